Source: an optimization exercise on an open RTL-to-GDS flow (aim: small area, a short achievable clock period and few clock cycles per item). Production flows keep margins and buffers that such runs may drop.
At most, simulation tests tie the RTL to the original design; equivalence was not proved.
The runs stand in the order in which they began. Some may have run side by side, so a run need not build on the results above it, and the first need not be the original design.
Some runs may be left out. An edit can pass the tests and still lose a function that they never use.
The RTL of runs 2, 4, 6, 7 and 9 was laid out without a check of its function.

`flow/config.mk`:
```
export PLATFORM = sky130hd
export DESIGN_NAME = mod_exp
export DESIGN_NICKNAME = mod_exp
export VERILOG_FILES = /design/flow/design.v
export SDC_FILE = /design/flow/constraint.sdc
export NUM_CORES = 4
export LEC_CHECK = 0
export CAP_MARGIN = 20
export CORE_MARGIN = 2
export CORE_UTILIZATION = 40
export SLEW_MARGIN = 20
```
`flow/constraint.sdc`:
```
create_clock -name core_clock -period 95.0 [get_ports {clk}]
set_input_delay 19.0000 -clock core_clock [delete_from_list [all_inputs] [get_ports {clk}]]
set_output_delay 19.0000 -clock core_clock [all_outputs]
set_load 0.01 [all_outputs]
```
`flow/design.v`:
```
module mod_exp(
    input clk,
    input rst,
    input start,
    input [31:0] base,
    input [31:0] exponent,
    input [31:0] modulus,
    output reg [31:0] result,
    output reg done
);
    reg [31:0] temp;
    reg [31:0] exp;
    reg [31:0] base_reg;  
    reg [4:0] bit_idx;
    reg [1:0] state;
    always @(posedge clk or posedge rst) begin
        if (rst) begin
            done <= 0;
            state <= 0;
            result <= 0;
        end else begin
            case (state)
                0: begin
                    if (start) begin
                        temp <= 1;
                        exp <= exponent;
                        base_reg <= base;  
                        bit_idx <= 0;
                        done <= 0;
                        state <= 1;
                    end
                end
                1: begin
                    if (exp[bit_idx]) begin
                        temp <= (temp * base_reg) % modulus;
                    end
                    base_reg <= (base_reg * base_reg) % modulus;  
                    if (bit_idx == 31) begin
                        result <= exp[bit_idx] ? (temp * base_reg) % modulus : temp;
                        done <= 1;
                        state <= 0;
                    end else begin
                        bit_idx <= bit_idx + 1;
                    end
                end
                default: state <= 0;
            endcase
        end
    end
endmodule
```
`flow/run.sh`:
```
#!/bin/bash
# synth_recipe.tcl (not shown) runs the flow's synth.tcl, then flattens the netlist and writes it again
# the make line also repeats each setting of config.mk as NAME=value (left out here)
make -C /OpenROAD-flow-scripts/flow DESIGN_CONFIG=/design/flow/config.mk WORK_HOME=/design/flow/orfs CLKGATE_MAP_FILE= SYNTH_SCRIPT=/design/flow/synth_recipe.tcl finish
```
==> summary.txt, run 1 <==
The largest registers in the layout are exp x32, result x32, temp x32. The transition at the pin with the smallest max-transition slack came out at 1.19 ns. The final layout contains 16684 nets.

In the post-synthesis netlist, the biggest area contributors are ha_1 (17%), fa_1 (16%), nand2_1 (5.8%), inv_1 (5.3%), xnor2_1 (5.1%). The most common cell after layout, fill and taps aside is buf_4. In this run the remaining antenna-violating nets after routing total 0. The die covers 0.242 mm^2. The synthesis-to-finish area growth came out at 21.2%. For this run, the number of Yosys warnings is 1. Dividing the synthesized area by the synthesized cell count gives 7.45 um^2. In the routed layout, each cell is associated on average with a via count of 5.66. Leaving out fill and tap cells, the most frequent cells in the layout are buf_4 (1975), nand2_1 (1462), inv_1 (1323).

The critical path class is in -> reg. The number of antenna violations at the first check in global routing came out at 12. Measured along the y axis, the die boundary spans 492 um. The maximum clock skew at final layout is 0.00996 ns. Entering global routing, the biggest net connects 65 pins. The synthesized design contains 101 enable-type register cells. The run finished with no timing, DRC or antenna violations.

The type of destination of the critical path is a register. The last weighted congestion value of the routability-driven placer is 1.03. The final number of hold-violating endpoints is 0. The flip-flop and latch count after synthesis is 135. Counting I/O delays and the setup requirement, the final critical path takes 91.19 ns.

The maximum operating frequency came out at 0.0110 GHz. Across every metal layer, demand over resource in global routing totals 29.9%. The arrival time of the worst setup path is 91.51 ns. In the synthesized netlist the dominant register cell turns out to be edfxtp_1. The mapped netlist covers 0.0952 mm^2. The top-level port count is 132. The total of max-cap violations is 0. The total via count after detailed routing came out at 100094. The remaining design rule violation count is 0. The clock passes through at most 2 buffers.

The CTS tree is built. The CTS clock-pin slew for the worst setup and hold paths is 0.06 ns. The CTS buffer count came out at 17. The port buffer count came out at 131.

After the first detailed-routing iteration, the DRC count stood at 8243. The max-slew violation count is 0. Among the stages of the critical path, the cell type that occurs most often is ha_1. The worst relative slew slack is 20.0%.

The average detailed-routed wire length per instance is 21.1 um. The first-pass GRT wire length came out at 570000 um. Of all cell types, the one taking the most synthesized area is ha_1. From left edge to right edge, the die measures 492 um. The area share of the largest cell type after synthesis is 17.3%. Synthesis produced 12775 cells. The share of cells above drive strength 1 is 17.4%.

Once detailed placement completed, the half-perimeter wirelength came to 304000 um. The number of global-route vias before repair is 97043. In the finished design, the share of the clock period the worst path needs comes to 96.0%. The setup slack at placement is -0.913 ns. The worst setup path is launched from an input pin.

The H-tree level count came out at 4. Sequential cells were found to cover 4.08% of the synthesized design area. The count of hold buffers inserted by post-cts repair is 0. The largest driver fanout on the critical path is 35. The detailed-router iteration count before antenna repair is 6. The cell at the root of the clock tree is clkbuf_16. Among cell families on the critical path, the largest total delay comes from compound AO/OA/AOI/OAI gates. The largest individual stage delay along the critical path comes from the cell or4_4. The sum of overflow across all layers after global routing came out at 0. The internal reg-to-reg setup slack came out at 15.74 ns. The count of unique library cells instantiated by Yosys is 118. The core area is 0.237 mm^2.

The worst-case setup margin in the final layout came out at 3.81 ns. Wires add up to 374000 um. The number of standard-cell rows in the floorplan is 179. For this configuration, the core starts out at a cell density of 40.1%. CTS saw 135 sinks. The required time of the worst setup path came out at 95.32 ns. The clock insertion delay at the later pin of the skew report is 0.43 ns. The class of the tightest hold or removal check is reg -> reg.

Counting flops with an async set or reset pin after synthesis yields a share of 25.2%. The buffer and inverter count on the worst path is 39. The number of endpoints failing setup at the final stage came out at 0.

The largest stage delay on the critical path is 0.66 ns.
==> cell families after synthesis <==
kind of cell             Yosys count  synth area share (%)
AND/OR/NAND/NOR                 4435                  22.1
AO/OA/AOI/OAI                   3317                  22.9
adder cells (fa/ha/maj)         2090                  33.6
buffers and inverters           1770                  7.28
XOR/XNOR                         842                  7.76
multiplexers                     186                  2.23
flip-flops                       135                  4.08
==> final timing paths <==
path	start	end	depth (start not counted)
worst max-delay path	modulus[6]	result[18]	316
worst min-delay path	result[21]	result[21]	2
worst max register to register	base_reg[12]	base_reg[22]	354
worst min register to register	result[21]	result[21]	2
max in group asynchronous	rst	state[0]	3
min in group asynchronous	rst	result[31]	3
==> cell type report <==
cell class,instances,area (um^2)
inverters,1344,5060
flip-flops and latches,135,3880
clock buffers,17,425
well taps,3167,3960
diodes,2,5.00
repair buffers,2127,16500
clock inverters,15,191
fillers,23840,122000
multi-input cells,10870,85200
==> synth_stat cells (84+ instances only) <==
master and instances:
mux2_2 106, o21a_1 286, a21oi_1 876, a211oi_1 98
o21bai_1 91, a21o_1 361, nor2_1 1079, nand2_1 1465
and2_1 517, clkbuf_1 355, inv_1 1344, nand2b_1 117
o211ai_1 110, nor3_1 323, o21ai_0 614, ha_1 1312
nor2b_1 124, nand3_1 231, a31oi_1 161, nand4_1 93
o31ai_1 101, edfxtp_1 101, xnor2_1 558, or3_1 139
fa_1 778, and3_1 84, xor2_1 283
==> per-stage QoR <==
stage          cells  area, um^2  TNS [ns]  hold WS [ns]  utilization, %
4_1_cts        17656      114000         0         0.503            48.2
5_1_grt        17675      115000     -6.76         0.552            48.6
3_5_place_dp   17624      114000    -38.70         0.490            48.0
3_3_place_gp   17624      114000         0         0.481            48.0
6_report       17677      115000         0         0.505            48.6
2_1_floorplan  12775       95200         0         0.510               -
==> layer usage <==
layer / global-route usage [%] / share of wire [%]
met2: 50.1 / 46
met1: 40.2 / 43
met3: 3.50 / 7.1
met4: 9.05 / 3.6
met5: 0 / 0.0032
==> tightest hold or removal path: cells and delay by family (launching register included) <==
family | cells | cell delay [ns]
AOI/OAI and AO/OA | 1 | 0.06
DFF | 1 | 0.35
and+or+nand+nor | 1 | 0.05
==> what timing repair did <==
| action | 4_1_cts | 5_1_grt |
|---|---|---|
| setup buffers | 0 | 18 |
| endpoints found under the setup margin | 64 | 97 |
| pin swaps | 0 | 16 |
| gates resized for setup | 5 | 174 |
Testbench counts, summed over its fixed seeds: cycles 10,560, ops 320.
Power of run 1 is left out: the tool's default activity adds up to more than one toggle a clock period on the data nets, which glitch-free logic cannot reach.
==> inputs of run 2 (changes only) <==
==> flow/design.v (replaced) <==
module mod_exp(
    input clk,
    input rst,
    input start,
    input [31:0] base,
    input [31:0] exponent,
    input [31:0] modulus,
    output [31:0] result,
    output reg done
);
    localparam integer J1 = 2;               
    localparam integer J2 = 5;               
    localparam integer DW = 32 + J2 - J1;    
    reg        busy;
    reg        ph;        
    reg        indiv;     
    reg        tone;      
    reg [31:0] s, t, e, M;
    reg [DW-1:0] D;       
    reg [5:0]  L0;        
    reg [5:0]  lim;       
    assign result = t;
    wire tcp = ph && tone && !indiv;    
    wire [31:0] A = (ph && !tcp) ? t : s;
    wire [31:0] P = A * s;
    wire [31:0] x [0:J2];
    assign x[0] = A;
    genvar k;
    generate
        for (k = 1; k <= J2; k = k + 1) begin : g_step
            wire [31:0] xin = (k == J2 - J1 + 1) ? ((indiv || tcp) ? x[k-1] : P) : x[k-1];
            wire [DW-1:0] dk = D >> (k - 1);
            wire [DW:0] diff = {1'b0, {(DW-32){1'b0}}, xin} - {1'b0, dk};
            wire act = (lim >= k) && !diff[DW];
            assign x[k] = act ? diff[31:0] : xin;
        end
    endgenerate
    wire norm = !M[31];
    wire nz4 = (M[31:28] == 4'd0);
    wire [31:0] Mn = !busy ? modulus : norm ? (nz4 ? {M[27:0], 4'd0} : {M[30:0], 1'b0}) : M;
    wire fin = (lim <= J2);
    wire ehz = (e[31:1] == 31'd0);
    wire fin_all = (!ph && ehz) || (!norm && fin && ph && ehz);
    always @(posedge clk) begin
        M <= Mn;
        if (!busy || norm || fin)
            D <= {Mn, {(J2-J1){1'b0}}};
        else
            D <= D >> J2;
        if (!busy) begin
            s <= base;
            e <= exponent;
            ph <= exponent[0];
            indiv <= 1'b0;
            tone <= 1'b1;
            L0 <= 6'd1 + J2 - J1;
            lim <= 6'd1 + J2 - J1;
        end else if (!ph && ehz) begin
            t <= 32'd1;            
        end else if (norm) begin
            L0 <= L0 + (nz4 ? 6'd4 : 6'd1);
            lim <= L0 + (nz4 ? 6'd4 : 6'd1);
        end else begin
            if (ph) t <= x[J2]; else s <= x[J2];
            if (fin) begin
                lim <= L0;
                indiv <= 1'b0;
                if (!ph) begin
                    e <= e >> 1;
                    ph <= e[1];
                end else begin
                    ph <= 1'b0;
                    tone <= 1'b0;
                end
            end else begin
                lim <= lim - J2;
                indiv <= 1'b1;
            end
        end
    end
    always @(posedge clk or posedge rst) begin
        if (rst) begin
            busy <= 1'b0;
            done <= 1'b0;
        end else if (start) begin
            busy <= 1'b1;
            done <= 1'b0;
        end else if (busy && fin_all) begin
            busy <= 1'b0;
            done <= 1'b1;
        end
    end
endmodule
==> summary.txt, run 2 <==
The total of max-cap violations came out at 0 (unchanged). The count of routing violations after the opening detailed-route iteration was 2309 (-72%). The port buffer count came out at 131 (unchanged). The area share of the largest cell type after synthesis came out at 24.4% (+7.1 points). The flip-flop and latch count after synthesis was 179 (+33%). The estimated wirelength of the detail-placed design came out at 89500 um (-71%). The library cells used most frequently in the layout, excluding fill and tap cells, are inv_1 (598), nand2_1 (588), fa_1 (413). The first-pass GRT wire length is 172000 um (-70%). The count of mapped cells out of synthesis was 4035 (-68%).

The net total in the final layout is 4874 (-71%). The met3 global-route usage is 3.71% (+0.21 points). The largest stage delay on the critical path is 0.61 ns (-0.05 ns). The slowest stage of the critical path is the clkdlybuf4s50_1 cell.

The number of global-route vias before repair came out at 28103 (-71%). The share of the clock period used by the worst path came out at 21.6% (-74 points). The worst setup path is captured at a primary output. The transition at the pin with the smallest max-transition slack came out at 1.13 ns (-0.0647 ns).

The effective utilization at floorplan came to 40.5% (+0.38 points). The CTS clock-pin slew for the worst setup and hold paths is 0.11 ns (+0.05 ns). The register area came out at 0.00456 mm^2 (+17%). The most frequent cell after synthesis is inv_1. The most common cell after layout, fill and taps aside is inv_1. The remaining design rule violation count came out at 0 (unchanged). The final number of hold-violating endpoints was 0 (unchanged). The area of the mapped netlist was 0.0340 mm^2 (-64%).

The post-CTS setup repair buffer count came out at 0 (unchanged). In this run the clock root is driven by a clkbuf_16. Setup repair after global routing left no endpoint under its margin. The top-level port count is 132 (unchanged).

The area of the multi-input gates came to 0.0265 mm^2 (-69%). The maximum clock skew at final layout is 0.0456 ns (+0.0356 ns). By count the netlist is led by inv_1 (598), nand2_1 (588), fa_1 (413). The average vias per placed instance is 5.48 (-3.2%). In the synthesized netlist the dominant register cell turns out to be edfxtp_1. The CTS tree is built. The sum of overflow across all layers after global routing is 0 (unchanged).

The run finished, with violations left. The CTS buffer count is 17 (unchanged). The count of cells resized by post-cts repair is 0 (-5).

The chip width came out at 295 um (-40%). The post-route setup TNS came out at 0 ns (unchanged). The count of hold buffers inserted by post-cts repair is 0 (unchanged). The detailed-router iteration count before antenna repair came out at 6 (unchanged). The largest net degree at the start of global routing is 81 (+25%). The number of synthesized flops with an enable pin was 96 (-5.0%).

The count of unique library cells instantiated by Yosys is 88 (-25%). The met1 routing resource usage after global routing came out at 36.2% (-4.0 points). The met2 layer usage reported by global route is 42.2% (-7.9 points).

The number of antenna violations at the first check in global routing is 3 (-9). The number of clock sinks came out at 179 (+33%). The buffer and inverter count on the worst path came out at 1 (-97%).

The minimum clock period came to 20.55 ns (-70.64 ns). The part of the Yosys area used for sequential elements came out at 13.4% (+9.3 points). The H-tree level count came out at 4 (unchanged). The number of endpoints failing setup at the final stage is 0 (unchanged).

Yosys attributes the largest share of cell area to fa_1 (24%), ha_1 (11%), edfxtp_1 (8.5%), inv_1 (6.6%), nand2_1 (6.5%). The largest driver fanout on the critical path came to 4 (-89%). The total length of routed wires is 112000 um (-70%). STA classifies the critical path startpoint as a register.

The maximum count of clock buffers along a single path is 2 (unchanged). The total via count after detailed routing came out at 28658 (-71%). The violated checks flagged are antenna violations. The total of fill cells in the finished design was 8455 (-65%). The cell class contributing the biggest share of worst-path delay is buffers and inverters. The arrival time of the worst setup path came to 1.55 ns (-89.96 ns). The share of flip-flops with an asynchronous set or reset came to 1.12% (-24 points). The warning count from the yosys run is 1 (unchanged).

The maximum operating frequency is 0.0487 GHz (+340%). The height of the die came out at 295 um (-40%). The layer with the highest usage after global routing is met2.

The register with the most flip-flops in the final layout is D. The total global routing track utilization is 26.1% (-3.8 points). The worst setup path is of the reg -> out kind. The area enclosed by the die boundary is 0.0872 mm^2 (-64%). The register with the most flip-flops in the layout has 35 of them.

The mean post-synth cell area came out at 8.41 um^2 (+13%). The clock insertion delay at the later pin of the skew report came to 0.53 ns (+0.10 ns). The max-slew violation count came out at 0 (unchanged).

The worst relative slew slack came out at 24.5% (+4.6 points). From synthesis to final layout, the design area changed by 9.45%. fa_1 takes more of the synthesized area than any other cell. The share of cells above drive strength 1 is 7.15% (-10 points). The average detailed-routed wire length per instance came to 21.4 um (+1.1%).

The path class of the tightest hold or removal check is reg -> reg. The critical path goes through clkdlybuf4s50_1. The number of standard-cell rows in the floorplan came out at 106 (-41%). The required time of the worst setup path is 76.00 ns (-19.32 ns).

The post-detailed-route count of antenna-violating nets is 1 (+1). The last weighted congestion value of the routability-driven placer came out at 0.973 (-5.2%). The core area came out at 0.0838 mm^2 (-65%).
[run 2: logic make-up after synthesis]
logic type / Yosys count / share of synthesized area, %
simple gates: 1185 / 15.7
buf+inv: 778 / 8.84
compound gates: 781 / 14.6
flops: 179 / 13.4
fa+ha+maj: 702 / 35.0
mux: 208 / 6.90
xor+xnor: 202 / 5.46
[run 2: area by class of cell]
cell class | instances | share of cell area [%]
Clock inverter | 12 | 0.330
Multi-Input combinational cell | 3078 | 71.3
Sequential cell | 179 | 12.3
Clock buffer | 20 | 1.32
Timing Repair Buffer | 198 | 4.90
Inverter | 599 | 6.05
Tap cell | 1134 | 3.82
Antenna cell | 6 | 0.0404
[run 2: final timing paths]
kind                            startpoint  cells past startpoint   endpoint  slack, ns
worst max-delay path                  t[0]                      1  result[0]      74.45
worst min-delay path                 L0[0]                      2      L0[0]       0.49
worst max register to register        tone                     63      t[20]      75.14
worst min register to register       L0[0]                      2      L0[0]       0.49
max in group asynchronous              rst                      2       busy      76.24
min in group asynchronous              rst                      2       busy      18.64
[run 2: layer usage]
layer  wire length, um  vias to the layer above  share of wire [%]
met5                13                        -              0.012
met1             49600                    14136                 44
met3              7440                      180                6.7
met2             51100                      999                 46
met4              3530                        2                3.2
li1                  -                    13341                  -
[run 2: metrics by stage]
stage	cell area (um^2)	util (%)	std cells	hold slack, ns	worst slack, ns
4_1_cts	37100	44.3	5219	0.496	74.41
6_report	37200	44.3	5226	0.492	74.45
3_3_place_gp	36500	43.6	5187	0.470	74.99
3_5_place_dp	36500	43.6	5187	0.484	74.98
2_1_floorplan	34000	-	4035	0.454	75.43
5_1_grt	37100	44.3	5220	0.514	74.05
Power of run 2 is left out for the same reason.
==> inputs of run 3 (changes only) <==
--- a/flow/design.v
+++ b/flow/design.v
@@ -23,5 +23,6 @@
     wire tcp = ph && tone && !indiv;    
     wire [31:0] A = (ph && !tcp) ? t : s;
-    wire [31:0] P = A * s;
+    wire [31:0] P;
+    booth32 u_mul(.a(A), .b(s), .p(P));
     wire [31:0] x [0:J2];
     assign x[0] = A;
@@ -92,2 +93,21 @@
     end
 endmodule
+module booth32(input [31:0] a, input [31:0] b, output [31:0] p);
+  wire [32:0] bb = {b, 1'b0};
+  wire [31:0] rows [0:15];
+  wire [31:0] negv;
+  genvar i;
+  generate for (i = 0; i < 16; i = i + 1) begin : g
+    wire b0 = bb[2*i], b1 = bb[2*i+1], b2 = bb[2*i+2];
+    wire neg = b2 & ~(b1 & b0);
+    wire one = b1 ^ b0;
+    wire two = (b2 & ~b1 & ~b0) | (~b2 & b1 & b0);
+    wire [32:0] a2 = {a, 1'b0};
+    wire [31:0] mag = ({32{one}} & a) | ({32{two}} & a2[31:0]);
+    wire [31:0] r = (mag ^ {32{neg}});
+    assign rows[i] = r << (2*i);
+    assign negv[2*i] = neg;
+    assign negv[2*i+1] = 1'b0;
+  end endgenerate
+  assign p = rows[0] + rows[1] + rows[2] + rows[3] + rows[4] + rows[5] + rows[6] + rows[7] + rows[8] + rows[9] + rows[10] + rows[11] + rows[12] + rows[13] + rows[14] + rows[15] + negv;
+endmodule
==> summary.txt, run 3 <==
The min-delay analysis places its worst path in the category reg -> reg. The CTS clock-pin slew for the worst setup and hold paths is 0.09 ns (-0.02 ns). The part of the Yosys area used for sequential elements is 14.7% (+1.3 points). The most used flip-flop cell after synthesis is edfxtp_1.

The warning count from the yosys run is 2 (+1). The last weighted congestion value of the routability-driven placer is 0.986 (+1.4%). The flip-flop count of the largest register, all copies and words added came to 35 (unchanged). The total of fill cells in the finished design is 7786 (-7.9%). The area of the mapped netlist came out at 0.0310 mm^2 (-8.6%).

The internal reg-to-reg setup slack was 75.55 ns (+0.41 ns). The flow ran to the end and the layout has no timing, DRC or antenna violations. TritonCTS built the clock tree. The average detailed-routed wire length per instance came out at 23.8 um (+11%). The required time of the worst setup path is 76.00 ns (about the same). The area share of the largest cell type after synthesis came out at 12.4% (-12 points). The number of endpoints failing setup at the final stage is 0 (unchanged).

The post-route setup TNS is 0 ns (unchanged). The worst setup path is captured at a primary output. The total via count after detailed routing is 28518 (-0.49%).

The synthesis-to-finish area growth came out at 9.57%. The max-slew violation count came out at 0 (unchanged). The largest stage delay on the critical path is 0.62 ns (about the same).

The maximum count of clock buffers along a single path is 2 (unchanged). The chip width came to 283 um (-4.3%). The count of mapped cells out of synthesis came to 3678 (-8.8%). The share of the clock period used by the worst path came out at 21.5% (-0.097 points).

The count of unique library cells instantiated by Yosys was 96 (+9.1%). The most common cell in the synthesized netlist is ha_1. The number of antenna repair diodes came out at 0 (-6). The average vias per placed instance was 6.03 (+10%).

The share of cells above drive strength 1 came out at 7.41% (+0.26 points). The clock insertion delay at the later pin of the skew report came out at 0.48 ns (-0.05 ns). The number of global-route vias before repair is 27455 (-2.3%).

The remaining design rule violation count came out at 0 (unchanged). The count of hold buffers inserted by post-cts repair is 0 (unchanged). The number of standard-cell rows in the floorplan came out at 102 (-3.8%). The height of the die is 283 um (-4.3%).

The total global routing track utilization is 27.9% (+1.7 points). The mean post-synth cell area is 8.44 um^2 (+0.26%). The top-level port count is 132 (unchanged). The largest driver fanout on the critical path came out at 2 (-2). The count of routing violations after the opening detailed-route iteration is 2698 (+17%). The share of flip-flops with an asynchronous set or reset came out at 1.12% (unchanged). The cell class contributing the biggest share of worst-path delay is buffers and inverters.

The net total in the final layout is 4245 (-13%). The maximum clock skew at final layout was 0.0220 ns (-0.0236 ns). The first-pass GRT wire length is 169000 um (-1.9%).

The total of max-cap violations is 0 (unchanged). The worst setup path is of the reg -> out kind. The H-tree level count came to 4 (unchanged).

The most common cell after layout, fill and taps aside is ha_1. The post-detailed-route count of antenna-violating nets is 0 (-1). The post-CTS setup repair buffer count was 0 (unchanged). The commonest cells after synthesis are ha_1 (281), xnor2_1 (271), inv_1 (246). The CTS buffer count came out at 17 (unchanged). The maximum operating frequency came out at 0.0489 GHz (+0.45%).

The flip-flop and latch count after synthesis is 179 (unchanged). The transition at the pin with the smallest max-transition slack came out at 1.06 ns (-0.0607 ns). In the post-synthesis netlist, the biggest area contributors are fa_1 (12%), ha_1 (11%), edfxtp_1 (9.3%), xnor2_1 (7.6%), a22oi_1 (5.9%). In the layout the commonest cells are ha_1 (281), xnor2_1 (271), inv_1 (246). The estimated wirelength of the detail-placed design is 85100 um (-4.9%). The register area came out at 0.00456 mm^2 (unchanged). The detailed-router iteration count before antenna repair is 6 (unchanged).

The buffer and inverter count on the worst path was 1 (unchanged). Ranked by flip-flop count, first place goes to D. The area enclosed by the die boundary was 0.0798 mm^2 (-8.5%). The largest net degree at the start of global routing is 64 (-21%). The minimum clock period is 20.45 ns (-0.0925 ns).

Setup repair after global routing left no endpoint under its margin. The worst setup path is launched from a register. The total length of routed wires came out at 112000 um (+0.65%).

The number of antenna violations at the first check in global routing came out at 0 (-3). The sum of overflow across all layers after global routing was 0 (unchanged). The port buffer count is 131 (unchanged). The final number of hold-violating endpoints is 0 (unchanged). The largest individual stage delay along the critical path comes from the cell clkdlybuf4s50_1. The arrival time of the worst setup path was 1.45 ns (-0.10 ns). The biggest area contributor in the post-synthesis netlist is fa_1. The number of clock sinks is 179 (unchanged). The worst relative slew slack came out at 27.0% (+2.5 points). The effective utilization at floorplan was 40.3% (-0.25 points). Walking the worst path, the cells encountered are clkdlybuf4s50_1. The core area is 0.0771 mm^2 (-8.0%).

The area of the multi-input gates is 0.0248 mm^2 (-6.4%). The number of synthesized flops with an enable pin was 96 (unchanged). The count of cells resized by post-cts repair is 0 (unchanged). The cell at the root of the clock tree is clkbuf_16.
## run 3: layout make-up
cell class,count,area share (%)
repair buffers,198,5.34
flip-flops and latches,179,13.4
multi-input cells,3028,72.9
clock inverters,14,0.534
inverters,249,2.75
well taps,1040,3.83
clock buffers,18,1.26
## run 3: kinds of logic after synthesis
| family | Yosys count | synth area share, % |
|---|---|---|
| AOI/OAI and AO/OA | 1144 | 24.8 |
| and+or+nand+nor | 800 | 12.1 |
| adders and majority gates | 473 | 23.7 |
| buffers and inverters | 471 | 5.91 |
| xor gates and xnor gates | 413 | 11.8 |
| muxes | 198 | 6.94 |
| DFF | 179 | 14.7 |
## run 3: tightest hold or removal path, stage by stage, from the launching register on
cell and delay, ns:
dfxtp_1 0.33, nand2_1 0.05, a21boi_0 0.06
## run 3: per-layer routing
layer,vias up,GRT usage (%),wire length [um],part of all wire [%]
li1,13232,-,-,-
met1,13833,36.1,46500,41
met2,1191,46.5,52800,47
met3,262,3.58,7730,6.9
met4,0,12.3,5410,4.8
met5,-,0,0,0
## run 3: worst paths after layout
kind                            startpoint  cells past startpoint         to
worst max-delay path                  t[6]                      1  result[6]
worst min-delay path                 L0[0]                      2      L0[0]
worst max register to register          ph                     57       s[1]
worst min register to register       L0[0]                      2      L0[0]
max in group asynchronous              rst                      2       busy
min in group asynchronous              rst                      2       done
## run 3: through the flow
step,area [um^2],util [%],setup WS [ns],hold slack [ns],instances
6_report,34000,44.1,74.55,0.496,4726
2_1_floorplan,31000,-,75.46,0.457,3678
3_3_place_gp,33400,43.3,75.00,0.478,4694
3_5_place_dp,33400,43.3,75.00,0.485,4694
4_1_cts,34000,44.1,74.53,0.500,4726
5_1_grt,34000,44.1,74.52,0.515,4726
Testbench counts for the RTL of run 3, summed over its fixed seeds: cycles 32,174, ops 320.
Power of run 3 is left out for the same reason.
==> inputs of run 4 (changes only) <==
--- a/flow/design.v
+++ b/flow/design.v
@@ -9,6 +9,6 @@
     output reg done
 );
-    localparam integer J1 = 2;               
-    localparam integer J2 = 5;               
+    localparam integer J1 = 3;               
+    localparam integer J2 = 6;               
     localparam integer DW = 32 + J2 - J1;    
     reg        busy;
==> flow/flow/run.sh (new file) <==
#!/bin/bash
# The standard layout, with timing repair aimed at a 20.2 ns cycle
# (the design's 95 ns clock less a 74.8 ns setup margin) instead of 95 ns.
set -euo pipefail
bash standard.sh SETUP_SLACK_MARGIN=74.8 finish > standard_flow.log 2>&1
==> flow/standard.sh (new file) <==
#!/bin/bash
# synth_recipe.tcl (not shown) runs the flow's synth.tcl, then flattens the netlist and writes it again
# the make line also repeats each setting of config.mk as NAME=value (left out here)
make -C /OpenROAD-flow-scripts/flow DESIGN_CONFIG=/design/flow/config.mk WORK_HOME=/design/flow/orfs CLKGATE_MAP_FILE= SYNTH_SCRIPT=/design/flow/synth_recipe.tcl "${@:-finish}"
removed: flow/run.sh
==> summary.txt, run 4 <==
The final number of hold-violating endpoints is 0 (unchanged). The most common flop cell mapped by yosys is edfxtp_1. The worst-case setup margin in the final layout was 74.82 ns (+0.273 ns). The buffer and inverter count on the worst path is 1 (unchanged). The sum of overflow across all layers after global routing was 0 (unchanged). The CTS clock-pin slew for the worst setup and hold paths is 0.08 ns (about the same).

The flip-flop count of the largest register, all copies and words added is 35 (unchanged). The depth of the critical timing path with buffers and inverters included came out at 1 (unchanged). The height of the die is 288 um (+1.9%). The flip-flop and latch count after synthesis came to 179 (unchanged). The total global routing track utilization came out at 28.3% (+0.42 points). Traced cell by cell, the critical path runs through clkdlybuf4s15_1. The area of the mapped netlist is 0.0323 mm^2 (+4.0%). The number of antenna violations at the first check in global routing came out at 3 (+3).

The total of max-cap violations came to 0 (unchanged). The largest driver fanout on the critical path came to 2 (unchanged). STA classifies the critical path endpoint as a primary output. The required time of the worst setup path came out at 76.00 ns (about the same). The library cell used most frequently in the layout, excluding fill and tap cells, is xnor2_1. The largest stage delay on the critical path came out at 0.46 ns (-0.16 ns). The internal reg-to-reg setup slack is 75.91 ns (+0.36 ns). The core area came out at 0.0802 mm^2 (+4.0%). The detailed-router iteration count before antenna repair is 6 (unchanged). The CTS buffer count came out at 17 (unchanged). The area enclosed by the die boundary came out at 0.0829 mm^2 (+3.9%).

The count of mapped cells out of synthesis is 3845 (+4.5%). The warning count from the yosys run is 2 (unchanged). The minimum clock period came out at 20.18 ns (-0.273 ns). The most critical setup path has its endpoint at result[8]. The startpoint type of the worst setup path is a register. The arrival time of the worst setup path is 1.18 ns (-0.27 ns). The total via count after detailed routing is 29926 (+4.9%). The share of cells above drive strength 1 came out at 10.2% (+2.8 points).

The source of the critical timing path is t[8]. The chip width came out at 288 um (+1.9%). The post-detailed-route count of antenna-violating nets is 0 (unchanged). The total placed cells including tap cells is 4882 (+4.0%). The startpoint identified for the worst register-to-register timing path is tone. The post-route setup TNS came out at 0 ns (unchanged). The last weighted congestion value of the routability-driven placer is 0.998 (+1.2%). The H-tree level count is 4 (unchanged).

By startpoint and endpoint, the worst setup path is classified as reg -> out. Grouping stages by cell kind, the critical path spends the most delay in flip-flops. TritonCTS built the clock tree.

The setup slack at placement came to 73.75 ns (-1.25 ns). The worst reg2reg path depth is 75 (+32%). The share of flip-flops with an asynchronous set or reset came out at 1.12% (unchanged).

The net total in the final layout is 4483 (+5.6%). The area share of the largest cell type after synthesis came out at 12.0% (-0.40 points). The number of global-route vias before repair is 28568 (+4.1%).

The count of hold buffers inserted by post-cts repair came out at 0 (unchanged). Clock tree synthesis selected as its root buffer the cell clkbuf_16. The count of routing violations after the opening detailed-route iteration is 2752 (+2.0%). The commonest cells after synthesis are xnor2_1 (313), ha_1 (309), a21oi_1 (275).

The most frequent cell after synthesis is xnor2_1. The total length of routed wires is 120000 um (+6.6%). The maximum clock skew at final layout is 0.0233 ns (+0.00124 ns).

The non-filler instance count after layout is 4957 (+4.9%). The endpoint identified for the worst register-to-register timing path is t[0]. The number of standard-cell rows in the floorplan was 104 (+2.0%). The average vias per placed instance came out at 6.04 (about the same). The estimated wirelength of the detail-placed design is 91400 um (+7.4%). The number of endpoints failing setup at the final stage came to 0 (unchanged). The mean post-synth cell area came out at 8.39 um^2 (-0.54%). The highest-delay cell along the critical path is edfxtp_1. The effective utilization at floorplan is 40.3% (about the same).

The transition at the pin with the smallest max-transition slack came out at 1.12 ns (+0.0540 ns). The library cells used most frequently in the layout, excluding fill and tap cells, are xnor2_1 (313), ha_1 (309), a21oi_1 (271). The class of the tightest hold or removal check is reg -> reg. The top-level port count came out at 132 (unchanged).

The remaining design rule violation count is 0 (unchanged). In the post-synthesis netlist, the biggest area contributors are ha_1 (12%), fa_1 (12%), edfxtp_1 (8.9%), xnor2_1 (8.5%), a22oi_1 (5.6%). The number of clock sinks is 179 (unchanged). The part of the Yosys area used for sequential elements came out at 14.1% (-0.56 points). Summed over all instances, the cell type with the most area after synthesis is ha_1. The flow ran to the end and the layout has no timing, DRC or antenna violations. The count of unique library cells instantiated by Yosys was 87 (-9.4%). The max-slew violation count came out at 0 (unchanged).

The first-pass GRT wire length came out at 178000 um (+5.3%). The maximum operating frequency is 0.0496 GHz (+1.4%). The synthesis-to-finish area growth came out at 10.6%. The port buffer count was 131 (unchanged). The number of synthesized flops with an enable pin is 96 (unchanged). The worst relative slew slack is 25.4% (-1.6 points). The clock insertion delay at the later pin of the skew report came out at 0.47 ns (about the same). The share of the clock period used by the worst path was 21.2% (-0.29 points). Setup repair after global routing left no endpoint under its margin. The maximum count of clock buffers along a single path came out at 2 (unchanged).

The largest net degree at the start of global routing came to 85 (+33%). The average detailed-routed wire length per instance is 24.2 um (+1.6%). Ranked by flip-flop count, first place goes to D.
==> run 4: repair_timing <==
item	CTS	global route
buffers inserted	24	14
endpoints found under the hold margin	0	0
gates resized for setup	99	34
pin swaps	3	5
gates cloned	1	2
endpoints found under the setup margin	97	77
==> run 4: per-stage QoR <==
stage | instance area [um^2] | utilization [%] | hold slack [ns]
floorplan | 32300 | - | 0.458
global placement | 34700 | 43.2 | 0.464
detailed placement | 34700 | 43.2 | 0.473
CTS | 35500 | 44.3 | 0.490
global route | 35700 | 44.5 | 0.506
finish | 35700 | 44.5 | 0.486
==> run 4: logic make-up (layout without fill, tap and decap cells) <==
family	Yosys count	count (layout)	share of synthesized area (%)
buffers and inverters	488	535	5.87
muxes	242	242	8.26
adders and majority gates	502	502	24.0
AOI/OAI and AO/OA	1178	1179	24.0
DFF	179	179	14.1
xor gates and xnor gates	448	448	12.3
other	0	2	0
and+or+nand+nor	808	810	11.5
==> run 4: how the worst min path moves through the flow <==
stage	from	endpoint	slack (ns)	depth (start not counted)
floorplan	D[29]	D[23]	0.46	1
global placement	D[16]	D[10]	0.46	1
detailed placement	D[14]	D[8]	0.47	1
CTS	D[14]	D[8]	0.49	1
global route	D[18]	D[12]	0.51	1
finish	D[14]	D[8]	0.49	1
==> run 4: cell type report <==
cell class,instances,area (um^2)
diodes,2,5.00
inverters,262,983
repair buffers,241,2080
multi-input cells,3181,26100
clock inverters,15,199
flip-flops and latches,179,4560
fillers,8179,44500
well taps,1060,1330
clock buffers,17,425
==> run 4: worst reg2reg max path: cells and delay by family (launching register included) <==
kind                     cells  cell delay (ns)
multiplexers                 3             1.47
flip-flops                   1             0.39
adder cells (fa/ha/maj)      6             2.15
buffers and inverters        8             1.71
AND/OR/NAND/NOR              9             2.13
AO/OA/AOI/OAI               49            10.96
==> run 4: layer usage <==
metal,share of wire (%),up-vias,GRT usage (%)
met5,0,-,0
met4,5.3,0,13.3
met3,8.1,269,4.82
met2,46,1280,45.8
met1,41,14489,36.7
li1,-,13888,-
Power of run 4 is left out for the same reason.
==> inputs of run 5 (changes only) <==
--- a/flow/design.v
+++ b/flow/design.v
@@ -10,5 +10,5 @@
 );
     localparam integer J1 = 3;               
-    localparam integer J2 = 6;               
+    localparam integer J2 = 5;               
     localparam integer DW = 32 + J2 - J1;    
     reg        busy;
==> flow/run.sh (new file) <==
#!/bin/bash
# synth_recipe.tcl (not shown) runs the flow's synth.tcl, then flattens the netlist and writes it again
# the make line also repeats each setting of config.mk as NAME=value (left out here)
make -C /OpenROAD-flow-scripts/flow DESIGN_CONFIG=/design/flow/config.mk WORK_HOME=/design/flow/orfs CLKGATE_MAP_FILE= SYNTH_SCRIPT=/design/flow/synth_recipe.tcl finish
--- a/flow/config.mk
+++ b/flow/config.mk
@@ -6,4 +6,5 @@
 export NUM_CORES = 4
 export LEC_CHECK = 0
+export ABC_AREA = 1
 export CAP_MARGIN = 20
 export CORE_MARGIN = 2
removed: flow/flow/run.sh
removed: flow/standard.sh
==> summary.txt, run 5 <==
The buffer and inverter count on the worst path is 1 (unchanged). The sum of overflow across all layers after global routing is 0 (unchanged). The largest stage delay on the critical path came out at 0.59 ns (+0.13 ns).

The post-CTS setup repair buffer count is 0 (-100%). The worst setup path is captured at a primary output. The transition at the pin with the smallest max-transition slack came to 1.16 ns (+0.0436 ns). The maximum count of clock buffers along a single path came out at 2 (unchanged). The minimum clock period is 20.43 ns (+0.249 ns).

The number of clock sinks came out at 178 (-0.56%). The mean post-synth cell area is 7.03 um^2 (-16%). The largest net degree at the start of global routing is 78 (-8.2%). In this design, the largest share of critical-path delay is due to buffers and inverters. The count of hold buffers inserted by post-cts repair came to 0 (unchanged). The largest register by flop count is D.

The cell at the root of the clock tree is clkbuf_16. The worst hold slack came out at 0.478 ns (-0.00776 ns). The max-slew violation count is 0 (unchanged). The area of the multi-input gates came out at 0.0228 mm^2 (-13%). The count of unique library cells instantiated by Yosys is 59 (-32%). The count of mapped cells out of synthesis was 4325 (+12%). The total of fill cells in the finished design was 8063 (-1.4%). The chip width is 280 um (-2.9%).

The remaining design rule violation count was 0 (unchanged). The warning count from the yosys run is 2 (unchanged). The effective utilization at floorplan is 40.2% (about the same). The largest driver fanout on the critical path came to 2 (unchanged). The number of antenna repair diodes is 0 (-2). The area of the mapped netlist came to 0.0304 mm^2 (-5.7%). The number of synthesized flops with an enable pin was 96 (unchanged). The top-level port count came out at 132 (unchanged). After synthesis, the most frequently instantiated cells are nand2_1 (986), inv_1 (597), xor2_1 (325). By area the synthesized netlist is led by fa_1 (13%), nand2_1 (12%), ha_1 (11%), edfxtp_1 (9.5%), xor2_1 (9.4%).

The total length of routed wires came to 116000 um (-3.0%). The total of max-cap violations came out at 0 (unchanged). The library cell used most frequently in the layout, excluding fill and tap cells, is nand2_1. The share of the clock period used by the worst path is 21.5% (+0.26 points). The number of endpoints failing setup at the final stage came to 0 (unchanged).

The area share of the largest cell type after synthesis was 12.6% (+0.66 points). The height of the die came to 280 um (-2.9%). The worst setup path is of the reg -> out kind. The CTS buffer count came out at 17 (unchanged). The part of the Yosys area used for sequential elements came out at 14.9% (+0.79 points). The total via count after detailed routing was 30219 (+0.98%). The port buffer count is 131 (unchanged). The final number of hold-violating endpoints is 0 (unchanged). The most used flip-flop cell after synthesis is edfxtp_1. The area enclosed by the die boundary is 0.0782 mm^2 (-5.7%).

The maximum operating frequency is 0.0489 GHz (-1.2%). The first-pass GRT wire length is 175000 um (-1.4%). The count of cells resized by post-cts repair came out at 0 (-100%). The share of cells above drive strength 1 was 3.79% (-6.4 points). The share of flip-flops with an asynchronous set or reset came out at 1.12% (+0.0063 points).

The post-route setup TNS is 0 ns (unchanged). The flip-flop and latch count after synthesis came to 178 (-0.56%). The run finished with no timing, DRC or antenna violations.

The detailed-router iteration count before antenna repair is 6 (unchanged). The synthesis-to-finish area growth is 9.84%. The post-detailed-route count of antenna-violating nets is 0 (unchanged).

Among all cell types in the netlist, the one instantiated most often is nand2_1. The worst relative slew slack is 21.7% (-3.7 points). The core area is 0.0756 mm^2 (-5.7%). The clock insertion delay at the later pin of the skew report came out at 0.46 ns (about the same). The total global routing track utilization came out at 29.4% (+1.1 points). The signal on the critical path passes through clkdlybuf4s50_1. The last weighted congestion value of the routability-driven placer is 0.995 (-0.29%). The H-tree level count is 4 (unchanged). The flip-flop count of the largest register, all copies and words added is 34 (-2.9%). The required time of the worst setup path was 76.00 ns (about the same).

The cell type with the largest total area after synthesis is fa_1. The net total in the final layout is 4932 (+10%). The register area came to 0.00454 mm^2 (-0.52%).

The slowest stage of the critical path belongs to the cell clkdlybuf4s50_1. Setup repair after global routing left no endpoint under its margin. The worst setup path is launched from a register.

The number of antenna violations at the first check in global routing is 1 (-2). The maximum clock skew at final layout is 0.0184 ns (-0.00483 ns). The path class of the tightest hold or removal check is reg -> reg. The CTS clock-pin slew for the worst setup and hold paths is 0.09 ns (about the same). The number of standard-cell rows in the floorplan is 101 (-2.9%).

The average vias per placed instance is 5.65 (-6.5%). The count of routing violations after the opening detailed-route iteration came out at 2784 (+1.2%). The number of global-route vias before repair is 28743 (+0.61%).

The estimated wirelength of the detail-placed design came out at 90200 um (-1.4%). The top cell types in the final layout, fill and taps aside, are nand2_1 (986), inv_1 (596), xor2_1 (325). The average detailed-routed wire length per instance came out at 21.7 um (-10%).

The arrival time of the worst setup path was 1.43 ns (+0.25 ns). TritonCTS built the clock tree.
==> run 5: cell count changes after synthesis, moves of 125 or more <==
cell     change
nand3_1    +125
o22ai_1    +224
mux2_2     -154
inv_1      +336
xnor2_1    -222
nand2_1    +734
xor2_1     +194
a22oi_1    -237
==> run 5: layout make-up <==
cell class	instances	area share [%]
multi-input cells	3342	68.3
flip-flops and latches	178	13.6
inverters	624	7.02
repair buffers	199	5.51
well taps	978	3.66
clock buffers	17	1.27
clock inverters	15	0.603
==> run 5: through the flow <==
step                      cells  utilization [%]  area (um^2)  setup slack [ns]
after CTS                  5352             44.2        33400             74.54
final                      5353             44.2        33400             74.57
after global placement     5320             43.3        32700             74.95
after floorplan            4325                -        30400             75.43
after global routing       5353             44.2        33400             73.66
after detailed placement   5320             43.3        32700             74.96
==> run 5: kinds of logic (layout without fill, tap and decap cells) <==
| kind of cell | count (synthesis) | count (layout) | share of synthesized area (%) |
|---|---|---|---|
| and+or+nand+nor | 1495 | 1495 | 20.3 |
| AOI/OAI and AO/OA | 954 | 954 | 18.2 |
| buffers and inverters | 805 | 855 | 10.2 |
| adders and majority gates | 471 | 471 | 24.1 |
| xor gates and xnor gates | 417 | 417 | 12.1 |
| DFF | 178 | 178 | 14.9 |
| muxes | 5 | 5 | 0.169 |
==> run 5: routing by layer <==
metal	up-vias	part of all wire (%)	GRT usage, %
li1	14399	-	-
met1	14385	43	39.3
met2	1209	45	47.7
met3	224	7.0	3.43
met4	2	5.1	13.2
met5	-	0.0077	0
==> run 5: path summary, 6_finish.rpt <==
kind	startpoint	to	slack (ns)	cells after the start
min reg2reg	L0[5]	L0[5]	0.48	2
min	L0[5]	L0[5]	0.48	2
min in group asynchronous	rst	done	18.69	2
max in group asynchronous	rst	busy	76.19	2
max	t[20]	result[20]	74.57	1
max reg2reg	ph	t[31]	75.02	81
Testbench counts for the RTL of run 5, summed over its fixed seeds: cycles 30,693, ops 320.
Power of run 5 is left out for the same reason.
==> inputs of run 6 (changes only) <==
--- a/flow/design.v
+++ b/flow/design.v
@@ -9,6 +9,6 @@
     output reg done
 );
-    localparam integer J1 = 3;               
-    localparam integer J2 = 5;               
+    localparam integer J1 = 4;               
+    localparam integer J2 = 7;               
     localparam integer DW = 32 + J2 - J1;    
     reg        busy;
==> flow/flow/run.sh (new file) <==
#!/bin/bash
# The standard layout, with timing repair aimed at a 20.2 ns cycle
# (the design's 95 ns clock less a 74.8 ns setup margin) instead of 95 ns.
set -euo pipefail
bash standard.sh SETUP_SLACK_MARGIN=74.8 finish > standard_flow.log 2>&1
==> flow/standard.sh (new file) <==
#!/bin/bash
# synth_recipe.tcl (not shown) runs the flow's synth.tcl, then flattens the netlist and writes it again
# the make line also repeats each setting of config.mk as NAME=value (left out here)
make -C /OpenROAD-flow-scripts/flow DESIGN_CONFIG=/design/flow/config.mk WORK_HOME=/design/flow/orfs CLKGATE_MAP_FILE= SYNTH_SCRIPT=/design/flow/synth_recipe.tcl "${@:-finish}"
removed: flow/run.sh
==> summary.txt, run 6 <==
The worst-case setup margin in the final layout was 74.82 ns (+0.250 ns). The count of hold buffers inserted by post-cts repair is 0 (unchanged). In the post-synthesis netlist, the biggest area contributors are nand2_1 (13%), ha_1 (13%), fa_1 (12%), xor2_1 (9.5%), edfxtp_1 (8.6%). The path class of the tightest hold or removal check is reg -> reg. The number of endpoints failing setup at the final stage is 0 (unchanged). The largest stage delay on the critical path was 0.45 ns (-0.14 ns).

The maximum clock skew at final layout is 0.0232 ns (+0.00481 ns). The final number of hold-violating endpoints came to 0 (unchanged). The clock insertion delay at the later pin of the skew report came out at 0.47 ns (about the same). The share of the clock period used by the worst path is 21.2% (-0.26 points). The largest driver fanout on the critical path is 2 (unchanged).

The CTS clock-pin slew for the worst setup and hold paths came out at 0.07 ns (-0.02 ns). The required time of the worst setup path is 76.00 ns (about the same). The arrival time of the worst setup path is 1.18 ns (-0.25 ns).

The share of flip-flops with an asynchronous set or reset came out at 1.12% (-0.0063 points). The effective utilization at floorplan is 40.2% (about the same). The total of fill cells in the finished design is 8571 (+6.3%). The most common cell after layout, fill and taps aside is nand2_1. Setup repair after global routing could not meet its margin everywhere. The chip width came out at 293 um (+4.9%). The total via count after detailed routing came to 34651 (+15%). The largest total area in the synthesized netlist belongs to nand2_1. The cell at the root of the clock tree is clkbuf_16. The cell class contributing the biggest share of worst-path delay is flip-flops. In the post-synthesis netlist, the cell with the most instances is nand2_1. The average detailed-routed wire length per instance came out at 21.7 um (+0.13%). The area of the mapped netlist came out at 0.0335 mm^2 (+10%).

Among all flip-flop cells after synthesis, the most frequent one is edfxtp_1. The height of the die came to 293 um (+4.9%). The post-detailed-route count of antenna-violating nets was 0 (unchanged). The share of cells above drive strength 1 is 8.16% (+4.4 points). The largest net degree at the start of global routing came out at 73 (-6.4%). The number of synthesized flops with an enable pin is 96 (unchanged). The total global routing track utilization is 29.6% (+0.14 points). The number of standard-cell rows in the floorplan is 106 (+5.0%). The critical path is of the reg -> out type. The port buffer count came to 131 (unchanged). The number of global-route vias before repair came out at 32929 (+15%).

The net total in the final layout came out at 5608 (+14%). The count of unique library cells instantiated by Yosys came to 58 (-1.7%). The flip-flop count of the largest register, all copies and words added came out at 35 (+2.9%). The area enclosed by the die boundary is 0.0861 mm^2 (+10%).

The number of antenna violations at the first check in global routing was 1 (unchanged). The count of mapped cells out of synthesis is 4841 (+12%). The area share of the largest cell type after synthesis is 12.8% (+0.18 points).

The H-tree level count is 4 (unchanged). The worst setup path is launched from a register. The top-level port count came out at 132 (unchanged). The maximum operating frequency came out at 0.0496 GHz (+1.2%).

The largest register by flop count is D. The sum of overflow across all layers after global routing is 0 (unchanged). The type of destination of the critical path is a primary output. The remaining design rule violation count is 0 (unchanged). The flip-flop and latch count after synthesis is 179 (+0.56%). The core area is 0.0833 mm^2 (+10%).

After synthesis, the most frequently instantiated cells are nand2_1 (1144), inv_1 (606), o21ai_0 (369). The average vias per placed instance is 5.71 (+1.1%). The transition at the pin with the smallest max-transition slack came out at 1.02 ns (-0.142 ns). The max-slew violation count came out at 0 (unchanged). The last weighted congestion value of the routability-driven placer was 0.969 (-2.6%). The critical path goes through clkdlybuf4s15_2. Relative to the synthesized area, the layout overhead comes to 14.7%.

The buffer and inverter count on the worst path was 1 (unchanged). The number of clock sinks is 179 (+0.56%). The worst relative slew slack is 31.9% (+10 points). The total of max-cap violations is 0 (unchanged). TritonCTS built the clock tree. The CTS buffer count came out at 17 (unchanged). The detailed-router iteration count before antenna repair was 6 (unchanged).

The post-route setup TNS is 0 ns (unchanged). The estimated wirelength of the detail-placed design came out at 100000 um (+11%). The total length of routed wires came out at 132000 um (+14%).

The flow ran to the end and the layout has no timing, DRC or antenna violations. The warning count from the yosys run came out at 2 (unchanged). The minimum clock period came out at 20.18 ns (-0.250 ns). The count of routing violations after the opening detailed-route iteration came out at 3447 (+24%).

The part of the Yosys area used for sequential elements is 13.6% (-1.3 points). The first-pass GRT wire length came to 195000 um (+11%). The top cell types in the final layout, fill and taps aside, are nand2_1 (1121), inv_1 (602), xor2_1 (364). On the critical path, the stage with the largest delay is an instance of edfxtp_1. The mean post-synth cell area is 6.92 um^2 (-1.6%).

The maximum count of clock buffers along a single path came out at 2 (unchanged). The setup slack at placement came out at 69.81 ns (-5.14 ns).
-- run 6: cell count changes in the layout (fill, tap and decap cells not counted), sizes merged, moves of 19 or more --
cell,previous run,this run
a21oi,256,325
ha,279,340
clkdlybuf4s15,0,19
xnor2,91,118
o21ai,297,388
nand2,1003,1163
xor2,325,364
buf,68,164
clkdlybuf4s50,131,98
-- run 6: per-stage QoR --
stage | util, % | cell area (um^2) | cells | hold slack, ns
global placement | 43.3 | 36000 | 5943 | 0.464
floorplan | - | 33500 | 4841 | 0.449
detailed placement | 43.3 | 36000 | 5943 | 0.476
CTS | 44.7 | 37200 | 6011 | 0.486
finish | 46.1 | 38400 | 6071 | 0.485
global route | 46.1 | 38400 | 6068 | 0.503
-- run 6: repair_timing --
action                                  4_1_cts  5_1_grt
endpoints found under the setup margin       97       65
setup buffers                                26       48
pin swaps                                    12       46
gates cloned                                 10        8
gates resized for setup                     205      186
-- run 6: layout make-up --
class / count / area, um^2 / area share (%)
clock buffer: 18 / 429 / 1.12
clock inverter: 14 / 151 / 0.394
antenna: 3 / 7.51 / 0.0195
multi-input combinational: 3853 / 26700 / 69.6
timing repair inverter: 1 / 6.26 / 0.0163
sequential: 179 / 4560 / 11.9
timing repair buffer: 290 / 2790 / 7.26
inverter: 633 / 2400 / 6.24
tap: 1080 / 1350 / 3.52
-- run 6: logic make-up after synthesis --
family | after synthesis | share of synthesized area, %
AOI/OAI and AO/OA | 1120 | 19.0
xor gates and xnor gates | 482 | 12.6
DFF | 179 | 13.6
adders and majority gates | 534 | 24.3
buffers and inverters | 819 | 9.35
muxes | 9 | 0.276
and+or+nand+nor | 1698 | 20.8
-- run 6: per-layer routing --
layer / up-vias / routed length [um] / share of wire [%] / GRT usage, %
met4: 2 / 6000 / 4.5 / 12.8
met3: 297 / 10800 / 8.2 / 4.33
met2: 1529 / 61300 / 46 / 49.1
met1: 16375 / 54000 / 41 / 38.1
met5: - / 15 / 0.011 / 0
li1: 16448 / - / - / -
-- run 6: final timing paths --
kind	start	to	slack, ns	cells past startpoint
min in group asynchronous	rst	done	18.68	2
hold / removal	L0[2]	L0[2]	0.48	2
hold reg to reg	L0[2]	L0[2]	0.48	2
setup / recovery	t[11]	result[11]	74.82	1
max in group asynchronous	rst	busy	76.20	2
setup reg to reg	ph	s[31]	75.95	120
Power of run 6 is left out for the same reason.
==> inputs of run 7 (changes only) <==
--- a/flow/design.v
+++ b/flow/design.v
@@ -9,6 +9,6 @@
     output reg done
 );
-    localparam integer J1 = 4;               
-    localparam integer J2 = 7;               
+    localparam integer J1 = 5;               
+    localparam integer J2 = 8;               
     localparam integer DW = 32 + J2 - J1;    
     reg        busy;
@@ -31,8 +31,5 @@
         for (k = 1; k <= J2; k = k + 1) begin : g_step
             wire [31:0] xin = (k == J2 - J1 + 1) ? ((indiv || tcp) ? x[k-1] : P) : x[k-1];
-            wire [DW-1:0] dk = D >> (k - 1);
-            wire [DW:0] diff = {1'b0, {(DW-32){1'b0}}, xin} - {1'b0, dk};
-            wire act = (lim >= k) && !diff[DW];
-            assign x[k] = act ? diff[31:0] : xin;
+            csub #(.DW(DW)) u_cs(.x(xin), .d(D >> (k - 1)), .en(lim >= k), .y(x[k]));
         end
     endgenerate
@@ -112,2 +109,32 @@
   assign p = rows[0] + rows[1] + rows[2] + rows[3] + rows[4] + rows[5] + rows[6] + rows[7] + rows[8] + rows[9] + rows[10] + rows[11] + rows[12] + rows[13] + rows[14] + rows[15] + negv;
 endmodule
+module csub #(parameter DW = 35) (input [31:0] x, input [DW-1:0] d, input en, output [31:0] y);
+  reg [31:0] g, p, G, P, c;
+  integer l, i, j;
+  always @* begin
+    for (i = 0; i < 32; i = i + 1) begin
+      g[i] = x[i] & ~d[i];
+      p[i] = x[i] ^ ~d[i];
+    end
+    G = g; P = p;
+    G[0] = g[0] | p[0];    
+    for (l = 0; l < 5; l = l + 1)
+      for (i = 0; i < 32; i = i + 1)
+        if (((i + 1) % (2 << l)) == 0) begin
+          j = i - (1 << l);
+          G[i] = G[i] | (P[i] & G[j]);
+          P[i] = P[i] & P[j];
+        end
+    for (l = 3; l >= 0; l = l - 1)
+      for (i = 0; i < 32; i = i + 1)
+        if (((i + 1) % (2 << l)) == (1 << l) && i >= (2 << l)) begin
+          j = i - (1 << l);
+          G[i] = G[i] | (P[i] & G[j]);
+          P[i] = P[i] & P[j];
+        end
+    c[0] = 1'b1;
+    for (i = 1; i < 32; i = i + 1) c[i] = G[i-1];
+  end
+  wire ge = G[31] & ~(|d[DW-1:32]) & en;
+  assign y = ge ? (p ^ c) : x;
+endmodule
==> summary.txt, run 7 <==
The flow ran to the end and the layout has no timing, DRC or antenna violations. The clock insertion delay at the later pin of the skew report came out at 0.47 ns (about the same). The top-level port count came out at 132 (unchanged). The largest driver fanout on the critical path is 8 (+6). The total length of routed wires is 144000 um (+9.1%).

The number of clock sinks is 179 (unchanged). By count the netlist is led by nand2_1 (986), inv_1 (631), ha_1 (361). The number of standard-cell rows in the floorplan came out at 106 (unchanged). The required time of the worst setup path came out at 95.23 ns (+19.23 ns). The buffer and inverter count on the worst path was 44 (+43). The count of unique library cells instantiated by Yosys came to 67 (+16%). The share of cells above drive strength 1 is 19.6% (+11 points). The detailed-router iteration count before antenna repair is 7 (+1).

The total of max-cap violations came out at 0 (unchanged). The largest stage delay on the critical path came to 0.45 ns (about the same). The area of the multi-input gates is 0.0288 mm^2 (+7.7%). The estimated wirelength of the detail-placed design is 99200 um (-0.96%). The number of global-route vias before repair came out at 33777 (+2.6%). The share of the clock period used by the worst path was 21.7% (+0.45 points). nand2_1 is the most common cell in the netlist. The final number of hold-violating endpoints was 0 (unchanged). TritonCTS built the clock tree. The port buffer count came out at 131 (unchanged).

The sum of overflow across all layers after global routing is 0 (unchanged). The post-route setup TNS came out at 0 ns (unchanged). STA classifies the critical path endpoint as a register. The post-detailed-route count of antenna-violating nets is 0 (unchanged). In the layout the commonest cells are nand2_1 (860), inv_1 (593), xor2_1 (336). The first-pass GRT wire length came to 208000 um (+6.8%).

Among all flip-flop cells after synthesis, the most frequent one is edfxtp_1. The effective utilization at floorplan is 40.4% (+0.16 points). The remaining design rule violation count is 0 (unchanged). The number of synthesized flops with an enable pin is 96 (unchanged). The non-filler instance count after layout was 5985 (-1.4%). The worst hold slack came out at 0.491 ns (+0.00649 ns). The number of endpoints failing setup at the final stage came out at 0 (unchanged). The largest register by flop count is D. The count of mapped cells out of synthesis is 4480 (-7.5%). Leaving out fill and tap cells, the most frequent cell in the layout is nand2_1. The count of hold buffers inserted by post-cts repair is 0 (unchanged). The maximum operating frequency was 0.0485 GHz (-2.1%).

The flip-flop and latch count after synthesis is 179 (unchanged). The chip width is 295 um (+0.44%). The worst setup path is launched from a register.

The total of fill cells in the finished design came to 7959 (-7.1%). The number of antenna repair diodes came out at 0 (-3). The met2 layer usage reported by global route came out at 51.3% (+2.1 points). The maximum count of clock buffers along a single path came out at 2 (unchanged).

The area enclosed by the die boundary is 0.0868 mm^2 (+0.87%). The met1 routing resource usage after global routing came out at 40.3% (+2.1 points). The total placed cells including tap cells was 5623 (-5.4%). The height of the die is 295 um (+0.44%). The area of the mapped netlist came out at 0.0338 mm^2 (+0.89%). The CTS clock-pin slew for the worst setup and hold paths came out at 0.08 ns (about the same).

The area share of the largest cell type after synthesis came to 18.4% (+5.6 points). The H-tree level count came to 4 (unchanged). The total via count after detailed routing came out at 34956 (+0.88%). The flip-flop count of the largest register, all copies and words added is 35 (unchanged). The part of the Yosys area used for sequential elements came out at 13.5% (-0.12 points). The net total in the final layout is 5609 (+0.018%). The worst relative slew slack came out at 30.8% (-1.1 points).

The class of the tightest hold or removal check is reg -> reg. The CTS buffer count came to 17 (unchanged). The critical path is of the reg -> reg type.

The total global routing track utilization is 32.2% (+2.6 points). The count of routing violations after the opening detailed-route iteration came out at 3968 (+15%). The share of flip-flops with an asynchronous set or reset came to 1.12% (unchanged). The most numerous cell type found on the critical path is buf_4. The maximum clock skew at final layout came out at 0.0192 ns (-0.00402 ns). On the critical path the largest part of the delay comes from compound AO/OA/AOI/OAI gates.

The cell at the root of the clock tree is clkbuf_16. By area the synthesized netlist is led by fa_1 (18%), ha_1 (13%), nand2_1 (11%), xor2_1 (8.7%), edfxtp_1 (8.5%). The last weighted congestion value of the routability-driven placer is 0.962 (-0.69%). The synthesized design spends more area on one cell type than any other, namely fa_1.

The transition at the pin with the smallest max-transition slack came out at 1.04 ns (+0.0162 ns). The synthesis-to-finish area growth came out at 26.7%. The register area is 0.00457 mm^2 (+0.19%). The max-slew violation count is 0 (unchanged). The minimum clock period is 20.61 ns (+0.429 ns). The core area came to 0.0837 mm^2 (+0.48%). The largest individual stage delay along the critical path comes from the cell fa_1. The average detailed-routed wire length per instance is 24.1 um (+11%).

The warning count from the yosys run is 3 (+1). The largest net degree at the start of global routing is 76 (+4.1%). The met3 global-route usage is 5.70% (+1.4 points).

The layer with the highest usage after global routing is met2. The average vias per placed instance is 5.84 (+2.3%). The arrival time of the worst setup path came out at 20.84 ns (+19.66 ns). The number of antenna violations at the first check in global routing is 1 (unchanged). Setup repair after global routing could not meet its margin everywhere. The mean post-synth cell area came to 7.54 um^2 (+9.0%).
-- run 7: worst register-to-register path: cells and delay by family (launching register included) --
family	cells	cell delay, ns
xor+xnor	1	0.19
simple gates	45	5.11
buf+inv	44	4.55
compound gates	33	5.72
fa+ha+maj	15	4.54
flops	1	0.35
-- run 7: cells by family (layout without fill, tap and decap cells) --
| logic type | Yosys count | after routing | synth area share [%] |
|---|---|---|---|
| and+or+nand+nor | 1502 | 1533 | 19.1 |
| AOI/OAI and AO/OA | 879 | 879 | 15.7 |
| buffers and inverters | 855 | 1195 | 9.75 |
| adders and majority gates | 672 | 672 | 31.8 |
| xor gates and xnor gates | 391 | 391 | 10.1 |
| DFF | 179 | 179 | 13.5 |
| muxes | 2 | 2 | 0.0629 |
-- run 7: cell type report --
class                           count  area share, %
Tap cell                         1134           3.31
Timing Repair Buffer              501           11.2
Inverter                          659           6.03
Clock inverter                     15          0.418
Timing Repair inverter              3         0.0818
Sequential cell                   179           10.7
Clock buffer                       17          0.994
Multi-Input combinational cell   3477           67.3
-- run 7: layer usage --
layer / vias to the layer above / routed length, um / share of wire, %
li1: 15624 / - / -
met2: 2010 / 64600 / 45
met4: 2 / 10800 / 7.5
met1: 16800 / 54800 / 38
met5: - / 12 / 0.0083
met3: 520 / 13800 / 9.6
-- run 7: metrics by stage --
| stage | util [%] | worst slack, ns | cell area [um^2] |
|---|---|---|---|
| 2_1_floorplan | - | 74.76 | 34400 |
| 3_3_place_gp | 43.8 | 69.20 | 36700 |
| 3_5_place_dp | 43.8 | 68.50 | 36700 |
| 4_1_cts | 49.0 | 74.80 | 41000 |
| 5_1_grt | 51.2 | 73.33 | 42800 |
| 6_report | 51.2 | 74.39 | 42800 |
-- run 7: repair_timing --
| action | CTS | global route |
|---|---|---|
| cloned | 45 | 5 |
| pin swaps | 142 | 110 |
| setup endpoints to repair | 97 | 70 |
| resized for setup | 463 | 257 |
| setup buffers | 191 | 86 |
-- run 7: worst paths after layout --
path / start / cells after the start / slack (ns) / endpoint
max: ph / 138 / 74.39 / s[12]
min reg2reg: L0[0] / 2 / 0.49 / L0[0]
max reg2reg: ph / 138 / 74.39 / s[12]
min in group asynchronous: rst / 2 / 18.68 / busy
min: L0[0] / 2 / 0.49 / L0[0]
max in group asynchronous: rst / 2 / 76.19 / busy
Power of run 7 is left out for the same reason.
==> inputs of run 8 (changes only) <==
--- a/flow/design.v
+++ b/flow/design.v
@@ -9,6 +9,6 @@
     output reg done
 );
-    localparam integer J1 = 5;               
-    localparam integer J2 = 8;               
+    localparam integer J1 = 4;               
+    localparam integer J2 = 7;               
     localparam integer DW = 32 + J2 - J1;    
     reg        busy;
==> summary.txt, run 8 <==
The most used flip-flop cell after synthesis is edfxtp_1. The most frequent cell after synthesis is nand2_1. The count of unique library cells instantiated by Yosys came to 60 (-10%). Of all cell types, the one taking the most synthesized area is fa_1. The average vias per placed instance is 5.71 (-2.2%). The total of max-cap violations is 0 (unchanged). The path class of the tightest hold or removal check is reg -> reg.

The maximum operating frequency is 0.0496 GHz (+2.1%). The commonest cells after synthesis are nand2_1 (937), inv_1 (578), ha_1 (335). The estimated wirelength of the detail-placed design came out at 93500 um (-5.7%).

The required time of the worst setup path is 76.00 ns (-19.23 ns). The total of fill cells in the finished design came out at 7872 (-1.1%). The worst setup path is captured at a primary output. The total via count after detailed routing came to 31065 (-11%).

The cell family contributing the most delay on the critical path is flip-flops. Leaving out fill and tap cells, the most frequent cells in the layout are nand2_1 (908), inv_1 (570), ha_1 (328). The number of global-route vias before repair is 29616 (-12%). The area of the mapped netlist is 0.0320 mm^2 (-5.4%).

The effective utilization at floorplan came out at 40.5% (+0.083 points). The total length of routed wires came out at 125000 um (-13%). The largest driver fanout on the critical path is 2 (-6). The height of the die is 287 um (-2.7%). On the critical path, the stage with the largest delay is an instance of edfxtp_1. The synthesis-to-finish area growth is 15.7%. The area share of the largest cell type after synthesis came to 18.6% (+0.18 points). The share of the clock period used by the worst path is 21.2% (-0.45 points).

The flip-flop count of the largest register, all copies and words added is 35 (unchanged). The arrival time of the worst setup path came out at 1.18 ns (-19.66 ns). The remaining design rule violation count came out at 0 (unchanged). The count of hold buffers inserted by post-cts repair came out at 0 (unchanged). The share of cells above drive strength 1 was 9.53% (-10 points). Ranked by flip-flop count, first place goes to D. The post-detailed-route count of antenna-violating nets came to 0 (unchanged). In the post-synthesis netlist, the biggest area contributors are fa_1 (19%), ha_1 (13%), nand2_1 (11%), edfxtp_1 (9.0%), xor2_1 (8.7%). The non-filler instance count after layout is 5436 (-9.2%). The top-level port count came to 132 (unchanged). The detailed-router iteration count before antenna repair is 6 (-1). The CTS buffer count is 17 (unchanged). The run finished with no timing, DRC or antenna violations. The CTS clock-pin slew for the worst setup and hold paths is 0.08 ns (about the same). The core area came to 0.0790 mm^2 (-5.6%). The share of flip-flops with an asynchronous set or reset came out at 1.12% (unchanged). The count of mapped cells out of synthesis came out at 4212 (-6.0%). The clock insertion delay at the later pin of the skew report was 0.46 ns (about the same). The warning count from the yosys run came out at 3 (unchanged).

The critical path class is reg -> out. CTS placed an instance of clkbuf_16 at the clock tree root. The minimum clock period came out at 20.18 ns (-0.428 ns). The port buffer count is 131 (unchanged). Leaving out fill and tap cells, the most frequent cell in the layout is nand2_1. The buffer and inverter count on the worst path is 1 (-98%). The final number of hold-violating endpoints came out at 0 (unchanged). The area enclosed by the die boundary is 0.0822 mm^2 (-5.3%). The mean post-synth cell area came out at 7.59 um^2 (+0.61%). The flip-flop and latch count after synthesis came to 179 (unchanged).

The critical path goes through clkdlybuf4s15_2. The maximum count of clock buffers along a single path came out at 2 (unchanged). The part of the Yosys area used for sequential elements was 14.2% (+0.77 points). The number of standard-cell rows in the floorplan is 103 (-2.8%).

The number of clock sinks is 179 (unchanged). TritonCTS built the clock tree. The maximum clock skew at final layout came to 0.00914 ns (-0.0101 ns).

The max-slew violation count was 0 (unchanged). The net total in the final layout is 5103 (-9.0%). The largest net degree at the start of global routing came out at 75 (-1.3%). The transition at the pin with the smallest max-transition slack is 1.20 ns (+0.168 ns). The post-route setup TNS is 0 ns (unchanged). The largest stage delay on the critical path came out at 0.46 ns (about the same). The number of antenna violations at the first check in global routing is 2 (+1). The last weighted congestion value of the routability-driven placer was 0.999 (+3.8%). The sum of overflow across all layers after global routing is 0 (unchanged). The number of synthesized flops with an enable pin came out at 96 (unchanged).

The first-pass GRT wire length is 181000 um (-13%). The H-tree level count was 4 (unchanged). The number of endpoints failing setup at the final stage is 0 (unchanged). The total global routing track utilization was 29.2% (-3.0 points).

The count of routing violations after the opening detailed-route iteration is 3302 (-17%). The worst relative slew slack came out at 19.1% (-12 points). The startpoint type of the worst setup path is a register.

The total placed cells including tap cells is 5275 (-6.2%). Setup repair after global routing left no endpoint under its margin. The average detailed-routed wire length per instance was 23.0 um (-4.2%). The chip width is 287 um (-2.7%).
run 8: cell types whose count changed after synthesis, moves of 9 or more:
cell,previous run,this run
ha_1,361,335
nand3_1,213,190
o21ai_0,276,240
xnor2_1,54,63
or2_2,37,26
fa_1,311,297
o21ai_1,9,23
nand2_2,17,8
xor2_1,337,318
inv_1,631,578
nand2_1,986,937
o211ai_1,32,23
run 8: stage by stage:
step | area, um^2 | utilization [%] | setup slack, ns | hold WS [ns]
3_3_place_gp | 34400 | 43.5 | 71.26 | 0.473
6_report | 37000 | 46.8 | 74.82 | 0.491
4_1_cts | 35400 | 44.8 | 74.78 | 0.493
3_5_place_dp | 34400 | 43.5 | 70.77 | 0.480
5_1_grt | 37000 | 46.8 | 74.68 | 0.520
2_1_floorplan | 32000 | - | 75.42 | 0.456
run 8: logic make-up after synthesis:
family | after synthesis | synth area share, %
compound gates | 843 | 15.8
xor+xnor | 381 | 10.4
fa+ha+maj | 632 | 31.7
buf+inv | 790 | 9.54
flops | 179 | 14.2
mux | 2 | 0.0626
simple gates | 1385 | 18.2
run 8: worst paths after layout:
check | end | start | slack, ns | cells past startpoint
worst max register to register | s[13] | ph | 75.92 | 119
worst min register to register | L0[5] | L0[5] | 0.49 | 2
max in group asynchronous | busy | rst | 76.20 | 2
worst max-delay path | result[31] | t[31] | 74.82 | 1
min in group asynchronous | busy | rst | 18.68 | 2
worst min-delay path | L0[5] | L0[5] | 0.49 | 2
run 8: routing by layer:
layer	global-route usage (%)	wire [um]
met1	38.0	49100
met2	47.5	56900
met3	3.88	11700
met4	14.8	7450
met5	0	0
run 8: repair_timing:
item,4_1_cts,5_1_grt
pin swaps,5,39
setup endpoints to repair,97,70
gates cloned,8,19
setup buffers,30,70
resized for setup,145,180
run 8: final cells by class:
class | instances | area, um^2 | area share (%)
sequential | 179 | 4560 | 12.3
inverter | 602 | 2290 | 6.20
multi-input combinational | 3254 | 25200 | 68.0
clock buffer | 17 | 425 | 1.15
antenna | 1 | 2.50 | 0.00677
clock inverter | 15 | 169 | 0.457
timing repair buffer | 313 | 3020 | 8.17
tap | 1050 | 1310 | 3.55
timing repair inverter | 5 | 32.5 | 0.0880
Testbench counts for the RTL of run 8, summed over its fixed seeds: cycles 25,883, ops 320.
Power of run 8 is left out for the same reason.
==> inputs of run 9 (changes only) <==
--- a/flow/design.v
+++ b/flow/design.v
@@ -9,5 +9,5 @@
     output reg done
 );
-    localparam integer J1 = 4;               
+    localparam integer J1 = 5;               
     localparam integer J2 = 7;               
     localparam integer DW = 32 + J2 - J1;    
--- a/flow/config.mk
+++ b/flow/config.mk
@@ -9,4 +9,5 @@
 export CAP_MARGIN = 20
 export CORE_MARGIN = 2
-export CORE_UTILIZATION = 40
+export CORE_UTILIZATION = 60
+export PLACE_DENSITY = 0.68
 export SLEW_MARGIN = 20
==> summary.txt, run 9 <==
The root buffer cell chosen for the clock tree is clkbuf_16. The largest stage delay on the critical path is 0.84 ns (+0.38 ns). The required time of the worst setup path was 95.21 ns (+19.21 ns).

The last weighted congestion value of the routability-driven placer came out at 1.01 (+1.1%). The area enclosed by the die boundary came to 0.0553 mm^2 (-33%). The core area was 0.0527 mm^2 (-33%). The total length of routed wires is 140000 um (+11%). The number of endpoints failing setup at the final stage came out at 0 (unchanged). Sorting the synthesized cells by how often they occur yields nand2_1 (915), inv_1 (566), ha_1 (333). Yosys attributes the largest share of cell area to fa_1 (18%), ha_1 (13%), nand2_1 (11%), edfxtp_1 (9.0%), xor2_1 (8.8%).

The CTS tree is built. The number of standard-cell rows in the floorplan came out at 84 (-18%). The share of flip-flops with an asynchronous set or reset was 1.12% (+0.0063 points).

The detailed-router iteration count before antenna repair came out at 22 (+16). The number of antenna violations at the first check in global routing came to 5 (+3). The average detailed-routed wire length per instance is 26.6 um (+15%).

The count of unique library cells instantiated by Yosys came out at 61 (+1.7%). The transition at the pin with the smallest max-transition slack was 1.41 ns (+0.205 ns). The net total in the final layout came to 5277 (+3.4%). The number of global-route vias before repair is 31560 (+6.6%).

The worst hold slack is 0.489 ns (-0.00188 ns). The warning count from the yosys run is 3 (unchanged). The flip-flop count of the largest register, all copies and words added came out at 34 (-2.9%). The area share of the largest cell type after synthesis was 18.4% (-0.18 points). The CTS clock-pin slew for the worst setup and hold paths was 0.08 ns (about the same). The register with the most flip-flops in the final layout is D. The run finished with no timing, DRC or antenna violations.

The max-slew violation count was 0 (unchanged). The height of the die is 235 um (-18%). The flip-flop and latch count after synthesis came out at 178 (-0.56%). The maximum count of clock buffers along a single path came to 2 (unchanged).

The arrival time of the worst setup path is 20.77 ns (+19.59 ns). STA classifies the critical path endpoint as a register. The chip width came out at 235 um (-18%). The first-pass GRT wire length is 190000 um (+5.1%).

The total of fill cells in the finished design came to 3939 (-50%). The largest net degree at the start of global routing came out at 77 (+2.7%). The total via count after detailed routing is 34256 (+10%). The count of routing violations after the opening detailed-route iteration came out at 5009 (+52%). The estimated wirelength of the detail-placed design was 89100 um (-4.7%). Setup repair after global routing left no endpoint under its margin.

Summed over all instances, the cell type with the most area after synthesis is fa_1. The slowest stage of the critical path belongs to the cell fa_2. The effective utilization at floorplan was 60.9% (+20 points). The area of the mapped netlist is 0.0321 mm^2 (+0.31%).

The H-tree level count is 4 (unchanged). The post-route setup TNS was 0 ns (unchanged). The minimum clock period is 20.56 ns (+0.376 ns). Among all cell types in the netlist, the one instantiated most often is nand2_1. The CTS buffer count was 17 (unchanged). The clock insertion delay at the later pin of the skew report was 0.47 ns (about the same). The mean post-synth cell area is 7.61 um^2 (+0.26%). The number of synthesized flops with an enable pin is 96 (unchanged). The port buffer count is 131 (unchanged).

The maximum clock skew at final layout is 0.0127 ns (+0.00352 ns). The synthesis-to-finish area growth is 25.1%. The number of clock sinks is 178 (-0.56%). The maximum operating frequency is 0.0486 GHz (-1.8%).

The min-delay analysis places its worst path in the category reg -> reg. The part of the Yosys area used for sequential elements is 14.1% (-0.11 points). The share of the clock period used by the worst path came out at 21.6% (+0.40 points).

The final number of hold-violating endpoints is 0 (unchanged). The count of mapped cells out of synthesis came out at 4214 (+0.047%). In the synthesized netlist the dominant register cell turns out to be edfxtp_1. The most numerous cell type found on the critical path is nand2_1. The top-level port count came out at 132 (unchanged). The average vias per placed instance came to 6.52 (+14%). Leaving out fill and tap cells, the most frequent cell in the layout is nand2_1. STA classifies the critical path startpoint as a register. The remaining design rule violation count came to 0 (unchanged).

The total global routing track utilization came out at 45.3% (+16 points). The post-detailed-route count of antenna-violating nets came out at 0 (unchanged). The sum of overflow across all layers after global routing came out at 0 (unchanged). By startpoint and endpoint, the worst setup path is classified as reg -> reg. The worst relative slew slack came to 5.74% (-13 points). The total of max-cap violations came out at 0 (unchanged). The library cells used most frequently in the layout, excluding fill and tap cells, are nand2_1 (852), inv_1 (532), xor2_1 (311).

The share of cells above drive strength 1 is 19.3% (+9.8 points). The largest driver fanout on the critical path came out at 8 (+6).
==> run 9: changes by cell type after synthesis, moves of 12 or more <==
cell     previous run  this run
nand2_1           937       915
o21ai_0           240       220
nor2_1            128       114
nand3_1           190       208
inv_1             578       566
a21oi_1           132       116
inv_2              10        37
==> run 9: final cells by class <==
type	count	area, um^2	area share [%]
Antenna cell	1	2.50	0.00624
Clock buffer	18	429	1.07
Clock inverter	14	121	0.303
Inverter	619	2470	6.17
Multi-Input combinational cell	3255	26900	67.1
Sequential cell	178	4540	11.3
Tap cell	688	861	2.15
Timing Repair Buffer	464	4640	11.6
Timing Repair inverter	15	108	0.268
==> run 9: layer usage <==
metal	wire length, um	track usage (%)
met4	14200	31.7
met2	58000	69.7
met3	20200	12.3
met5	395	0
met1	46800	55.2
==> run 9: path summary, 6_finish.rpt <==
| kind | slack [ns] | cells past startpoint | endpoint | start |
|---|---|---|---|---|
| max reg2reg | 74.44 | 128 | s[10] | s[5] |
| max | 74.44 | 128 | s[10] | s[5] |
| max in group asynchronous | 76.20 | 2 | busy | rst |
| min in group asynchronous | 18.69 | 2 | done | rst |
| min reg2reg | 0.49 | 2 | L0[0] | L0[0] |
| min | 0.49 | 2 | L0[0] | L0[0] |
==> run 9: critical path, delay by kind of cell, from the launching register on <==
family	cells	cell delay (ns)
compound gates	28	4.05
xor+xnor	1	0.22
fa+ha+maj	15	6.11
buf+inv	18	2.22
flops	1	0.51
simple gates	66	7.11
==> run 9: cell families (layout without fill, tap and decap cells) <==
family,count (synthesis),count (layout),synth area share (%)
compound gates,812,812,15.4
simple gates,1410,1434,19.0
xor+xnor,378,378,10.3
fa+ha+maj,628,628,31.4
buf+inv,805,1130,9.70
flops,178,178,14.1
mux,3,3,0.0937
other cells,0,1,0
==> run 9: per-stage QoR <==
stage	cells	util [%]	area (um^2)	worst slack (ns)
floorplan	4214	-	32100	74.88
global placement	4901	64.4	33900	70.27
detailed placement	4901	64.4	33900	69.52
CTS	5111	70.5	37100	74.80
global route	5252	76.2	40100	73.93
finish	5252	76.2	40100	74.44
==> run 9: repair_timing <==
| action | 4_1_cts | 5_1_grt |
|---|---|---|
| cloned | 41 | 14 |
| pin swaps | 49 | 165 |
| setup endpoints to repair | 97 | 74 |
| hold buffers | 0 | 0 |
| buffers inserted | 137 | 123 |
| gates resized for setup | 339 | 366 |
Power of run 9 is left out for the same reason.
==> inputs of run 10 (changes only) <==
--- a/flow/design.v
+++ b/flow/design.v
@@ -9,5 +9,5 @@
     output reg done
 );
-    localparam integer J1 = 5;               
+    localparam integer J1 = 4;               
     localparam integer J2 = 7;               
     localparam integer DW = 32 + J2 - J1;    
==> summary.txt, run 10 <==
Broken down by cell family, the worst path's largest delay share belongs to flip-flops. The port buffer count was 131 (unchanged). The maximum count of clock buffers along a single path was 2 (unchanged).

The clock insertion delay at the later pin of the skew report came out at 0.47 ns (about the same). Walking the worst path, the cells encountered are clkdlybuf4s15_2. The area share of the largest cell type after synthesis is 18.6% (+0.18 points). The net total in the final layout is 5080 (-3.7%).

The post-route setup TNS was 0 ns (unchanged). The internal reg-to-reg setup slack came out at 75.67 ns (+1.23 ns). The startpoint identified for the worst register-to-register timing path is indiv.

The chip width came out at 235 um (-0.15%). The minimum clock period is 20.19 ns (-0.361 ns). The depth of the critical timing path with buffers and inverters included is 1 (-99%). By area the synthesized netlist is led by fa_1 (19%), ha_1 (13%), nand2_1 (11%), edfxtp_1 (9.0%), xor2_1 (8.7%). The count of mapped cells out of synthesis came out at 4212 (-0.047%). The number of endpoints failing setup at the final stage was 0 (unchanged). The tightest min-delay check is of the reg -> reg type. The number of antenna violations at the first check in global routing came out at 0 (-5). The first-pass GRT wire length is 179000 um (-5.4%). The worst setup path is captured at a primary output. The warning count from the yosys run is 3 (unchanged).

The max-slew violation count was 0 (unchanged). The remaining design rule violation count came out at 0 (unchanged). The largest register by flop count is D. The total length of routed wires is 122000 um (-13%). The maximum clock skew at final layout came out at 0.0134 ns (+0.000783 ns).

The number of synthesized flops with an enable pin came out at 96 (unchanged). The CTS tree is built. The worst setup path is of the reg -> out kind. The synthesis-to-finish area growth came out at 13.2%.

The number of global-route vias before repair came to 29970 (-5.0%). The transition at the pin with the smallest max-transition slack came to 1.08 ns (-0.325 ns). The library cells used most frequently in the layout, excluding fill and tap cells, are nand2_1 (921), inv_1 (572), ha_1 (327). The count of unique library cells instantiated by Yosys came out at 60 (-1.6%).

The total of max-cap violations came out at 0 (unchanged). The number of antenna repair diodes is 0 (-1). The last weighted congestion value of the routability-driven placer is 1.03 (+1.8%). The largest driver fanout on the critical path was 2 (-6). The total via count after detailed routing came to 31463 (-8.2%). The share of cells above drive strength 1 came out at 8.64% (-11 points). The count of routing violations after the opening detailed-route iteration is 3713 (-26%). The required time of the worst setup path is 76.00 ns (-19.21 ns). The post-detailed-route count of antenna-violating nets came out at 0 (unchanged). The commonest cells after synthesis are nand2_1 (937), inv_1 (578), ha_1 (335).

Setup repair after global routing left no endpoint under its margin. The worst relative slew slack is 27.7% (+22 points). The H-tree level count is 4 (unchanged). The most common flop cell mapped by yosys is edfxtp_1. The arrival time of the worst setup path came to 1.19 ns (-19.58 ns). The share of the clock period used by the worst path came to 21.3% (-0.38 points). The area enclosed by the die boundary came to 0.0551 mm^2 (-0.30%).

The most common cell in the synthesized netlist is nand2_1. The effective utilization at floorplan is 60.7% (-0.19 points). Leaving out fill and tap cells, the most frequent cell in the layout is nand2_1. The buffer and inverter count on the worst path is 1 (-17).

The path with the worst hold slack has its endpoint at L0[0]. The sum of overflow across all layers after global routing is 0 (unchanged). The worst hold path stage count is 2 (unchanged). The worst reg2reg path depth is 125 (-2.3%). The maximum operating frequency came out at 0.0495 GHz (+1.8%). The CTS buffer count is 17 (unchanged). The flow ran to the end and the layout has no timing, DRC or antenna violations. The startpoint type of the worst setup path is a register. The largest individual stage delay along the critical path comes from the cell edfxtp_1. The most critical setup path has its startpoint at t[7]. The number of clock sinks came out at 179 (+0.56%). The largest stage delay on the critical path came out at 0.47 ns (-0.37 ns). The total global routing track utilization was 43.0% (-2.3 points). The average detailed-routed wire length per instance is 24.1 um (-9.3%). The estimated wirelength of the detail-placed design came out at 90100 um (+1.0%). The top-level port count came out at 132 (unchanged). The final number of hold-violating endpoints is 0 (unchanged). The average vias per placed instance came out at 6.23 (-4.5%). The flip-flop count of the largest register, all copies and words added came out at 35 (+2.9%). The detailed-router iteration count before antenna repair came out at 7 (-68%).

The flip-flop and latch count after synthesis came out at 179 (+0.56%). The core area came to 0.0527 mm^2 (unchanged). The height of the die came out at 235 um (-0.15%).

The part of the Yosys area used for sequential elements was 14.2% (+0.11 points). The CTS clock-pin slew for the worst setup and hold paths came to 0.07 ns (about the same). The mean post-synth cell area is 7.59 um^2 (-0.26%). The root buffer cell chosen for the clock tree is clkbuf_16. The endpoint identified for the worst register-to-register timing path is s[12]. The area of the mapped netlist is 0.0320 mm^2 (-0.31%). The count of hold buffers inserted by post-cts repair came out at 0 (unchanged).

The number of standard-cell rows in the floorplan was 84 (unchanged). The largest net degree at the start of global routing came out at 74 (-3.9%). The share of flip-flops with an asynchronous set or reset is 1.12% (-0.0063 points). In this run the most critical hold path is launched from L0[0]. The largest total area in the synthesized netlist belongs to fa_1.
run 10: cell types whose count changed after synthesis, moves of 14 or more:
cell and delta:
nand2_1 +22, nand3_1 -18, o21ai_0 +20, inv_2 -27
a21oi_1 +16, nor2_1 +14
run 10: area by class of cell:
type                       count  area, um^2
tap                          688         861
fill                        4536       16500
clock buffer                  17         425
sequential                   179        4560
inverter                     602        2280
timing repair buffer         290        2730
clock inverter                15         170
multi-input combinational   3256       25100
timing repair inverter         3        17.5
run 10: repair_timing:
action / 4_1_cts / 5_1_grt
setup endpoints to repair: 97 / 75
cloned: 10 / 10
pin swaps: 5 / 42
gates resized for setup: 131 / 145
buffers inserted: 36 / 46
run 10: worst min-delay path, stage by stage, from the launching register on:
cell and delay [ns]:
dfxtp_1 0.33, nand2_1 0.06, a21oi_1 0.05
run 10: logic make-up (layout without fill, tap and decap cells):
family,count (synthesis),after routing,share of synthesized area [%]
adder cells (fa/ha/maj),632,632,31.7
XOR/XNOR,381,381,10.4
AO/OA/AOI/OAI,843,844,15.8
AND/OR/NAND/NOR,1385,1397,18.2
flip-flops,179,179,14.2
buffers and inverters,790,927,9.54
multiplexers,2,2,0.0626
run 10: worst max path at each step:
| stage | endpoint | slack, ns |
|---|---|---|
| finish | result[7] | 74.81 |
| global placement | s[25] | 71.39 |
| floorplan | D[23] | 75.42 |
| global route | s[12] | 74.60 |
| detailed placement | s[14] | 70.94 |
| CTS | result[3] | 74.80 |
run 10: metal layers:
metal	wire, um	vias to the layer above	global-route usage (%)
met4	9960	0	28.4
met1	45000	14783	54.7
met5	0	-	0
met2	53500	1912	66.4
met3	13300	475	8.65
li1	-	14293	-
run 10: through the flow:
stage | cells | cell area (um^2) | setup WS, ns | hold slack [ns] | util, %
after floorplan | 4212 | 32000 | 75.42 | 0.456 | -
after global placement | 4914 | 33900 | 71.39 | 0.475 | 64.4
after detailed placement | 4914 | 33900 | 70.94 | 0.479 | 64.4
after CTS | 4992 | 35100 | 74.80 | 0.490 | 66.7
after global routing | 5050 | 36200 | 74.60 | 0.526 | 68.7
final | 5050 | 36200 | 74.81 | 0.484 | 68.7
Testbench counts for the RTL of run 10, summed over its fixed seeds: cycles 25,883, ops 320.
Power of run 10 is left out for the same reason.
==> inputs of run 11 (changes only) <==
--- a/flow/design.v
+++ b/flow/design.v
@@ -12,8 +12,11 @@
     localparam integer J2 = 7;               
     localparam integer DW = 32 + J2 - J1;    
+    localparam integer CR = 18;              
     reg        busy;
     reg        ph;        
     reg        indiv;     
     reg        tone;      
+    reg        sred;      
+    reg        rn;        
     reg [31:0] s, t, e, M;
     reg [DW-1:0] D;       
@@ -21,6 +24,8 @@
     reg [5:0]  lim;       
     assign result = t;
-    wire tcp = ph && tone && !indiv;    
-    wire [31:0] A = (ph && !tcp) ? t : s;
+    wire tcp = ph && tone && !sred && !indiv;
+    wire cp  = ph && tone && sred && !indiv && !rn;
+    wire eph = ph && !cp;                   
+    wire [31:0] A = (eph && !tcp) ? t : s;
     wire [31:0] P;
     booth32 u_mul(.a(A), .b(s), .p(P));
@@ -34,13 +39,21 @@
         end
     endgenerate
-    wire norm = !M[31];
+    wire norm = !M[31] && !sred;
+    wire nz16 = (M[31:16] == 16'd0);
     wire nz4 = (M[31:28] == 4'd0);
-    wire [31:0] Mn = !busy ? modulus : norm ? (nz4 ? {M[27:0], 4'd0} : {M[30:0], 1'b0}) : M;
+    wire [5:0] nsh = nz16 ? 6'd16 : nz4 ? 6'd4 : 6'd1;
+    wire rn4 = (lim >= 6'd4);
+    wire [5:0] rsh = rn4 ? 6'd4 : 6'd1;
+    wire [31:0] Mn = !busy ? modulus :
+                     norm ? (nz16 ? {M[15:0], 16'd0} : nz4 ? {M[27:0], 4'd0} : {M[30:0], 1'b0}) :
+                     rn ? (rn4 ? {4'd0, M[31:4]} : {1'b0, M[31:1]}) : M;
     wire fin = (lim <= J2);
     wire ehz = (e[31:1] == 31'd0);
-    wire fin_all = (!ph && ehz) || (!norm && fin && ph && ehz);
+    wire step = !norm && !rn && !(cp && ehz);
+    wire fin_all = (!ph && ehz) || (!norm && cp && ehz) || (step && fin && eph && ehz);
+    wire [6:0] k0 = {L0, 1'b0} - 7'd2 * (1 + J2 - J1) - 7'd32;    
     always @(posedge clk) begin
         M <= Mn;
-        if (!busy || norm || fin)
+        if (!busy || norm || rn || fin)
             D <= {Mn, {(J2-J1){1'b0}}};
         else
@@ -52,4 +65,6 @@
             indiv <= 1'b0;
             tone <= 1'b1;
+            sred <= 1'b0;
+            rn <= 1'b0;
             L0 <= 6'd1 + J2 - J1;
             lim <= 6'd1 + J2 - J1;
@@ -57,14 +72,33 @@
             t <= 32'd1;            
         end else if (norm) begin
-            L0 <= L0 + (nz4 ? 6'd4 : 6'd1);
-            lim <= L0 + (nz4 ? 6'd4 : 6'd1);
+            L0 <= L0 + nsh;
+            lim <= L0 + nsh;
+        end else if (rn) begin
+            L0 <= L0 - rsh;
+            if (lim == rsh) begin
+                rn <= 1'b0;
+                lim <= L0 - rsh;
+            end else begin
+                lim <= lim - rsh;
+            end
+        end else if (cp && ehz) begin
+            t <= s;                
         end else begin
-            if (ph) t <= x[J2]; else s <= x[J2];
+            if (eph) t <= x[J2]; else s <= x[J2];
+            if (cp) begin
+                t <= s;
+                tone <= 1'b0;
+            end
             if (fin) begin
                 lim <= L0;
                 indiv <= 1'b0;
-                if (!ph) begin
+                if (!eph) begin
                     e <= e >> 1;
                     ph <= e[1];
+                    sred <= 1'b1;
+                    if (!sred && L0 >= CR + 1 + J2 - J1) begin
+                        rn <= 1'b1;
+                        lim <= k0[5:0];
+                    end
                 end else begin
                     ph <= 1'b0;
@@ -74,4 +108,5 @@
                 lim <= lim - J2;
                 indiv <= 1'b1;
+                if (cp) ph <= 1'b0;
             end
         end
==> summary.txt, run 11 <==
The average vias per placed instance was 6.33 (+1.6%). The share of the clock period used by the worst path is 21.2% (about the same). After synthesis, the largest family of logic cells by area is adder cells. The share of cell area taken by muxes after synthesis came out at 0.118% (+0.056 points). The flip-flop count of the largest register, all copies and words added is 35 (unchanged). TritonCTS built the clock tree. The area enclosed by the die boundary came to 0.0582 mm^2 (+5.6%). The critical path class is reg -> out. The chip width came out at 241 um (+2.8%).

The post-route setup TNS came to 0 ns (unchanged). The worst relative slew slack is 6.36% (-21 points). The count of unique library cells instantiated by Yosys came out at 62 (+3.3%).

The remaining design rule violation count came out at 0 (unchanged). The kind of cell with the highest combined delay along the critical path is flip-flops. The area of the mapped netlist is 0.0338 mm^2 (+5.7%).

The warning count from the yosys run was 3 (unchanged). The number of synthesized flops with an enable pin came to 96 (unchanged). Counting flops per register, the top entry is D. The synthesis-to-finish area growth came out at 12.9%.

In this run the critical register-to-register path is launched from ph. The number of standard-cell rows in the floorplan is 86 (+2.4%). The effective utilization at floorplan is 61.0% (+0.27 points). The count of routing violations after the opening detailed-route iteration is 3942 (+6.2%). The required time of the worst setup path came out at 76.00 ns (about the same). The share of cells above drive strength 1 is 9.48% (+0.83 points).

The area share of and/or/nand/nor cells after synthesis came out at 18.4% (+0.25 points). The total via count after detailed routing is 34384 (+9.3%). In the layout the commonest cells are nand2_1 (944), inv_1 (628), ha_1 (335). The post-detailed-route count of antenna-violating nets is 0 (unchanged). The area share of the largest cell type after synthesis came out at 17.6% (-1.0 points). The maximum count of clock buffers along a single path is 2 (unchanged). In this run the worst hold path is classified as reg -> reg. CTS placed an instance of clkbuf_16 at the clock tree root. The last weighted congestion value of the routability-driven placer came to 1.00 (-2.2%). The number of global-route vias before repair came out at 32128 (+7.2%). The final number of hold-violating endpoints is 0 (unchanged). The total length of routed wires was 131000 um (+7.4%). The flow ran to the end and the layout has no timing, DRC or antenna violations. The most frequent cell after synthesis is nand2_1. The part of the Yosys area used for sequential elements is 13.6% (-0.65 points). The CTS buffer count is 17 (unchanged). The slowest stage of the critical path is the edfxtp_1 cell. The cell type with the largest total area after synthesis is fa_1.

The first-pass GRT wire length came out at 190000 um (+5.9%). By area the synthesized netlist is led by fa_1 (18%), ha_1 (13%), nand2_1 (11%), edfxtp_1 (8.5%), xor2_1 (8.3%). The largest driver fanout on the critical path is 2 (unchanged). The average detailed-routed wire length per instance is 24.1 um (-0.18%). The arrival time of the worst setup path came out at 1.18 ns (about the same).

The largest stage delay on the critical path is 0.45 ns (-0.02 ns). The post-synthesis share of cell area spent on xor and xnor gates is 9.98% (-0.46 points). The mean post-synth cell area is 7.39 um^2 (-2.6%).

The flip-flop and latch count after synthesis came out at 181 (+1.1%). The share of the synthesized area in compound gates (AO/OA/AOI/OAI) was 17.4% (+1.6 points). The estimated wirelength of the detail-placed design was 96100 um (+6.7%). Counting instances in the post-synthesis netlist gives the leading cell types as nand2_1 (983), inv_1 (632), ha_1 (344). The CTS clock-pin slew for the worst setup and hold paths is 0.07 ns (about the same). The net total in the final layout is 5413 (+6.6%). STA classifies the critical path endpoint as a primary output.

The number of antenna violations at the first check in global routing is 1 (+1). The detailed-router iteration count before antenna repair came out at 9 (+2). The adder-cell share of the synthesized area is 30.3% (-1.4 points). The port buffer count came out at 131 (unchanged). The number of endpoints failing setup at the final stage is 0 (unchanged). The top-level port count came out at 132 (unchanged). The max-slew violation count came to 0 (unchanged).

The number of antenna repair diodes is 0 (unchanged). The H-tree level count was 4 (unchanged). The worst hold path begins at done. The most used flip-flop cell after synthesis is edfxtp_1. The count of mapped cells out of synthesis is 4570 (+8.5%). The maximum operating frequency is 0.0495 GHz (about the same). The largest net degree at the start of global routing is 83 (+12%).

The critical path starts at t[25]. The number of clock sinks came out at 181 (+1.1%). The buffer and inverter count on the worst path is 1 (unchanged). The clock insertion delay at the later pin of the skew report is 0.46 ns (about the same). The most common cell after layout, fill and taps aside is nand2_1. The count of hold buffers inserted by post-cts repair came out at 0 (unchanged). The maximum clock skew at final layout came out at 0.0110 ns (-0.00240 ns). The sum of overflow across all layers after global routing is 0 (unchanged). The signal on the critical path passes through clkdlybuf4s15_1.

The total of max-cap violations came out at 0 (unchanged). STA classifies the critical path startpoint as a register. The total global routing track utilization is 43.7% (+0.79 points).

The height of the die came to 241 um (+2.8%). Setup repair after global routing could not meet its margin everywhere. The minimum clock period is 20.18 ns (-0.00980 ns). The transition at the pin with the smallest max-transition slack came out at 1.40 ns (+0.314 ns).

The share of flip-flops with an asynchronous set or reset came out at 1.10% (-0.012 points). The internal reg-to-reg setup slack came to 75.63 ns (-0.04 ns). The core area came out at 0.0554 mm^2 (+5.2%).
run 11: layout make-up:
class                   count  area, um^2
clock buffers              17         425
clock inverters            14         168
fillers                  4872       17300
inverters                 664        2540
multi-input cells        3517       26800
flip-flops and latches    181        4600
well taps                 748         936
repair buffers            289        2680
repair inverters            3        27.5
run 11: worst register-to-register path: cells and delay by family, from the launching register on:
kind	cells	cell delay [ns]
compound gates	40	7.48
buf+inv	19	2.03
fa+ha+maj	11	3.23
simple gates	53	5.72
flops	1	0.41
xor+xnor	2	0.32
run 11: path summary, 6_finish.rpt:
check | endpoint | depth (start not counted)
max | result[25] | 1
min | done | 2
max reg2reg | s[18] | 125
min reg2reg | done | 2
max in group asynchronous | busy | 2
min in group asynchronous | done | 2
run 11: logic make-up after synthesis:
| group | count (synthesis) |
|---|---|
| adders and majority gates | 641 |
| muxes | 4 |
| DFF | 181 |
| xor gates and xnor gates | 385 |
| AOI/OAI and AO/OA | 997 |
| and+or+nand+nor | 1478 |
| buffers and inverters | 884 |
run 11: per-layer routing:
metal  wire length, um  vias up  global-route usage (%)  share of wire, %
li1                  -    15457                       -                 -
met2             57200     2317                    66.9                44
met5                13        -                       0            0.0099
met4             10800        2                    30.7               8.3
met1             47700    16031                    54.9                36
met3             15100      577                    9.87                12
run 11: timing repair:
| item | 4_1_cts | 5_1_grt |
|---|---|---|
| setup endpoints to repair | 97 | 71 |
| setup buffers | 25 | 51 |
| pin swaps | 11 | 49 |
| gates resized for setup | 180 | 214 |
| cloned | 8 | 12 |
run 11: metrics by stage:
stage | setup slack, ns | instance area (um^2) | instances | hold slack [ns] | utilization [%]
6_report | 74.82 | 38200 | 5433 | 0.526 | 68.9
5_1_grt | 74.58 | 38200 | 5433 | 0.546 | 68.9
4_1_cts | 74.80 | 36800 | 5370 | 0.531 | 66.5
3_5_place_dp | 70.01 | 35700 | 5306 | 0.506 | 64.5
3_3_place_gp | 70.80 | 35700 | 5306 | 0.490 | 64.5
2_1_floorplan | 74.91 | 33800 | 4570 | 0.471 | -
Testbench counts for the RTL of run 11, summed over its fixed seeds: cycles 24,137, ops 320.
Power of run 11 is left out for the same reason.
==> inputs of run 12 (changes only) <==
--- a/flow/design.v
+++ b/flow/design.v
@@ -52,5 +52,5 @@
     wire step = !norm && !rn && !(cp && ehz);
     wire fin_all = (!ph && ehz) || (!norm && cp && ehz) || (step && fin && eph && ehz);
-    wire [6:0] k0 = {L0, 1'b0} - 7'd2 * (1 + J2 - J1) - 7'd32;    
+    wire [6:0] k0 = {L0, 1'b0} - 7'd2 * (1 + J2 - J1) - 7'd31;    
     always @(posedge clk) begin
         M <= Mn;
==> summary.txt, run 12 <==
In the layout the commonest cells are nand2_1 (925), inv_1 (630), ha_1 (335). The share of the synthesized area in compound gates (AO/OA/AOI/OAI) was 17.5% (+0.11 points). The sum of overflow across all layers after global routing came out at 0 (unchanged). The count of unique library cells instantiated by Yosys is 60 (-3.2%). The share of cell area taken by muxes after synthesis is 0.119% (+0.00019 points). The area share of and/or/nand/nor cells after synthesis is 18.2% (-0.25 points).

By area, the combinational part of the netlist is dominated by adder cells. The minimum clock period came out at 20.18 ns (-0.00310 ns). The detailed-router iteration count before antenna repair came out at 8 (-1). The total of max-cap violations came to 0 (unchanged). The effective utilization at floorplan is 61.0% (about the same). The H-tree level count came out at 4 (unchanged). The post-route setup TNS came to 0 ns (unchanged). The area enclosed by the die boundary was 0.0581 mm^2 (-0.16%). The min-delay analysis places its worst path in the category reg -> reg. The highest-delay cell along the critical path is edfxtp_1. The area of the mapped netlist came out at 0.0337 mm^2 (-0.16%). The final number of hold-violating endpoints is 0 (unchanged). The synthesized design spends more area on one cell type than any other, namely fa_1.

Setup repair after global routing left no endpoint under its margin. The warning count from the yosys run came to 3 (unchanged). The number of global-route vias before repair is 32501 (+1.2%). The maximum operating frequency is 0.0495 GHz (about the same).

The total length of routed wires is 133000 um (+1.7%). The post-detailed-route count of antenna-violating nets is 0 (unchanged). Among cell families on the critical path, the largest total delay comes from flip-flops. The last weighted congestion value of the routability-driven placer is 1.01 (+1.0%). The critical path class is reg -> out. The share of the clock period used by the worst path came out at 21.2% (about the same). In the synthesized netlist, the cells that appear most often are nand2_1 (969), inv_1 (636), ha_1 (344). The share of cells above drive strength 1 is 9.57% (+0.094 points).

The flip-flop and latch count after synthesis is 181 (unchanged). The chip width was 241 um (about the same). The port buffer count came out at 131 (unchanged). Compared with the post-synthesis result, the final layout area differs by 13.7%. By area the synthesized netlist is led by fa_1 (18%), ha_1 (13%), nand2_1 (11%), edfxtp_1 (8.5%), xor2_1 (8.4%).

The transition at the pin with the smallest max-transition slack is 1.17 ns (-0.233 ns). Among all flip-flop cells after synthesis, the most frequent one is edfxtp_1. The number of standard-cell rows in the floorplan is 86 (unchanged). The buffer and inverter count on the worst path is 1 (unchanged).

The maximum clock skew at final layout is 0.0167 ns (+0.00567 ns). The CTS buffer count is 17 (unchanged). The first-pass GRT wire length was 192000 um (+1.0%). The mean post-synth cell area came out at 7.40 um^2 (about the same). Signal routing reaches up to met5. The number of clock sinks is 181 (unchanged). The area share of the largest cell type after synthesis came out at 17.6% (+0.028 points). The number of antenna violations at the first check in global routing was 2 (+1). The core area is 0.0553 mm^2 (-0.19%).

The CTS clock-pin slew for the worst setup and hold paths came to 0.09 ns (+0.02 ns). The largest net degree at the start of global routing came to 84 (+1.2%). The worst relative slew slack is 22.0% (+16 points). The number of antenna repair diodes came out at 0 (unchanged). The count of hold buffers inserted by post-cts repair is 0 (unchanged).

The signal on the critical path passes through clkdlybuf4s15_2. The average detailed-routed wire length per instance came to 24.4 um (+1.6%). The total via count after detailed routing is 34454 (+0.20%). The average vias per placed instance came out at 6.33 (about the same). The count of mapped cells out of synthesis came out at 4559 (-0.24%). The total global routing track utilization came out at 44.3% (+0.57 points). The share of flip-flops with an asynchronous set or reset is 1.10% (unchanged). The largest stage delay on the critical path is 0.46 ns (about the same). The remaining design rule violation count came out at 0 (unchanged). The maximum count of clock buffers along a single path was 2 (unchanged). The post-synthesis share of cell area spent on xor and xnor gates came out at 10.1% (+0.12 points). The part of the Yosys area used for sequential elements is 13.6% (+0.022 points).

The count of routing violations after the opening detailed-route iteration came out at 4304 (+9.2%). The adder-cell share of the synthesized area is 30.4% (+0.048 points). The most common cell after layout, fill and taps aside is nand2_1.

The largest driver fanout on the critical path is 2 (unchanged). The required time of the worst setup path came out at 76.00 ns (about the same). The top-level port count is 132 (unchanged). The estimated wirelength of the detail-placed design came to 97100 um (+1.0%). The type of destination of the critical path is a primary output. The number of synthesized flops with an enable pin came out at 96 (unchanged). The met2 wire length is 57400 um (+0.47%). The max-slew violation count came to 0 (unchanged).

The number of endpoints failing setup at the final stage is 0 (unchanged). The routed metal-1 wire length was 47000 um (-1.4%). TritonCTS built the clock tree. The routed wire length on met3 came to 16000 um (+6.0%). By instance count, the leading cell after synthesis is nand2_1. The arrival time of the worst setup path came out at 1.18 ns (about the same). The clock insertion delay at the later pin of the skew report came out at 0.48 ns (+0.02 ns). The run finished with no timing, DRC or antenna violations. The height of the die is 241 um (about the same). The net total in the final layout is 5418 (+0.092%). Ranked by flip-flop count, first place goes to D. The root buffer cell chosen for the clock tree is clkbuf_16.

The flip-flop count of the largest register, all copies and words added is 35 (unchanged). The startpoint type of the worst setup path is a register.
## run 12: kinds of logic (layout without fill, tap and decap cells)
kind of cell | after synthesis | in the layout
AOI/OAI and AO/OA | 1000 | 1000
xor gates and xnor gates | 389 | 389
adders and majority gates | 641 | 641
buffers and inverters | 883 | 1001
DFF | 181 | 181
muxes | 4 | 4
and+or+nand+nor | 1461 | 1475
## run 12: layout make-up
cell class / count / area (um^2)
Tap cell: 748 / 936
Clock inverter: 15 / 170
Timing Repair inverter: 1 / 5.00
Inverter: 667 / 2540
Timing Repair Buffer: 301 / 2870
Multi-Input combinational cell: 3509 / 26800
Clock buffer: 17 / 425
Sequential cell: 181 / 4600
Fill cell: 4843 / 16900
## run 12: repair_timing
item,in CTS,in global routing
endpoints found under the setup margin,97,74
pin swaps,9,54
setup buffers,33,58
gates resized for setup,198,186
cloned,10,15
## run 12: through the flow
step	hold WS (ns)	worst slack [ns]	instance area, um^2	std cells	util, %
floorplan	0.437	75.13	33700	4559	-
global placement	0.496	69.97	35600	5291	64.4
detailed placement	0.497	69.28	35600	5291	64.4
CTS	0.510	74.80	37000	5366	66.9
global route	0.517	74.50	38400	5439	69.4
finish	0.500	74.82	38400	5439	69.4
## run 12: per-layer routing
layer	GRT usage [%]	vias up
met5	0	-
met4	33.7	4
met3	10.6	633
met2	67.7	2342
met1	54.2	16011
li1	-	15464
## run 12: worst paths after layout
| path | slack, ns | start | endpoint | depth (start not counted) |
|---|---|---|---|---|
| max in group asynchronous | 76.20 | rst | busy | 2 |
| min | 0.50 | tone | tone | 2 |
| min reg2reg | 0.50 | tone | tone | 2 |
| min in group asynchronous | 18.69 | rst | done | 2 |
| max | 74.82 | t[9] | result[9] | 1 |
| max reg2reg | 75.47 | s[11] | t[13] | 93 |
Testbench counts for the RTL of run 12, summed over its fixed seeds: cycles 24,122, ops 320.
Power of run 12 is left out for the same reason.
==> inputs of run 13 (changes only) <==
--- a/flow/design.v
+++ b/flow/design.v
@@ -52,5 +52,5 @@
     wire step = !norm && !rn && !(cp && ehz);
     wire fin_all = (!ph && ehz) || (!norm && cp && ehz) || (step && fin && eph && ehz);
-    wire [6:0] k0 = {L0, 1'b0} - 7'd2 * (1 + J2 - J1) - 7'd31;    
+    wire [6:0] k0 = {L0, 1'b0} - 7'd2 * (1 + J2 - J1) - 7'd32;    
     always @(posedge clk) begin
         M <= Mn;
==> flow/flow/run.sh (replaced) <==
#!/bin/bash
# The standard layout, with timing repair aimed at a 20.5 ns cycle
# (the design's 95 ns clock less a 74.5 ns setup margin) instead of 95 ns.
set -euo pipefail
bash standard.sh SETUP_SLACK_MARGIN=74.5 finish > standard_flow.log 2>&1
==> summary.txt, run 13 <==
The sum of overflow across all layers after global routing is 0 (unchanged). The CTS clock-pin slew for the worst setup and hold paths is 0.08 ns (about the same). The startpoint identified for the worst hold timing path is tone. The worst setup path is launched from a register.

The number of antenna violations at the first check in global routing came out at 4 (+2). The post-detailed-route count of antenna-violating nets is 0 (unchanged). The CTS buffer count came out at 17 (unchanged).

The share of cells above drive strength 1 came out at 8.71% (-0.87 points). The worst relative slew slack was -19.8% (-42 points). The endpoint of the lowest-slack register-to-register path is s[24]. The cell area after layout is 0.0381 mm^2 (-0.66%). In this design, the largest share of critical-path delay is due to buffers and inverters. The core area is 0.0554 mm^2 (+0.19%). The effective utilization at floorplan came out at 61.0% (about the same). The post-route setup TNS is 0 ns (unchanged).

The class of the tightest hold or removal check is reg -> reg. The warning count from the yosys run came out at 3 (unchanged). The total global routing track utilization came out at 43.6% (-0.73 points). The max-slew violation count came out at 8 (+8).

The register with the most flip-flops in the final layout is D. The port buffer count was 131 (unchanged). The average detailed-routed wire length per instance came out at 23.9 um (-2.3%). The largest driver fanout on the critical path is 2 (unchanged). The mean post-synth cell area came out at 7.39 um^2 (about the same). The estimated wirelength of the detail-placed design came out at 95600 um (-1.5%).

The destination of the worst hold path is tone. The non-filler instance count after layout was 5425 (-0.26%). The number of endpoints failing setup at the final stage came out at 0 (unchanged). The transition at the pin with the smallest max-transition slack is 1.79 ns (+0.623 ns). A clean result was blocked by max-capacitance violations, max-slew violations. The buffer and inverter count on the worst path came out at 1 (unchanged). The total via count after detailed routing is 34301 (-0.44%).

The top-level port count came out at 132 (unchanged). The clock insertion delay at the later pin of the skew report came out at 0.47 ns (about the same). The number of synthesized flops with an enable pin is 96 (unchanged).

The H-tree level count came to 4 (unchanged). The flip-flop count of the largest register, all copies and words added came out at 35 (unchanged). The most used flip-flop cell after synthesis is edfxtp_1. The cell sitting at the root of the clock tree is a clkbuf_16. The worst hold path stage count came out at 2 (unchanged). The final number of hold-violating endpoints is 0 (unchanged). Ranked by total cell area, the synthesized netlist is headed by fa_1 (18%), ha_1 (13%), nand2_1 (11%), edfxtp_1 (8.5%), xor2_1 (8.3%). The count of hold buffers inserted by post-cts repair came to 0 (unchanged). The largest stage delay on the critical path is 0.59 ns (+0.13 ns).

The total cell area at the placement stage came out at 0.0357 mm^2 (+0.14%). Summed over all instances, the cell type with the most area after synthesis is fa_1. The share of the clock period used by the worst path is 21.6% (+0.34 points). The net total in the final layout was 5402 (-0.30%). The number of clock sinks came out at 181 (unchanged). TritonCTS built the clock tree. The run finished, with violations left. The most frequent cell after synthesis is nand2_1. The area share of the largest cell type after synthesis is 17.6% (-0.028 points). The most common cell after layout, fill and taps aside is nand2_1. The synthesis-to-finish area growth is 12.8%. The area enclosed by the die boundary came out at 0.0582 mm^2 (+0.16%).

The average vias per placed instance came out at 6.32 (-0.19%). The arrival time of the worst setup path came out at 1.51 ns (+0.33 ns). The slowest stage of the critical path is the clkdlybuf4s50_1 cell. The height of the die is 241 um (about the same). The number of standard-cell rows in the floorplan is 86 (unchanged). The first-pass GRT wire length was 190000 um (-1.3%).

The area of the mapped netlist is 0.0338 mm^2 (+0.16%). The chip width came to 241 um (about the same). Setup repair after global routing left no endpoint under its margin. The part of the Yosys area used for sequential elements was 13.6% (-0.022 points). The setup slack at placement is 69.40 ns (+0.124 ns). By startpoint and endpoint, the worst setup path is classified as reg -> out. After synthesis, the most frequently instantiated cells are nand2_1 (983), inv_1 (632), ha_1 (344).

The worst-case setup margin in the final layout came out at 74.49 ns (-0.325 ns). The last weighted congestion value of the routability-driven placer came out at 1.03 (+1.7%). The required time of the worst setup path came to 76.00 ns (about the same). The maximum clock skew at final layout came out at 0.0150 ns (-0.00169 ns). The detailed-router iteration count before antenna repair came to 7 (-1). The total of max-cap violations is 1 (+1). The total of fill cells in the finished design is 4898 (+1.1%). The worst reg2reg path depth is 121 (+30%). In this run the critical register-to-register path is launched from ph. Walking the worst path, the cells encountered are clkdlybuf4s50_1.

The maximum count of clock buffers along a single path came out at 2 (unchanged). The count of routing violations after the opening detailed-route iteration is 3946 (-8.3%). The internal reg-to-reg setup slack came out at 75.38 ns (-0.09 ns). The flip-flop and latch count after synthesis was 181 (unchanged). The minimum clock period is 20.51 ns (+0.325 ns). The total length of routed wires came to 130000 um (-2.6%). The total placed cells including tap cells is 5302 (+0.21%). The count of unique library cells instantiated by Yosys came out at 62 (+3.3%).

The number of global-route vias before repair was 32244 (-0.79%). The count of mapped cells out of synthesis came out at 4570 (+0.24%). The largest net degree at the start of global routing was 83 (-1.2%). The share of flip-flops with an asynchronous set or reset came out at 1.10% (unchanged). The maximum operating frequency was 0.0488 GHz (-1.6%). The remaining design rule violation count came out at 0 (unchanged). Leaving out fill and tap cells, the most frequent cells in the layout are nand2_1 (948), inv_1 (630), ha_1 (337).

The worst setup path is captured at a primary output.
[run 13: worst max path at each step]
| stage | start | endpoint | cells after the start |
|---|---|---|---|
| after floorplan | ph | t[12] | 146 |
| after global placement | ph | t[18] | 129 |
| after detailed placement | ph | t[12] | 127 |
| after CTS | t[11] | result[11] | 1 |
| after global routing | sred | s[10] | 122 |
| final | t[27] | result[27] | 1 |
[run 13: cells by family after synthesis]
logic type               after synthesis  share of synthesized area [%]
AO/OA/AOI/OAI                        997                           17.4
XOR/XNOR                             385                           9.98
adder cells (fa/ha/maj)              641                           30.3
buffers and inverters                884                           10.2
flip-flops                           181                           13.6
multiplexers                           4                          0.118
AND/OR/NAND/NOR                     1478                           18.4
[run 13: per-stage QoR]
stage / hold WS (ns) / utilization, %
after floorplan: 0.471 / -
after global placement: 0.493 / 64.4
after detailed placement: 0.497 / 64.4
after CTS: 0.510 / 66.5
after global routing: 0.531 / 68.8
final: 0.509 / 68.8
[run 13: area by class of cell]
cell class / count / area [um^2] / area share (%)
repair buffers: 279 / 2620 / 6.87
multi-input cells: 3518 / 26800 / 70.3
inverters: 664 / 2520 / 6.62
well taps: 748 / 936 / 2.46
repair inverters: 1 / 6.26 / 0.0164
flip-flops and latches: 181 / 4600 / 12.1
diodes: 2 / 5.00 / 0.0131
clock buffers: 17 / 425 / 1.12
clock inverters: 15 / 194 / 0.509
[run 13: timing repair]
action / in CTS / in global routing
resized for setup: 91 / 191
setup buffers: 21 / 49
pin swaps: 9 / 45
gates cloned: 9 / 9
setup endpoints to repair: 82 / 68
[run 13: routing by layer]
metal / vias to the layer above / share of wire, % / global-route usage, %
li1: 15449 / - / -
met1: 15918 / 37 / 55.1
met2: 2318 / 43 / 67.2
met3: 616 / 12 / 9.04
met4: 0 / 8.1 / 29.4
met5: - / 0 / 0
[run 13: worst min-delay path, delay by kind of cell, from the launching register on]
| kind | cells | cell delay, ns |
|---|---|---|
| AO/OA/AOI/OAI | 1 | 0.08 |
| AND/OR/NAND/NOR | 1 | 0.05 |
| flip-flops | 1 | 0.34 |
Testbench counts for the RTL of run 13, summed over its fixed seeds: cycles 24,137, ops 320.
Power of run 13 is left out for the same reason.
==> inputs of run 14 (changes only) <==
==> flow/flow/run.sh (replaced) <==
#!/bin/bash
# The standard layout, with timing repair aimed at a 20.8 ns cycle
# (the design's 95 ns clock less a 74.2 ns setup margin) instead of 95 ns.
set -euo pipefail
bash standard.sh SETUP_SLACK_MARGIN=74.2 finish > standard_flow.log 2>&1
==> summary.txt, run 14 <==
The run finished with no timing, DRC or antenna violations. The detailed-router iteration count before antenna repair is 8 (+1). The largest net degree at the start of global routing came to 83 (unchanged). Ranked by total cell area, the synthesized netlist is headed by fa_1 (18%), ha_1 (13%), nand2_1 (11%), edfxtp_1 (8.5%), xor2_1 (8.3%).

The number of antenna violations at the first check in global routing is 2 (-2). The count of routing violations after the opening detailed-route iteration came out at 3915 (-0.79%). The number of synthesized flops with an enable pin is 96 (unchanged). The CTS buffer count came out at 17 (unchanged). The clock insertion delay at the later pin of the skew report came to 0.48 ns (about the same). The number of endpoints failing setup at the final stage came out at 0 (unchanged). The most used flip-flop cell after synthesis is edfxtp_1.

The share of cells above drive strength 1 was 7.27% (-1.4 points). The worst relative slew slack came to 8.05% (+28 points). In this run the critical register-to-register path is launched from ph. The sum of overflow across all layers after global routing came out at 0 (unchanged). The chip width is 241 um (unchanged). The core area is 0.0554 mm^2 (unchanged). The total via count after detailed routing came out at 34230 (-0.21%). The number of standard-cell rows in the floorplan is 86 (unchanged). The post-route setup TNS is 0 ns (unchanged). The part of the Yosys area used for sequential elements is 13.6% (unchanged). The maximum clock skew at final layout is 0.0174 ns (+0.00238 ns). The net total in the final layout is 5374 (-0.52%). The internal reg-to-reg setup slack is 75.22 ns (-0.16 ns).

Leaving out fill and tap cells, the most frequent cells in the layout are nand2_1 (951), inv_1 (631), ha_1 (341). The count of mapped cells out of synthesis is 4570 (unchanged). The number of global-route vias before repair came out at 32160 (-0.26%).

The share of the clock period used by the worst path was 21.7% (+0.14 points). The number of clock sinks was 181 (unchanged). In the post-synthesis netlist, the cell with the most instances is nand2_1. The minimum clock period came out at 20.64 ns (+0.135 ns). TritonCTS built the clock tree. The largest driver fanout on the critical path came out at 2 (unchanged). The warning count from the yosys run came out at 3 (unchanged).

The worst setup path is of the reg -> out kind. The buffer and inverter count on the worst path is 1 (unchanged). The total of max-cap violations came out at 0 (-1). The count of hold buffers inserted by post-cts repair is 0 (unchanged). The total length of routed wires came to 129000 um (-0.37%). The estimated wirelength of the detail-placed design came out at 95600 um (unchanged). The first-pass GRT wire length is 189000 um (about the same). The top-level port count was 132 (unchanged). The signal on the critical path passes through clkdlybuf4s50_1.

Setup repair after global routing left no endpoint under its margin. The remaining design rule violation count came out at 0 (unchanged). STA classifies the critical path endpoint as a primary output.

The count of unique library cells instantiated by Yosys came out at 62 (unchanged). The largest stage delay on the critical path came out at 0.61 ns (+0.02 ns). In this run the critical register-to-register path is captured at s[15].

The share of flip-flops with an asynchronous set or reset came out at 1.10% (unchanged). The port buffer count was 131 (unchanged). The required time of the worst setup path was 76.00 ns (about the same).

The worst hold path belongs to the class reg -> reg. The highest-delay cell along the critical path is clkdlybuf4s50_1. The cell class contributing the biggest share of worst-path delay is buffers and inverters. The flip-flop count of the largest register, all copies and words added came to 35 (unchanged). The worst setup path is launched from a register.

The arrival time of the worst setup path is 1.64 ns (+0.13 ns). The transition at the pin with the smallest max-transition slack is 1.37 ns (-0.416 ns). In this run the most critical hold path is launched from tone. The H-tree level count is 4 (unchanged). The worst hold path stage count came to 2 (unchanged). The area of the mapped netlist is 0.0338 mm^2 (unchanged). The synthesis-to-finish area growth is 11.4%. The area share of the largest cell type after synthesis came out at 17.6% (unchanged).

Counting flops per register, the top entry is D. The effective utilization at floorplan came out at 61.0% (unchanged). The worst reg2reg path depth is 121 (unchanged). Summed over all instances, the cell type with the most area after synthesis is fa_1. The height of the die came out at 241 um (unchanged). The post-detailed-route count of antenna-violating nets is 0 (unchanged). Leaving out fill and tap cells, the most frequent cell in the layout is nand2_1. The last weighted congestion value of the routability-driven placer came out at 1.03 (unchanged).

The maximum operating frequency was 0.0484 GHz (-0.65%). The total global routing track utilization came out at 43.6% (about the same). The average detailed-routed wire length per instance was 23.9 um (+0.14%). The destination of the worst hold path is tone. The flip-flop and latch count after synthesis is 181 (unchanged). The maximum count of clock buffers along a single path is 2 (unchanged). The final number of hold-violating endpoints came out at 0 (unchanged). The max-slew violation count is 0 (-8). The average vias per placed instance is 6.34 (+0.31%). By count the netlist is led by nand2_1 (983), inv_1 (632), ha_1 (344).

The cell at the root of the clock tree is clkbuf_16. The area enclosed by the die boundary came out at 0.0582 mm^2 (unchanged). The CTS clock-pin slew for the worst setup and hold paths was 0.08 ns (about the same).

The mean post-synth cell area is 7.39 um^2 (unchanged).
==> run 14: changes by cell type in the layout (fill, tap and decap cells not counted), moves of 7 or more <==
cell / previous run / this run
buf_4: 126 / 102
clkdlybuf4s50_1: 115 / 131
dlygate4sd2_1: 13 / 0
o21ai_0: 243 / 256
nand3_1: 226 / 234
o21ai_2: 34 / 26
a21oi_1: 178 / 185
a21oi_2: 11 / 4
nand3_2: 13 / 6
==> run 14: logic make-up (layout without fill, tap and decap cells) <==
family | Yosys count | in the layout | share of synthesized area, %
compound gates | 997 | 997 | 17.4
xor+xnor | 385 | 385 | 9.98
fa+ha+maj | 641 | 641 | 30.3
buf+inv | 884 | 948 | 10.2
flops | 181 | 181 | 13.6
mux | 4 | 4 | 0.118
other cells | 0 | 2 | 0
simple gates | 1478 | 1491 | 18.4
==> run 14: worst reg2reg max path, delay by kind of cell (launching register included) <==
family / cells / cell delay (ns)
adders and majority gates: 13 / 4.08
DFF: 1 / 0.43
AOI/OAI and AO/OA: 37 / 6.77
buffers and inverters: 17 / 1.97
and+or+nand+nor: 53 / 6.24
xor gates and xnor gates: 1 / 0.14
==> run 14: worst max path at each step <==
stage / startpoint / to / slack [ns] / cells after the start
after floorplan: ph / t[12] / 74.52 / 146
after global placement: ph / t[18] / 70.11 / 129
after detailed placement: ph / t[12] / 69.40 / 127
after CTS: ph / s[21] / 74.22 / 125
after global routing: ph / s[15] / 74.03 / 127
final: t[23] / result[23] / 74.36 / 1
==> run 14: timing repair <==
item,CTS,global route
setup endpoints to repair,64,64
buffers inserted,10,32
gates resized for setup,63,134
cloned,9,9
hold endpoints to repair,0,0
pin swaps,8,28
==> run 14: through the flow <==
step / area, um^2 / setup WS, ns / std cells / utilization (%) / hold slack, ns
detailed placement: 35700 / 69.40 / 5302 / 64.4 / 0.497
global placement: 35700 / 70.11 / 5302 / 64.4 / 0.493
floorplan: 33800 / 74.52 / 4570 / - / 0.471
finish: 37600 / 74.36 / 5397 / 67.9 / 0.513
global route: 37600 / 74.03 / 5395 / 67.9 / 0.531
CTS: 36700 / 74.22 / 5353 / 66.3 / 0.510
==> run 14: layout make-up <==
type | instances | area (um^2)
Clock buffer | 17 | 425
Inverter | 664 | 2520
Multi-Input combinational cell | 3518 | 26600
Fill cell | 4954 | 17800
Timing Repair inverter | 1 | 6.26
Timing Repair Buffer | 251 | 2410
Sequential cell | 181 | 4600
Antenna cell | 2 | 5.00
Clock inverter | 15 | 194
Tap cell | 748 | 936
==> run 14: per-layer routing <==
metal	vias to the layer above	global-route usage, %	wire length [um]
met5	-	0	0
met4	0	29.4	10400
met3	595	9.26	15100
met2	2278	67.0	56100
met1	15956	55.1	47500
li1	15401	-	-
Power of run 14 is left out for the same reason.
==> inputs of run 15 (changes only) <==
==> flow/flow/run.sh (replaced) <==
#!/bin/bash
# The standard layout, with timing repair aimed at a 20.2 ns cycle
# (the design's 95 ns clock less a 74.8 ns setup margin) instead of 95 ns.
set -euo pipefail
bash standard.sh SETUP_SLACK_MARGIN=74.8 finish > standard_flow.log 2>&1
--- a/flow/config.mk
+++ b/flow/config.mk
@@ -6,5 +6,5 @@
 export NUM_CORES = 4
 export LEC_CHECK = 0
-export ABC_AREA = 1
+export ABC_AREA = 0
 export CAP_MARGIN = 20
 export CORE_MARGIN = 2
==> summary.txt, run 15 <==
The height of the die came out at 240 um (-0.41%). The total length of routed wires is 137000 um (+6.0%). The clock insertion delay at the later pin of the skew report is 0.47 ns (about the same). The number of antenna violations at the first check in global routing is 6 (+4). The total of max-cap violations came out at 0 (unchanged).

The warning count from the yosys run came out at 3 (unchanged). The critical path in this run is classified as reg -> reg. The sum of overflow across all layers after global routing came out at 0 (unchanged). By area the synthesized netlist is led by fa_1 (18%), ha_1 (13%), edfxtp_1 (8.6%), xnor2_1 (6.9%), a22oi_1 (5.3%).

The estimated wirelength of the detail-placed design came out at 93800 um (-2.0%). The arrival time of the worst setup path came to 22.08 ns (+20.44 ns). The effective utilization at floorplan came out at 60.7% (-0.27 points). The maximum operating frequency was 0.0460 GHz (-5.1%). The share of cells above drive strength 1 is 20.2% (+13 points). The total via count after detailed routing is 33051 (-3.4%).

The count of routing violations after the opening detailed-route iteration is 3564 (-9.0%). The share of the clock period used by the worst path is 22.9% (+1.2 points). Grouping stages by cell kind, the critical path spends the most delay in compound AO/OA/AOI/OAI gates. The share of flip-flops with an asynchronous set or reset came out at 1.10% (unchanged). The maximum clock skew at final layout is 0.0258 ns (+0.00844 ns). The number of standard-cell rows in the floorplan came to 86 (unchanged). The largest net degree at the start of global routing came out at 89 (+7.2%). The port buffer count is 131 (unchanged). The buffer and inverter count on the worst path is 16 (+15). The most prevalent standard cell on the critical path is a21o_1. The total placed cells including tap cells is 4595 (-13%). The minimum clock period came out at 21.76 ns (+1.11 ns).

The CTS buffer count came out at 17 (unchanged). The required time of the worst setup path came out at 95.32 ns (+19.32 ns). The worst-case setup margin in the final layout is 73.24 ns (-1.11 ns). The library cell used most frequently in the layout, excluding fill and tap cells, is ha_1. The most critical setup path has its startpoint at rn.

The number of synthesized flops with an enable pin came out at 96 (unchanged). The post-route setup TNS came to 0 ns (unchanged). The most common flop cell mapped by yosys is edfxtp_1. The post-detailed-route count of antenna-violating nets is 0 (unchanged). The worst setup path is launched from a register. TritonCTS built the clock tree. The mean post-synth cell area is 8.64 um^2 (+17%). The largest register by flop count is D. The last weighted congestion value of the routability-driven placer is 1.00 (-2.7%). The top cell types in the final layout, fill and taps aside, are ha_1 (308), inv_1 (303), nand2_1 (300). The count of mapped cells out of synthesis is 3878 (-15%). The non-filler instance count after layout came out at 4874 (-9.7%). The total of fill cells in the finished design is 4046 (-18%). The number of clock sinks is 181 (unchanged). The synthesized design spends more area on one cell type than any other, namely fa_1.

By instance count, the leading cell after synthesis is ha_1. The number of endpoints failing setup at the final stage is 0 (unchanged). The flow ran to the end and the layout has no timing, DRC or antenna violations.

The remaining design rule violation count is 0 (unchanged). The average vias per placed instance was 6.78 (+6.9%). From synthesis to final layout, the design area changed by 21.1%. The part of the Yosys area used for sequential elements came out at 13.7% (+0.11 points). For this design, the slowest cell found on the critical path is or4_4. The cell at the root of the clock tree is clkbuf_16.

The area of the multi-input gates is 0.0288 mm^2 (+8.4%). The net total in the final layout was 4849 (-9.8%). In this run the most critical hold path is launched from done. The largest driver fanout on the critical path came out at 26 (+24). The H-tree level count is 4 (unchanged). The transition at the pin with the smallest max-transition slack is 1.12 ns (-0.256 ns).

The reg-to-reg critical path startpoint is rn. The max-slew violation count came out at 0 (unchanged). The count of hold buffers inserted by post-cts repair is 0 (unchanged).

The area share of the largest cell type after synthesis is 17.7% (+0.15 points). The average detailed-routed wire length per instance is 28.0 um (+17%). In this run the worst hold path is classified as reg -> reg. The flip-flop count of the largest register, all copies and words added came out at 35 (unchanged).

The count of unique library cells instantiated by Yosys is 81 (+31%). The core area is 0.0552 mm^2 (-0.39%). Sorting the synthesized cells by how often they occur yields ha_1 (344), inv_1 (314), nand2_1 (304). The final number of hold-violating endpoints is 0 (unchanged). The largest stage delay on the critical path came out at 0.57 ns (-0.04 ns). The worst relative slew slack is 25.1% (+17 points). The area of the mapped netlist is 0.0335 mm^2 (-0.82%). The top-level port count came to 132 (unchanged).

The area enclosed by the die boundary came to 0.0578 mm^2 (-0.81%). The setup slack at placement is 69.64 ns (+0.237 ns). Setup repair after global routing could not meet its margin everywhere. The flip-flop and latch count after synthesis came out at 181 (unchanged).

The detailed-router iteration count before antenna repair is 9 (+1). The share of the core filled with cells in the final layout came out at 73.5% (+5.6 points). The number of global-route vias before repair is 33133 (+3.0%). The CTS clock-pin slew for the worst setup and hold paths is 0.08 ns (about the same). STA classifies the critical path endpoint as a register. The first-pass GRT wire length is 199000 um (+5.2%). The maximum count of clock buffers along a single path came to 2 (unchanged). The register area is 0.00461 mm^2 (+0.24%). The chip width is 240 um (-0.41%). The total global routing track utilization is 46.6% (+3.0 points).
run 15: cells by family after synthesis:
family / after synthesis / synth area share, %
XOR/XNOR: 407 / 10.7
multiplexers: 225 / 7.41
buffers and inverters: 561 / 6.45
flip-flops: 181 / 13.7
AND/OR/NAND/NOR: 802 / 10.5
adder cells (fa/ha/maj): 641 / 30.6
AO/OA/AOI/OAI: 1061 / 20.7
run 15: final timing paths:
| check | slack (ns) | cells past startpoint | to |
|---|---|---|---|
| worst min register to register | 0.50 | 2 | done |
| max in group asynchronous | 76.19 | 2 | busy |
| worst max register to register | 73.24 | 110 | s[17] |
| min in group asynchronous | 18.69 | 2 | busy |
| worst max-delay path | 73.24 | 110 | s[17] |
| worst min-delay path | 0.50 | 2 | done |
run 15: layout make-up:
type | count | share of cell area, %
sequential | 181 | 11.4
tap | 748 | 2.31
multi-input combinational | 3141 | 70.9
timing repair buffer | 451 | 10.8
antenna | 4 | 0.0247
inverter | 317 | 3.06
clock inverter | 15 | 0.450
clock buffer | 17 | 1.05
run 15: what timing repair did:
action / CTS / global route
hold endpoints to repair: 0 / 0
setup endpoints to repair: 97 / 78
pin swaps: 95 / 93
buffers inserted: 167 / 55
gates resized for setup: 385 / 123
gates cloned: 21 / 0
run 15: layer usage:
metal	vias up	global-route usage [%]	routed length, um
met2	2375	73.0	60300
met4	6	37.2	13300
met1	15781	52.9	46600
met3	814	14.0	16500
met5	-	0	35
li1	14075	-	-
run 15: stage by stage:
stage / hold WS (ns) / cell area [um^2]
finish: 0.501 / 40600
global route: 0.530 / 40600
CTS: 0.507 / 39700
detailed placement: 0.492 / 35900
global placement: 0.472 / 35900
floorplan: 0.453 / 34100
run 15: worst reg2reg max path: cells and delay by family, from the launching register on:
kind / cells / cell delay, ns
compound gates: 55 / 10.78
xor+xnor: 2 / 0.25
fa+ha+maj: 11 / 3.39
buf+inv: 16 / 2.20
flops: 1 / 0.33
mux: 6 / 1.40
simple gates: 20 / 3.20
Power of run 15 is left out for the same reason.
==> inputs of run 16 (changes only) <==
--- a/flow/config.mk
+++ b/flow/config.mk
@@ -6,5 +6,5 @@
 export NUM_CORES = 4
 export LEC_CHECK = 0
-export ABC_AREA = 0
+export ABC_AREA = 1
 export CAP_MARGIN = 20
 export CORE_MARGIN = 2
@@ -12,2 +12,3 @@
 export PLACE_DENSITY = 0.68
 export SLEW_MARGIN = 20
+export SYNTH_HIERARCHICAL = 1
==> summary.txt, run 16 <==
The count of routing violations after the opening detailed-route iteration came out at 4164 (+17%). The share of cells above drive strength 1 came to 5.34% (-15 points). The arrival time of the worst setup path came out at 1.23 ns (-20.85 ns).

The detailed-router iteration count before antenna repair came out at 8 (-1). The average vias per placed instance came out at 6.00 (-11%). The first-pass GRT wire length is 200000 um (+0.57%).

The worst setup path is captured at a primary output. The post-detailed-route count of antenna-violating nets came to 0 (unchanged). The cell class contributing the biggest share of worst-path delay is flip-flops. The cell area after layout came out at 0.0389 mm^2 (-4.2%). The flip-flop count of the largest register, all copies and words added is 35 (unchanged).

The area of the mapped netlist is 0.0364 mm^2 (+8.6%). TritonCTS built the clock tree. The count of hold buffers inserted by post-cts repair was 0 (unchanged).

The height of the die is 250 um (+4.2%). The register with the most flip-flops in the final layout is D. The flow ran to the end and the layout has no timing, DRC or antenna violations. The number of antenna repair diodes came to 0 (-4). The share of the clock period used by the worst path is 21.3% (-1.6 points).

The mean post-synth cell area came out at 7.17 um^2 (-17%). The warning count from the yosys run came out at 9 (+6). The critical path class is reg -> out. The minimum clock period is 20.23 ns (-1.52 ns).

The total length of routed wires was 133000 um (-2.8%). The maximum clock skew at final layout came out at 0.0245 ns (-0.00137 ns). The worst relative slew slack came out at 23.1% (-2.0 points).

The commonest cells after synthesis are nand2_1 (1439), inv_1 (767), ha_1 (344). The largest stage delay on the critical path came to 0.58 ns (about the same). The CTS buffer count was 17 (unchanged). The estimated wirelength of the detail-placed design is 103000 um (+9.4%). The synthesized design spends more area on one cell type than any other, namely fa_1. The transition at the pin with the smallest max-transition slack is 1.15 ns (+0.0361 ns). The number of clock sinks is 181 (unchanged). The area enclosed by the die boundary is 0.0627 mm^2 (+8.5%). The total of fill cells in the finished design is 5638 (+39%). The number of endpoints failing setup at the final stage came out at 0 (unchanged). The maximum count of clock buffers along a single path came to 2 (unchanged). The total via count after detailed routing came out at 35410 (+7.1%). The source of the critical timing path is t[4]. The worst hold slack is 0.496 ns (-0.00469 ns).

The most frequent cell after synthesis is nand2_1. The worst-case setup margin in the final layout came out at 74.77 ns (+1.52 ns). The max-slew violation count came out at 0 (unchanged).

The sum of overflow across all layers after global routing came to 0 (unchanged). The remaining design rule violation count came out at 0 (unchanged). The final number of hold-violating endpoints is 0 (unchanged). The signal on the critical path passes through buf_2. The count of unique library cells instantiated by Yosys came out at 55 (-32%). The number of global-route vias before repair came out at 33519 (+1.2%). The synthesis-to-finish area growth came out at 6.84%.

The net total in the final layout is 5849 (+21%). Leaving out fill and tap cells, the most frequent cell in the layout is nand2_1. The chip width is 250 um (+4.2%). In the layout the commonest cells are nand2_1 (1437), inv_1 (767), ha_1 (344). The buffer and inverter count on the worst path came out at 1 (-15).

The total global routing track utilization is 42.0% (-4.6 points). The number of antenna violations at the first check in global routing came out at 3 (-3). In this run the critical register-to-register path is launched from rn.

The count of mapped cells out of synthesis came out at 5080 (+31%). The total of max-cap violations was 0 (unchanged). The worst hold path belongs to the class reg -> reg. The maximum operating frequency came out at 0.0494 GHz (+7.5%). The average detailed-routed wire length per instance came to 22.5 um (-20%). The largest net degree at the start of global routing is 85 (-4.5%).

The worst hold path begins at tone. The top-level port count is 132 (unchanged). The area share of the largest cell type after synthesis came out at 16.7% (-1.0 points).

The cell sitting at the root of the clock tree is a clkbuf_16. The slowest stage of the critical path is the edfxtp_1 cell. The setup slack at placement came out at 74.85 ns (+5.21 ns). The H-tree level count came out at 4 (unchanged).

The part of the Yosys area used for sequential elements is 12.6% (-1.1 points). The number of synthesized flops with an enable pin came out at 96 (unchanged). The worst setup path is launched from a register. The total cell area at the placement stage is 0.0382 mm^2 (+6.5%).

The flip-flop and latch count after synthesis came out at 181 (unchanged). The port buffer count is 131 (unchanged). The share of flip-flops with an asynchronous set or reset came out at 1.10% (unchanged). The last weighted congestion value of the routability-driven placer came out at 1.02 (+1.9%). The required time of the worst setup path is 76.00 ns (-19.32 ns).

Setup repair after global routing could not meet its margin everywhere. The number of standard-cell rows in the floorplan came to 90 (+4.7%). For this run, the leading register cell type out of synthesis is edfxtp_1. The largest driver fanout on the critical path is 2 (-92%). The clock insertion delay at the later pin of the skew report is 0.45 ns (-0.02 ns). Sorting the synthesized cells by area gives the leading types as fa_1 (17%), nand2_1 (15%), ha_1 (12%), edfxtp_1 (7.9%), inv_1 (7.9%).

The post-route setup TNS is 0 ns (unchanged). The core area came to 0.0601 mm^2 (+8.9%). The CTS clock-pin slew for the worst setup and hold paths came out at 0.08 ns (about the same). The effective utilization at floorplan came out at 60.6% (-0.16 points).
[run 16: changes by cell type in the layout (fill, tap and decap cells not counted), moves of 83 or more]
cell / previous run / this run
a22oi_1: 238 / 6
buf_4: 250 / 75
inv_1: 303 / 767
mux2_2: 124 / 41
nand2_1: 300 / 1437
nand3_1: 21 / 311
nor2_1: 275 / 122
o22ai_1: 16 / 239
xnor2_1: 264 / 74
xor2_1: 141 / 321
[run 16: layout make-up]
| cell class | instances | area (um^2) | area share [%] |
|---|---|---|---|
| clock inverter | 15 | 203 | 0.521 |
| timing repair buffer | 207 | 1810 | 4.65 |
| sequential | 181 | 4600 | 11.8 |
| clock buffer | 17 | 425 | 1.09 |
| inverter | 797 | 3000 | 7.71 |
| multi-input combinational | 3898 | 27900 | 71.7 |
| tap | 782 | 978 | 2.52 |
[run 16: repair_timing]
action                                  in CTS  in global routing
endpoints found under the setup margin      33                 77
pin swaps                                    0                  1
cloned                                       0                  1
setup buffers                                5                  4
gates resized for setup                     60                 21
[run 16: modules after synthesis (local to each module, per instance), excerpt]
module   cell area (um^2)  times used  flip-flops and latches  cells
booth32             12500           1                       0   1587
mod_exp             10100           1                     181   1302
[run 16: final timing paths]
check	cells after the start	endpoint	slack, ns
max	1	result[4]	74.77
min	2	tone	0.50
max reg2reg	87	t[27]	76.10
min reg2reg	2	tone	0.50
max in group asynchronous	2	busy	76.17
min in group asynchronous	2	busy	18.70
[run 16: stage by stage]
step                      util [%]  instances
after floorplan                  -       5102
after global placement        63.6       5855
after detailed placement      63.6       5855
after CTS                     64.6       5892
after global routing          64.7       5897
final                         64.7       5897
[run 16: cells by family after synthesis]
kind of cell               after synthesis  share of synthesized area, %
adders and majority gates              648                          28.5
and+or+nand+nor                       2048                          24.1
muxes                                   69                          2.13
other                                    1                        0.0103
DFF                                    181                          12.6
xor gates and xnor gates               395                          9.50
buffers and inverters                 1024                          11.5
AOI/OAI and AO/OA                      714                          11.7
[run 16: worst min-delay path: cells and delay by family (launching register included)]
kind,cells,cell delay (ns)
AND/OR/NAND/NOR,1,0.05
AO/OA/AOI/OAI,1,0.08
flip-flops,1,0.33
[run 16: per-layer routing]
layer / part of all wire [%] / up-vias / GRT usage, % / routed length (um)
li1: - / 16355 / - / -
met1: 39 / 16570 / 54.4 / 51200
met2: 44 / 2043 / 65.3 / 57900
met3: 11 / 442 / 8.30 / 14100
met4: 7.3 / 0 / 24.4 / 9640
met5: 0 / - / 0 / 0
Power of run 16 is left out for the same reason.

afterwards: timing with drivers on the ports:
Ports are ideal in the flow. The routed layouts listed here were re-timed in OpenROAD. Step 1, drivers: a clkbuf_16 drives clk and a buf_2 each remaining input, both assumed. Step 2 also shifts input and output timing later by t, the mid clock arrival at the registers, as if the neighbouring blocks saw the same clock. Three values: ideal, step 1, step 2; two values: the first two.
run | shift t [ns] | setup WS [ns] | clock arrival spread, ns
run 1 | 0.468 | 3.813 / 3.800 / 3.332 | 0.010 / 0.010
run 2 | 0.573 | 74.454 / 74.387 / 74.950 | 0.046 / 0.045
run 3 | 0.524 | 74.547 / 74.492 / 74.984 | 0.022 / 0.022
run 4 | 0.510 | 74.820 / 74.768 / 74.860 | 0.023 / 0.023
run 5 | 0.506 | 74.571 / 74.520 / 74.953 | 0.020 / 0.020
run 6 | 0.516 | 74.821 / 74.768 / 74.844 | 0.024 / 0.024
run 7 | 0.510 | 74.392 / 74.392 / 74.392 | 0.019 / 0.019
run 8 | 0.510 | 74.820 / 74.768 / 74.855 | 0.010 / 0.010
run 9 | 0.510 | 74.444 / 74.444 / 74.444 | 0.013 / 0.012
run 10 | 0.522 | 74.805 / 74.747 / 74.889 | 0.017 / 0.017
run 11 | 0.514 | 74.815 / 74.758 / 74.938 | 0.011 / 0.011
run 12 | 0.525 | 74.818 / 74.761 / 74.886 | 0.016 / 0.016
run 13 | 0.526 | 74.493 / 74.435 / 74.931 | 0.015 / 0.015
run 14 | 0.528 | 74.359 / 74.301 / 74.830 | 0.017 / 0.017
run 15 | 0.512 | 73.245 / 73.245 / 73.245 | 0.027 / 0.027
run 16 | 0.493 | 74.766 / 74.715 / 74.925 | 0.025 / 0.024
For run 1, which loses most, drivers alone change the setup slack by -0.013 ns; drivers and shift together by -0.481 ns.
